Context: an optimization exercise on an open-source flow, tuned for small area and a short achievable clock period. The choices shown serve that exercise and are no tape-out recipe. RTL that was checked went through simulation tests only; none was proved equivalent to the original. Order is by start time. A run may have started before the one above it ended, and the first run may already hold edits. Not every run is shown, and edits may drop behaviour that the tests do not exercise. For runs 2 to 6, only the layout was checked, not whether the RTL still works.

File: design/flow/design.v
module max_priority_queue_data_structure #(
    parameter DATA_WIDTH = 8,  
    parameter PQ_DEPTH = 8,  
    parameter INDEX_OUT_WIDTH = $clog2(PQ_DEPTH)  
)(
    input wire [DATA_WIDTH*PQ_DEPTH-1:0] data_in,  
    input wire [PQ_DEPTH-1:0] valid_vector_in,  
    output wire [DATA_WIDTH-1:0] pq_out,  
    output wire pq_valid_out,  
    output wire [INDEX_OUT_WIDTH-1:0] pq_index_out  
);
    generate  
        if(PQ_DEPTH == 2) begin  
            assign pq_out = (data_in[DATA_WIDTH*2-1:DATA_WIDTH] >= data_in[DATA_WIDTH-1:0]) ?  
                                (valid_vector_in[1] ? data_in[DATA_WIDTH*2-1:DATA_WIDTH] : data_in[DATA_WIDTH-1:0]) :  
                                (valid_vector_in[0] ? data_in[DATA_WIDTH-1:0] : data_in[DATA_WIDTH*2-1:DATA_WIDTH]);  
            assign pq_valid_out = |valid_vector_in;  
            assign pq_index_out = (data_in[DATA_WIDTH*2-1:DATA_WIDTH] >= data_in[DATA_WIDTH-1:0]) ?  
                                    (valid_vector_in[1] ? 1'b1 : 1'b0) :  
                                    (valid_vector_in[0] ? 1'b0 : 1'b1);  
        end
        else begin  
            localparam HALF = PQ_DEPTH/2;  
            localparam INDEX_OUT_WIDTH_HALF = $clog2(HALF);  
            wire [DATA_WIDTH-1:0] pq_out_left, pq_out_right;  
            wire pq_valid_out_left, pq_valid_out_right;  
            wire [INDEX_OUT_WIDTH_HALF-1:0] pq_index_out_left, pq_index_out_right;  
            max_priority_queue_data_structure #(
                .DATA_WIDTH(DATA_WIDTH),  
                .PQ_DEPTH(HALF),  
                .INDEX_OUT_WIDTH(INDEX_OUT_WIDTH_HALF)  
            ) pq_left (
                .data_in(data_in[DATA_WIDTH*PQ_DEPTH-1:DATA_WIDTH*HALF]),  
                .valid_vector_in(valid_vector_in[PQ_DEPTH-1:HALF]),  
                .pq_out(pq_out_left),  
                .pq_valid_out(pq_valid_out_left),  
                .pq_index_out(pq_index_out_left)  
            );
            max_priority_queue_data_structure #(
                .DATA_WIDTH(DATA_WIDTH),  
                .PQ_DEPTH(HALF),  
                .INDEX_OUT_WIDTH(INDEX_OUT_WIDTH_HALF)  
            ) pq_right (
                .data_in(data_in[DATA_WIDTH*HALF-1:0]),  
                .valid_vector_in(valid_vector_in[HALF-1:0]),  
                .pq_out(pq_out_right),  
                .pq_valid_out(pq_valid_out_right),  
                .pq_index_out(pq_index_out_right)  
            );
            assign pq_out = (pq_out_left >= pq_out_right) ?  
                                (pq_valid_out_left ? pq_out_left : pq_out_right) :  
                                (pq_valid_out_right ? pq_out_right : pq_out_left);  
            assign pq_valid_out = pq_valid_out_left | pq_valid_out_right;  
            assign pq_index_out = (pq_out_left >= pq_out_right) ?  
                                    (pq_valid_out_left ? {1'b1, pq_index_out_left} : {1'b0, pq_index_out_right}) :  
                                    (pq_valid_out_right ? {1'b0, pq_index_out_right} : {1'b1, pq_index_out_left});  
        end
    endgenerate  
endmodule  
module max_priority_queue #(
    parameter DATA_WIDTH = 16,  
    parameter PQ_DEPTH = 32  
)(
    input wire clk,  
    input wire reset,  
    input wire [DATA_WIDTH-1:0] data_in,  
    input wire valid_in,  
    input wire [1:0] op,  
    output wire ready_out,  
    output wire [DATA_WIDTH-1:0] pq_out,  
    output wire valid_out,  
    input wire ready_in  
);
    localparam PQ_FL_PTR_SIZE  = $clog2(PQ_DEPTH);  
    localparam OP_NOP  = 2'b00,  
               OP_PUSH = 2'b01,  
               OP_POP  = 2'b10,  
               OP_TOP  = 2'b11;  
    reg [PQ_DEPTH-1:0] pq_valid_vector;  
    reg [DATA_WIDTH*PQ_DEPTH-1:0] pq_data_vector;  
    reg [PQ_FL_PTR_SIZE-1:0] pq_free_list [0:PQ_DEPTH-1];  
    reg [PQ_FL_PTR_SIZE-1:0] pq_fl_rd_ptr, pq_fl_wr_ptr;  
    wire [PQ_FL_PTR_SIZE-1:0] pq_popped_index_out;  
    always@(posedge clk) begin  
        if(reset) begin  
            pq_valid_vector <= 'd0;  
            pq_data_vector <= 'd0;  
            pq_fl_rd_ptr <= 'd0;  
            pq_fl_wr_ptr <= 'd0;  
            for(integer i=0; i<PQ_DEPTH; i=i+1) begin  
                pq_free_list[i] <= i;  
            end
        end
        else begin  
            case(op)  
                OP_PUSH: begin  
                    if(valid_in && ready_out) begin  
                        pq_valid_vector[pq_free_list[pq_fl_rd_ptr]] <= 1'b1;  
                        pq_data_vector[DATA_WIDTH*pq_free_list[pq_fl_rd_ptr] +: DATA_WIDTH] <= data_in;  
                        pq_fl_rd_ptr <= pq_fl_rd_ptr + 1'b1;  
                    end
                end
                OP_POP: begin  
                    if(ready_in && valid_out) begin  
                        pq_valid_vector[pq_popped_index_out] <= 1'b0;  
                        pq_free_list[pq_fl_wr_ptr] <= pq_popped_index_out;  
                        pq_fl_wr_ptr <= pq_fl_wr_ptr + 1'b1;  
                    end
                end
                default : begin  
                end
            endcase  
        end
    end  
    max_priority_queue_data_structure #(
        .DATA_WIDTH(DATA_WIDTH),  
        .PQ_DEPTH(PQ_DEPTH),  
        .INDEX_OUT_WIDTH(PQ_FL_PTR_SIZE)  
    ) pq_data_structure (
        .data_in(pq_data_vector),  
        .valid_vector_in(pq_valid_vector),  
        .pq_out(pq_out),  
        .pq_valid_out(valid_out),  
        .pq_index_out(pq_popped_index_out)  
    );
    assign ready_out = ~&pq_valid_vector;  
endmodule  
File: design/flow/run.sh
#!/bin/bash
# synth_recipe.tcl (not shown) runs the flow's synth.tcl, then flattens the netlist and writes it again
# the make line also repeats each setting of config.mk as NAME=value (left out here)
make -C /OpenROAD-flow-scripts/flow DESIGN_CONFIG=/design/flow/config.mk WORK_HOME=/design/flow/orfs CLKGATE_MAP_FILE= SYNTH_SCRIPT=/design/flow/synth_recipe.tcl finish
File: design/flow/config.mk
export PLATFORM = sky130hd
export DESIGN_NAME = max_priority_queue
export DESIGN_NICKNAME = max_priority_queue
export VERILOG_FILES = /design/flow/design.v
export SDC_FILE = /design/flow/constraint.sdc
export NUM_CORES = 4
export LEC_CHECK = 0
export CAP_MARGIN = 20
export CORE_MARGIN = 2
export CORE_UTILIZATION = 45
export SLEW_MARGIN = 20
File: design/flow/constraint.sdc
create_clock -name core_clock -period 15.0 [get_ports {clk}]
set_input_delay 3.0000 -clock core_clock [delete_from_list [all_inputs] [get_ports {clk}]]
set_output_delay 3.0000 -clock core_clock [all_outputs]
set_load 0.01 [all_outputs]
==> results of run 1 <==
## cell type report
class                      count  area, sq um  area share
tap                         1368         1710      0.0321
inverter                     449         1690      0.0316
timing repair buffer         276         2510      0.0471
multi-input combinational   3602        28400       0.532
clock inverter                40          637      0.0120
clock buffer                 117         2380      0.0446
sequential                   719        16000       0.300
## per-stage QoR
step	worst slack [ns]	cell area [sq um]	utilization	instances	setup TNS, ns
6_report	0.269	53300	0.524	6571	0
5_1_grt	-0.107	53300	0.524	6571	-1.28
4_1_cts	0.00975	51900	0.511	6514	0
3_5_place_dp	-0.427	48500	0.477	6338	-0.427
3_3_place_gp	-0.429	48400	0.477	6337	-0.429
2_1_floorplan	0.0299	46100	-	5036	0
## cell families (layout without fill, tap and decap cells)
family          Yosys count  count (layout)  share of synthesized area
compound gates          744             744                      0.101
buf+inv                 719             882                     0.0623
mux                     896             900                      0.212
simple gates           1435            1435                      0.136
xor+xnor                 15              15                    0.00302
fa+ha+maj               508             508                      0.138
flops                   719             719                      0.347
## what timing repair did
item	in CTS	in global routing
buffers inserted	17	50
cloned	2	8
pin swaps	5	27
setup endpoints to repair	16	16
resized for setup	67	172
## tightest hold or removal path, delay by kind of cell (launching register included)
| kind | cells | cell delay [ns] |
|---|---|---|
| compound gates | 1 | 0.05 |
| simple gates | 1 | 0.05 |
| flops | 1 | 0.31 |
## worst paths after layout
check | endpoint | slack, ns | start | cells after the start
setup reg to reg | pq_valid_vector[27] | 2.12 | pq_data_vector[143] | 50
hold reg to reg | pq_data_vector[424] | 0.46 | pq_data_vector[424] | 2
setup / recovery | pq_out[13] | 0.27 | pq_data_vector[143] | 46
hold / removal | pq_data_vector[424] | 0.46 | pq_data_vector[424] | 2
## metal layers
layer,routed length [um],vias up,GRT usage
li1,-,17848,-
met1,62900,17680,0.353
met2,63400,870,0.425
met3,7740,250,0.0395
met4,4190,0,0.0743
met5,0,-,0
## cell usage in the layout, fill, tap and decap left out, types with 96 or more instances in the layout
| cell | n |
|---|---|
| o21ai_0 | 96 |
| a21oi_1 | 331 |
| mux2_2 | 145 |
| inv_1 | 448 |
| edfxtp_1 | 160 |
| ha_1 | 508 |
| mux2i_1 | 609 |
| buf_4 | 194 |
| dfxtp_1 | 555 |
| nand2_1 | 247 |
| nor2_1 | 828 |
==> qor.txt, run 1 <==
outcome - complete, no violations
Final period util - 0.982
fill cell count - 9,361
dominant cell type by area after synthesis - dfxtp_1
DRT Pass-1 Iters - 6
max_cap viols - 0
slowest stage delay, CP - 0.54 ns
IO Pins - 40
worst-path fanout max - 18
CP Launch Type - flip-flop
Hold WS - 0.458 ns
Critical Path AT - 11.73 ns
setup violators final - 0
first-pass GRT wire length - 210 mm
H-tree level count - 3
Hold Fails Final Rpt - 0
FF+latch count, synth - 719
normalized max-slew margin - 0.215
layout cells sized above 1 - 0.158
hold crit path type - reg2reg
Slowest cell on crit path - clkdlybuf4s50_1
vias in the first global route - 34,639
# diodes - 0
Root Buffer - clkbuf_16
CTS sink count - 719
crit-path leading delay family - compound AO/OA/AOI/OAI gates
Avg WL per Cell - 21.0 um
prevailing post-synth register cell - dfxtp_1
Die Height - 324 um
Netlist cell types - 81
row count - 117
core area - 102,000 sq um
Reg with most FFs - pq_data_vector
Initial DRC Count - 3,094
Gate Count Post-Synth - 5,036
final wirelength - 138 mm
Final Max Slew Viols - 0
Synth async-reset ratio - 0
DRC Markers - 0
CTS Buffer Depth - 3
post-route minimum period - 14.73 ns
chip width - 324 um
most numerous cell in the Yosys netlist - nor2_1
Synth area leaders - dfxtp_1 24%, mux2i_1 15%, ha_1 14%, edfxtp_1 10%, nor2_1 6.8%
Mapped Area - 46,100 sq um
Area growth, synth to finish - 15.7%
final worst clock skew - 0.0331 ns
CP endpoint kind - output port
Syn. warnings - 1
# nets final - 5,662
latest clock arrival within the worst-skew pair - 0.69 ns
hold buffers post-CTS - 0
GP Congestion - 0.942
fmax - 67.9 MHz
TritonCTS Buffers - 84
Vias - 36,648
DIE AREA - 105,000 sq um
measured slew at the worst slew-check pin - 1.18 ns
pin count of the biggest net entering global routing - 214
number of synthesized flops with an enable pin - 160
vias per cell - 5.58
Seq/Total Area, Yosys - 0.347
Synth top area share - 0.243
Initial Utilization - 0.453
number of flip-flops in the largest register - 512
initial antenna violation count - 2
Critical Path RT - 12.00 ns
DRT antenna net count - 0
worst path bufs/invs - 11
clock-pin slew on the worst setup and hold paths - 0.06 ns
GR Util All Layers - 0.259
I/O Buffers - 39
DPL Wire Length - 96.5 mm
CTS tree - built
GR Overflow Total - 0
CP most frequent cell - ha_1
Crit Path Class - reg2out
most frequent cells after synthesis - 830 x nor2_1, 698 x mux2i_1, 559 x dfxtp_1
Syn Area/Cell - 9.15 sq um
Power of run 1 is not shown: the default activity estimate is doubtful for this run.
==> inputs of run 2 (changes only) <==
==> design/flow/design.v (replaced) <==
module max_priority_queue #(
    parameter DATA_WIDTH = 16,
    parameter PQ_DEPTH = 32
)(
    input wire clk,
    input wire reset,
    input wire [DATA_WIDTH-1:0] data_in,
    input wire valid_in,
    input wire [1:0] op,
    output wire ready_out,
    output wire [DATA_WIDTH-1:0] pq_out,
    output wire valid_out,
    input wire ready_in
);
    localparam W = DATA_WIDTH;
    localparam N = PQ_DEPTH;
    reg [W*N-1:0] cv;  
    reg [N-1:0] v;
    wire push = (op == 2'b01) & valid_in & ~v[N-1];
    wire pop  = (op == 2'b10) & ready_in & v[0];
    wire [N:0] g;
    assign g[0] = 1'b1;
    genvar i;
    generate
        for (i = 0; i < N; i = i + 1) begin : cmp
            assign g[i+1] = v[i] & (cv[W*i +: W] >= data_in);
        end
    endgenerate
    generate
        for (i = 0; i < N; i = i + 1) begin : cells
            wire take_d    = push & ~g[i+1] & g[i];
            wire take_prev = push & ~g[i];
            wire take_next = pop;
            wire keep      = ~(take_d | take_prev | take_next);
            wire [W-1:0] prev_v = (i == 0)   ? {W{1'b0}} : cv[W*((i == 0) ? 0 : i-1) +: W];
            wire [W-1:0] next_v = (i == N-1) ? cv[W*i +: W] : cv[W*((i == N-1) ? i : i+1) +: W];
            always @(posedge clk) begin
                cv[W*i +: W] <= ({W{keep}} & cv[W*i +: W]) |
                           ({W{take_d}} & data_in) |
                           ({W{take_prev}} & prev_v) |
                           ({W{take_next}} & next_v);
            end
        end
    endgenerate
    always @(posedge clk) begin
        if (reset)
            v <= {N{1'b0}};
        else if (push)
            v <= {v[N-2:0], 1'b1};
        else if (pop)
            v <= {1'b0, v[N-1:1]};
    end
    assign pq_out = cv[W-1:0];
    assign valid_out = v[0];
    assign ready_out = ~v[N-1];
endmodule
==> qor.txt, run 2 <==
Vias - 30,516 (was 36,648)
IO Pins - 40 (unchanged)
H-tree level count - 3 (unchanged)
core area - 73,200 sq um (was 102,000 sq um)
reg2reg end - cv[471] (was pq_valid_vector[27])
Syn. warnings - 1 (unchanged)
GR Overflow Total - 0 (unchanged)
Setup crit end - cv[471] (was pq_out[13])
initial antenna violation count - 1 (was 2)
post-CTS repair timing setup buffer count - 0 (was 17)
Root Buffer - clkbuf_16 (unchanged)
Initial DRC Count - 3,395 (was 3,094)
Layout Cells excl Fill - 4,343 (was 6,571)
Crit Path Class - in2reg (was reg2out)
Slowest cell on crit path - a21oi_1 (was clkdlybuf4s50_1)
# diodes - 0 (unchanged)
prevailing post-synth register cell - dfxtp_1 (unchanged)
hold buffers post-CTS - 0 (unchanged)
vias per cell - 7.03 (was 5.58)
CP Launch Type - input pin (was flip-flop)
most numerous cell in the Yosys netlist - dfxtp_1 (was nor2_1)
Mapped Area - 33,400 sq um (was 46,100 sq um)
dominant cell type by area after synthesis - dfxtp_1 (unchanged)
FF+latch count, synth - 544 (was 719)
fmax - 141 MHz (was 67.9 MHz)
CP endpoint kind - flip-flop (was output port)
# nets final - 3,854 (was 5,662)
flop-to-flop setup slack - 10.89 ns (was 2.12 ns)
most common cell after layout, fill and taps aside - dfxtp_1 (was nor2_1)
reg-to-reg startpoint - v[31] (was pq_data_vector[143])
CTS tree - built (unchanged)
post-route minimum period - 7.10 ns (was 14.73 ns)
Synth area leaders - dfxtp_1 33%, ha_1 19%, a221o_1 13%, a22o_1 11%, nand2_1 2.9% (was dfxtp_1 24%, mux2i_1 15%, ha_1 14%, edfxtp_1 10%, nor2_1 6.8%)
DRT antenna net count - 0 (unchanged)
post_cts resized - 0 (was 67)
Initial Utilization - 0.456 (was 0.453)
Setup TNS Final - 0 ns (unchanged)
Synth top area share - 0.326 (was 0.243)
most frequent cells after synthesis - 544 x dfxtp_1, 496 x ha_1, 418 x a221o_1 (was 830 x nor2_1, 698 x mux2i_1, 559 x dfxtp_1)
worst r2r path cells - 7 (was 50)
Layout Utilization - 0.499 (was 0.524)
first-pass GRT wire length - 178 mm (was 210 mm)
Reg with most FFs - cv (was pq_data_vector)
row count - 99 (was 117)
Final Cell Area - 36,500 sq um (was 53,300 sq um)
normalized max-slew margin - 0.274 (was 0.215)
Die Height - 276 um (was 324 um)
number of synthesized flops with an enable pin - 0 (was 160)
Avg WL per Cell - 26.5 um (was 21.0 um)
Seq/Total Area, Yosys - 0.326 (was 0.347)
chip width - 276 um (was 324 um)
vias in the first global route - 29,430 (was 34,639)
Netlist cell types - 67 (was 81)
commonest non-fill, non-tap cells in the layout - 544 x dfxtp_1, 496 x ha_1, 418 x a221o_1 (was 828 x nor2_1, 609 x mux2i_1, 555 x dfxtp_1)
outcome - complete, no violations (unchanged)
GR Util All Layers - 0.292 (was 0.259)
Area growth, synth to finish - 9.49% (was 15.7%)
Critical Path RT - 15.57 ns (was 12.00 ns)
DRT Pass-1 Iters - 8 (was 6)
number of flip-flops in the largest register - 512 (unchanged)
latest clock arrival within the worst-skew pair - 0.62 ns (was 0.69 ns)
measured slew at the worst slew-check pin - 1.08 ns (was 1.18 ns)
worst-path fanout max - 31 (was 18)
final worst clock skew - 0.0247 ns (was 0.0331 ns)
hold crit path type - reg2reg (unchanged)
TritonCTS Buffers - 66 (was 84)
crit-path leading delay family - compound AO/OA/AOI/OAI gates (unchanged)
Hold Fails Final Rpt - 0 (unchanged)
DRC Markers - 0 (unchanged)
Critical Path AT - 7.66 ns (was 11.73 ns)
GP Congestion - 0.884 (was 0.942)
clock-pin slew on the worst setup and hold paths - 0.06 ns (about the same)
Area after DPL - 34,200 sq um (was 48,500 sq um)
layout cells sized above 1 - 0.0724 (was 0.158)
DIE AREA - 76,400 sq um (was 105,000 sq um)
DPL Wire Length - 79.0 mm (was 96.5 mm)
Gate Count Post-Synth - 3,441 (was 5,036)
Final period util - 0.473 (was 0.982)
slowest stage delay, CP - 0.77 ns (was 0.54 ns)
CTS sink count - 544 (was 719)
WP depth - 13 (was 46)
CP Launch Point - data_in[8] (was pq_data_vector[143])
I/O Buffers - 39 (unchanged)
Syn Area/Cell - 9.70 sq um (was 9.15 sq um)
RSZ-0062 raised after global routing - no
pin count of the biggest net entering global routing - 181 (was 214)
worst path cell trace - buf_2 > buf_4 > inv_2 > buf_4 > ha_1 > a21oi_1 > o211ai_1 > a21oi_1 > o21ai_1 > a21oi_1 > buf_4 > and3_1 > a221o_1
max_cap viols - 0 (unchanged)
Final Max Slew Viols - 0 (unchanged)
Synth async-reset ratio - 0 (unchanged)
CTS Buffer Depth - 3 (unchanged)
fill cell count - 6,651 (was 9,361)
final wirelength - 115 mm (was 138 mm)
worst path bufs/invs - 5 (was 11)
setup violators final - 0 (unchanged)
placed cell count - 4,226 (was 6,338)
-- run 2: cell type report --
| class | instances | area, sq um | area share |
|---|---|---|---|
| Multi-Input combinational cell | 2519 | 21000 | 0.575 |
| Sequential cell | 544 | 10900 | 0.298 |
| Clock buffer | 90 | 1910 | 0.0524 |
| Tap cell | 959 | 1200 | 0.0328 |
| Timing Repair Buffer | 86 | 688 | 0.0188 |
| Inverter | 119 | 447 | 0.0122 |
| Clock inverter | 26 | 377 | 0.0103 |
-- run 2: kinds of logic (layout without fill, tap and decap cells) --
family / Yosys count / after routing / share of synthesized area
AOI/OAI and AO/OA: 1388 / 1388 / 0.350
adders and majority gates: 496 / 496 / 0.186
buffers and inverters: 378 / 321 / 0.0463
DFF: 544 / 544 / 0.326
muxes: 1 / 1 / 0.000300
and+or+nand+nor: 634 / 634 / 0.0913
-- run 2: worst min-delay path by stage --
stage | start | end | slack (ns) | cells after the start
5_1_grt | cv[508] | cv[508] | 0.51 | 2
2_1_floorplan | cv[496] | cv[496] | 0.43 | 2
3_3_place_gp | cv[496] | cv[496] | 0.44 | 2
4_1_cts | cv[488] | cv[488] | 0.48 | 2
3_5_place_dp | cv[505] | cv[489] | 0.47 | 2
6_report | cv[488] | cv[488] | 0.48 | 2
-- run 2: per-layer routing --
metal / share of wire / track usage / vias up
li1: - / - / 13839
met1: 0.44 / 0.399 / 14999
met2: 0.45 / 0.469 / 1399
met3: 0.074 / 0.0400 / 279
met4: 0.037 / 0.107 / 0
met5: 0 / 0 / -
-- run 2: through the flow --
stage | hold slack (ns) | setup WS (ns)
CTS | 0.481 | 7.93
floorplan | 0.426 | 9.08
finish | 0.479 | 7.90
detailed placement | 0.469 | 7.29
global route | 0.511 | 7.66
global placement | 0.439 | 7.38
-- run 2: worst register-to-register path, delay by kind of cell (launching register included) --
kind / cells / cell delay, ns
and+or+nand+nor: 2 / 1.47
DFF: 1 / 0.32
AOI/OAI and AO/OA: 2 / 1.13
buffers and inverters: 3 / 1.14
Power of run 2 is not shown: the default activity estimate is doubtful for this run.
==> inputs of run 3 (changes only) <==
==> design/flow/design.v (replaced) <==
module max_priority_queue #(
    parameter DATA_WIDTH = 16,
    parameter PQ_DEPTH = 32
)(
    input wire clk,
    input wire reset,
    input wire [DATA_WIDTH-1:0] data_in,
    input wire valid_in,
    input wire [1:0] op,
    output wire ready_out,
    output wire [DATA_WIDTH-1:0] pq_out,
    output wire valid_out,
    input wire ready_in
);
    localparam W = DATA_WIDTH;
    localparam N = PQ_DEPTH;
    localparam CW = $clog2(PQ_DEPTH) + 1;
    reg [W*N-1:0] cv;        
    reg [W-1:0] d_reg;       
    reg pend_push, pend_pop, pend_clr;
    reg [W-1:0] top;         
    reg [CW-1:0] cnt;        
    reg not_full, not_empty;
    wire push_in = ~reset & (op == 2'b01) & valid_in & not_full;
    wire pop_in  = ~reset & (op == 2'b10) & ready_in & not_empty;
    wire [N:0] g;
    assign g[0] = 1'b1;
    genvar i;
    generate
        for (i = 0; i < N; i = i + 1) begin : cmp
            cmp_ge #(.W(W)) u_ge (.a(cv[W*i +: W]), .b(d_reg), .ge(g[i+1]));
        end
    endgenerate
    generate
        for (i = 0; i < N; i = i + 1) begin : cells
            wire take_d    = ~pend_clr & pend_push & ~g[i+1] & g[i];
            wire take_prev = ~pend_clr & pend_push & ~g[i];
            wire take_next = ~pend_clr & pend_pop;
            wire keep      = ~pend_clr & ~pend_push & ~pend_pop | pend_push & g[i+1];
            wire [W-1:0] prev_v = (i == 0)   ? {W{1'b0}} : cv[W*((i == 0) ? 0 : i-1) +: W];
            wire [W-1:0] next_v = (i == N-1) ? {W{1'b0}} : cv[W*((i == N-1) ? i : i+1) +: W];
            always @(posedge clk) begin
                cv[W*i +: W] <= ({W{keep}} & cv[W*i +: W]) |
                                ({W{take_d}} & d_reg) |
                                ({W{take_prev}} & prev_v) |
                                ({W{take_next}} & next_v);
            end
        end
    endgenerate
    always @(posedge clk) begin
        d_reg <= data_in;
        pend_push <= push_in;
        pend_pop <= pop_in;
        pend_clr <= reset;
    end
    wire [W-1:0] c0 = cv[0 +: W];
    wire [W-1:0] c1 = cv[W +: W];
    wire [W-1:0] c2 = cv[2*W +: W];
    reg [W-1:0] second;
    always @(*) begin
        if (pend_clr)
            second = {W{1'b0}};
        else if (pend_push)
            second = ~g[1] ? c0 : (g[2] ? c1 : d_reg);
        else if (pend_pop)
            second = c2;
        else
            second = c1;
    end
    wire top_ge_x;
    cmp_ge #(.W(W)) u_top (.a(top), .b(data_in), .ge(top_ge_x));
    always @(posedge clk) begin
        if (reset)
            top <= {W{1'b0}};
        else if (push_in & ~top_ge_x)
            top <= data_in;
        else if (pop_in)
            top <= second;
    end
    always @(posedge clk) begin
        if (reset) begin
            cnt <= {CW{1'b0}};
            not_full <= 1'b1;
            not_empty <= 1'b0;
        end else if (push_in) begin
            cnt <= cnt + 1'b1;
            not_full <= (cnt != N-1);
            not_empty <= 1'b1;
        end else if (pop_in) begin
            cnt <= cnt - 1'b1;
            not_full <= 1'b1;
            not_empty <= (cnt != 1);
        end
    end
    assign pq_out = top;
    assign valid_out = not_empty;
    assign ready_out = not_full;
endmodule
module cmp_ge #(parameter W = 16) (
    input wire [W-1:0] a,
    input wire [W-1:0] b,
    output wire ge
);
    wire [W:0] c;
    assign c[0] = 1'b1;
    genvar k;
    generate
        for (k = 0; k < W; k = k + 1) begin : r
            assign c[k+1] = (a[k] & ~b[k]) | (a[k] & c[k]) | (~b[k] & c[k]);
        end
    endgenerate
    assign ge = c[W];
endmodule
==> qor.txt, run 3 <==
most frequent cells after synthesis - 693 x nand2_1, 555 x dfxtp_1, 339 x a222oi_1 (was 544 x dfxtp_1, 496 x ha_1, 418 x a221o_1)
worst path cell trace - clkdlybuf4s50_1 > nor2b_1 > maj3_1 > maj3_1 > a2111oi_0 > a21oi_1 > a41oi_1 > or3_1 > a2111oi_0 > or3b_1 (was buf_2 > buf_4 > inv_2 > buf_4 > ha_1 > a21oi_1 > o211ai_1 > a21oi_1 > o21ai_1 > a21oi_1 > buf_4 > and3_1 > a221o_1)
Synth async-reset ratio - 0 (unchanged)
crit-path leading delay family - simple AND/OR/NAND/NOR gates (was compound AO/OA/AOI/OAI gates)
GR Util All Layers - 0.353 (was 0.292)
max_cap viols - 0 (unchanged)
Syn. warnings - 1 (unchanged)
measured slew at the worst slew-check pin - 1.12 ns (was 1.08 ns)
row count - 97 (was 99)
DPL Wire Length - 85.0 mm (was 79.0 mm)
worst path bufs/invs - 1 (was 5)
CTS tree - built (unchanged)
vias per cell - 7.27 (was 7.03)
Gate Count Post-Synth - 3,783 (was 3,441)
Critical Path AT - 6.47 ns (was 7.66 ns)
H-tree level count - 3 (unchanged)
Critical Path RT - 15.49 ns (was 15.57 ns)
Initial DRC Count - 5,582 (was 3,395)
Final Cell Area - 34,300 sq um (was 36,500 sq um)
worst hold path depth - 2 (unchanged)
most numerous cell in the Yosys netlist - nand2_1 (was dfxtp_1)
setup violators final - 0 (unchanged)
Synth top area share - 0.352 (was 0.326)
GR Overflow Total - 0 (unchanged)
IO Pins - 40 (unchanged)
post-CTS repair timing setup buffer count - 0 (unchanged)
TritonCTS Buffers - 68 (was 66)
hold buffers post-CTS - 0 (unchanged)
DRT Pass-1 Iters - 13 (was 8)
Final Max Slew Viols - 0 (unchanged)
CP Launch Type - input pin (unchanged)
final worst clock skew - 0.0215 ns (was 0.0247 ns)
commonest non-fill, non-tap cells in the layout - 693 x nand2_1, 539 x dfxtp_1, 339 x a222oi_1 (was 544 x dfxtp_1, 496 x ha_1, 418 x a221o_1)
DRC Markers - 0 (unchanged)
Seq/Total Area, Yosys - 0.352 (was 0.326)
CTS Buffer Depth - 3 (unchanged)
chip width - 269 um (was 276 um)
Die Height - 269 um (was 276 um)
Root Buffer - clkbuf_16 (unchanged)
hold crit path type - reg2reg (unchanged)
latest clock arrival within the worst-skew pair - 0.62 ns (about the same)
prevailing post-synth register cell - dfxtp_1 (unchanged)
CP endpoint kind - flip-flop (unchanged)
Avg WL per Cell - 28.6 um (was 26.5 um)
number of flip-flops in the largest register - 512 (unchanged)
Layout Cells excl Fill - 4,574 (was 4,343)
Setup TNS Final - 0 ns (unchanged)
Syn Area/Cell - 8.34 sq um (was 9.70 sq um)
slowest stage delay, CP - 0.65 ns (was 0.77 ns)
WP depth - 10 (was 13)
# diodes - 0 (unchanged)
most common cell after layout, fill and taps aside - nand2_1 (was dfxtp_1)
post_cts resized - 0 (unchanged)
Netlist cell types - 91 (was 67)
Hold Fails Final Rpt - 0 (unchanged)
clock-pin slew on the worst setup and hold paths - 0.06 ns (about the same)
fmax - 167 MHz (was 141 MHz)
post-route minimum period - 5.99 ns (was 7.10 ns)
pin count of the biggest net entering global routing - 210 (was 181)
core area - 69,700 sq um (was 73,200 sq um)
Area growth, synth to finish - 8.80% (was 9.49%)
Vias - 33,265 (was 30,516)
initial antenna violation count - 1 (unchanged)
GP Congestion - 1.03 (was 0.884)
outcome - complete, no violations (unchanged)
CTS sink count - 555 (was 544)
Final period util - 0.399 (was 0.473)
FF+latch count, synth - 555 (was 544)
vias in the first global route - 31,058 (was 29,430)
Mapped Area - 31,600 sq um (was 33,400 sq um)
final wirelength - 131 mm (was 115 mm)
Slowest cell on crit path - or3_1 (was a21oi_1)
dominant cell type by area after synthesis - dfxtp_1 (unchanged)
Crit Path Class - in2reg (unchanged)
placed cell count - 4,459 (was 4,226)
# nets final - 3,614 (was 3,854)
number of synthesized flops with an enable pin - 0 (unchanged)
worst r2r path cells - 11 (was 7)
normalized max-slew margin - 0.250 (was 0.274)
Initial Utilization - 0.453 (was 0.456)
worst-path fanout max - 22 (was 31)
Synth area leaders - dfxtp_1 35%, a222oi_1 11%, nand2_1 8.2%, a221o_1 3.8%, maj3_1 2.7% (was dfxtp_1 33%, ha_1 19%, a221o_1 13%, a22o_1 11%, nand2_1 2.9%)
layout cells sized above 1 - 0.0765 (was 0.0724)
I/O Buffers - 39 (unchanged)
Area after DPL - 32,100 sq um (was 34,200 sq um)
first-pass GRT wire length - 198 mm (was 178 mm)
DIE AREA - 72,200 sq um (was 76,400 sq um)
RSZ-0062 raised after global routing - no (unchanged)
DRT antenna net count - 0 (unchanged)
## run 3: cell count changes in the layout (fill, tap and decap cells not counted), sizes merged, moves of 112 or more
cell	before	now
ha	496	3
nand2	254	693
a22o	401	88
a221o	418	120
a222oi	78	339
nand2b	7	119
## run 3: through the flow
step / util / setup WS, ns / hold WS, ns
2_1_floorplan: - / 9.73 / 0.444
3_3_place_gp: 0.460 / 8.41 / 0.472
3_5_place_dp: 0.460 / 8.38 / 0.480
4_1_cts: 0.492 / 8.99 / 0.490
5_1_grt: 0.493 / 8.80 / 0.540
6_report: 0.493 / 9.01 / 0.489
## run 3: worst paths after layout
path / from / endpoint / slack [ns]
worst max-delay path: data_in[11] / top[14] / 9.01
worst max register to register: d_reg[3] / cv[123] / 9.61
worst min-delay path: cv[465] / cv[481] / 0.49
worst min register to register: cv[465] / cv[481] / 0.49
## run 3: cell type report
| cell class | instances | area [sq um] |
|---|---|---|
| fill | 6700 | 35300 |
| inverter | 152 | 574 |
| timing repair buffer | 109 | 932 |
| multi-input combinational | 2703 | 18300 |
| clock inverter | 11 | 163 |
| sequential | 555 | 11100 |
| tap | 940 | 1180 |
| clock buffer | 104 | 2060 |
## run 3: logic make-up after synthesis
logic type,Yosys count,share of synthesized area
AO/OA/AOI/OAI,1468,0.377
multiplexers,1,0.000317
AND/OR/NAND/NOR,1125,0.164
flip-flops,555,0.352
adder cells (fa/ha/maj),104,0.0338
XOR/XNOR,5,0.00139
buffers and inverters,525,0.0716
## run 3: worst register-to-register path, cell delays in order, from the launching register on
cell,delay [ns]
dfxtp_2,0.64
buf_4,0.54
inv_2,0.39
buf_4,0.43
a21oi_1,0.22
a2bb2oi_1,0.18
a2111oi_1,0.14
o31ai_2,0.39
maj3_2,0.54
and2_1,0.59
nor3b_2,0.97
a221o_1,0.29
## run 3: layer usage
layer / vias to the layer above / GRT usage / share of wire / routed length (um)
met1: 16223 / 0.452 / 0.39 / 51500
met2: 2024 / 0.547 / 0.44 / 57600
li1: 14564 / - / - / -
met5: - / 0 / 0 / 0
met3: 454 / 0.0658 / 0.098 / 12900
met4: 0 / 0.224 / 0.069 / 8990
Power of run 3 is not shown: the default activity estimate is doubtful for this run.
==> inputs of run 4 (changes only) <==
==> design/flow/flow/run.sh (new file) <==
#!/bin/bash
# Standard layout, with timing repair aimed well below the clock period.
set -euo pipefail
bash standard.sh SETUP_SLACK_MARGIN=11 finish > standard_flow.log 2>&1
==> design/flow/standard.sh (new file) <==
#!/bin/bash
# synth_recipe.tcl (not shown) runs the flow's synth.tcl, then flattens the netlist and writes it again
# the make line also repeats each setting of config.mk as NAME=value (left out here)
make -C /OpenROAD-flow-scripts/flow DESIGN_CONFIG=/design/flow/config.mk WORK_HOME=/design/flow/orfs CLKGATE_MAP_FILE= SYNTH_SCRIPT=/design/flow/synth_recipe.tcl "${@:-finish}"
removed: design/flow/run.sh
==> qor.txt, run 4 <==
outcome - complete, no violations (unchanged)
Avg WL per Cell - 26.8 um (was 28.6 um)
Hold Fails Final Rpt - 0 (unchanged)
# diodes - 0 (unchanged)
row count - 97 (unchanged)
Netlist cell types - 91 (unchanged)
Worst Hold End - not_empty (was cv[481])
CP Launch Type - input pin (unchanged)
setup violators final - 0 (unchanged)
final wirelength - 124 mm (was 131 mm)
hold crit path type - reg2reg (unchanged)
commonest non-fill, non-tap cells in the layout - 691 x nand2_1, 521 x dfxtp_1, 339 x a222oi_1 (was 693 x nand2_1, 539 x dfxtp_1, 339 x a222oi_1)
Syn Area/Cell - 8.34 sq um (unchanged)
first-pass GRT wire length - 189 mm (was 198 mm)
most common cell after layout, fill and taps aside - nand2_1 (unchanged)
layout cells sized above 1 - 0.126 (was 0.0765)
CTS Buffer Depth - 3 (unchanged)
chip width - 269 um (unchanged)
reg-to-reg startpoint - d_reg[11] (was d_reg[3])
reg2reg end - top[5] (was cv[123])
RSZ-0062 raised after global routing - yes (was no)
post-route minimum period - 4.57 ns (was 5.99 ns)
vias in the first global route - 31,544 (was 31,058)
CP most frequent cell - maj3_2
normalized max-slew margin - 0.214 (was 0.250)
Die Height - 269 um (unchanged)
DIE AREA - 72,200 sq um (unchanged)
number of flip-flops in the largest register - 512 (unchanged)
Slowest cell on crit path - maj3_2 (was or3_1)
worst-path fanout max - 4 (was 22)
FF+latch count, synth - 555 (unchanged)
Hold WS - 0.507 ns (was 0.489 ns)
Initial DRC Count - 5,487 (was 5,582)
number of synthesized flops with an enable pin - 0 (unchanged)
slowest stage delay, CP - 0.35 ns (was 0.65 ns)
Syn. warnings - 1 (unchanged)
DRT Pass-1 Iters - 13 (unchanged)
Final Max Slew Viols - 0 (unchanged)
Vias - 33,285 (was 33,265)
IO Pins - 40 (unchanged)
I/O Buffers - 39 (unchanged)
CP endpoint kind - flip-flop (unchanged)
Synth async-reset ratio - 0 (unchanged)
Crit Path Class - in2reg (unchanged)
Seq/Total Area, Yosys - 0.352 (unchanged)
DRC Markers - 0 (unchanged)
measured slew at the worst slew-check pin - 1.18 ns (was 1.12 ns)
core area - 69,700 sq um (unchanged)
GR Util All Layers - 0.330 (was 0.353)
Gate Count Post-Synth - 3,783 (unchanged)
fmax - 219 MHz (was 167 MHz)
GP Congestion - 0.923 (was 1.03)
flop-to-flop setup slack - 10.80 ns (was 9.61 ns)
initial antenna violation count - 2 (was 1)
Hold Crit Start - cnt[5] (was cv[465])
Mapped Area - 31,600 sq um (unchanged)
worst r2r path cells - 10 (was 11)
Final period util - 0.305 (was 0.399)
prevailing post-synth register cell - dfxtp_1 (unchanged)
vias per cell - 7.20 (was 7.27)
max_cap viols - 0 (unchanged)
latest clock arrival within the worst-skew pair - 0.62 ns (about the same)
most numerous cell in the Yosys netlist - nand2_1 (unchanged)
# nets final - 3,662 (was 3,614)
Root Buffer - clkbuf_16 (unchanged)
dominant cell type by area after synthesis - dfxtp_1 (unchanged)
Synth area leaders - dfxtp_1 35%, a222oi_1 11%, nand2_1 8.2%, a221o_1 3.8%, maj3_1 2.7% (unchanged)
Setup TNS Final - 0 ns (unchanged)
H-tree level count - 3 (unchanged)
TritonCTS Buffers - 67 (was 68)
GR Overflow Total - 0 (unchanged)
final worst clock skew - 0.0157 ns (was 0.0215 ns)
CTS sink count - 555 (unchanged)
DPL Wire Length - 80.2 mm (was 85.0 mm)
Initial Utilization - 0.453 (unchanged)
pin count of the biggest net entering global routing - 266 (was 210)
worst hold path depth - 2 (unchanged)
Critical Path AT - 5.07 ns (was 6.47 ns)
DRT antenna net count - 0 (unchanged)
worst path cell trace - buf_8 > nor2b_4 > maj3_2 > maj3_2 > a2111oi_4 > a21oi_4 > a41oi_4 > or3_4 > a311o_1 > or3b_1 (was clkdlybuf4s50_1 > nor2b_1 > maj3_1 > maj3_1 > a2111oi_0 > a21oi_1 > a41oi_1 > or3_1 > a2111oi_0 > or3b_1)
clock-pin slew on the worst setup and hold paths - 0.06 ns (about the same)
most frequent cells after synthesis - 693 x nand2_1, 555 x dfxtp_1, 339 x a222oi_1 (unchanged)
Area growth, synth to finish - 12.7% (was 8.80%)
Synth top area share - 0.352 (unchanged)
CTS tree - built (unchanged)
Critical Path RT - 15.50 ns (was 15.49 ns)
## run 4: cell counts after synthesis
No cell type changed its count.
## run 4: cells by family after synthesis
kind of cell,share of synthesized area
flops,0.352
xor+xnor,0.00139
compound gates,0.377
mux,0.000317
buf+inv,0.0716
fa+ha+maj,0.0338
simple gates,0.164
## run 4: routing by layer
layer  part of all wire  vias up  track usage
met4              0.057        2        0.190
met2               0.46     1985        0.531
li1                   -    14684            -
met1               0.40    16255        0.422
met5            0.00021        -            0
met3              0.090      359       0.0466
## run 4: how the worst max path moves through the flow
stage	depth (start not counted)	end	slack [ns]	startpoint
detailed placement	9	top[15]	8.79	reset
global route	10	top[14]	10.35	data_in[11]
finish	10	top[14]	10.43	data_in[11]
CTS	10	top[2]	10.38	data_in[11]
global placement	9	top[14]	8.86	reset
floorplan	9	top[14]	10.13	data_in[11]
## run 4: through the flow
stage                     std cells  setup slack (ns)  cell area [sq um]  utilization
after floorplan                3783             10.13              31700            -
after global placement         4445              8.86              32000        0.460
after detailed placement       4446              8.79              32000        0.460
after CTS                      4606             10.38              35100        0.504
after global routing           4624             10.35              35600        0.510
final                          4624             10.43              35600        0.510
## run 4: cell type report
class                           instances  area (sq um)
Clock buffer                          103          1980
Inverter                              152           623
Clock inverter                         13           133
Tap cell                              940          1180
Fill cell                            6591         34100
Multi-Input combinational cell       2706         18900
Sequential cell                       555         11200
Timing Repair Buffer                  155          1500
## run 4: repair_timing
action                     4_1_cts  5_1_grt
hold buffers                     0        0
cloned                           2        1
setup buffers                   42       16
gates resized for setup        268       81
pin swaps                       29       22
setup endpoints to repair      524      481
## run 4: worst max-delay path: cells and delay by family
family | cells | cell delay [ns]
simple gates | 3 | 0.58
fa+ha+maj | 2 | 0.66
compound gates | 4 | 0.74
buf+inv | 1 | 0.08
Power of run 4 is not shown: the default activity estimate is doubtful for this run.
==> inputs of run 5 (changes only) <==
--- a/design/flow/design.v
+++ b/design/flow/design.v
@@ -28,7 +28,11 @@
     genvar i;
     generate
         for (i = 0; i < N; i = i + 1) begin : cmp
-            cmp_ge #(.W(W)) u_ge (.a(cv[W*i +: W]), .b(d_reg), .ge(g[i+1]));
+            if (i < 2) begin : cf
+                cmp_ge_fast #(.W(W)) u_ge (.a(cv[W*i +: W]), .b(d_reg), .ge(g[i+1]));
+            end else begin : cs
+                cmp_ge #(.W(W)) u_ge (.a(cv[W*i +: W]), .b(d_reg), .ge(g[i+1]));
+            end
         end
     endgenerate
     generate
@@ -68,7 +72,7 @@
             second = c1;
     end
     wire top_ge_x;
-    cmp_ge #(.W(W)) u_top (.a(top), .b(data_in), .ge(top_ge_x));
+    cmp_ge_fast #(.W(W)) u_top (.a(top), .b(data_in), .ge(top_ge_x));
     always @(posedge clk) begin
         if (reset)
             top <= {W{1'b0}};
@@ -111,3 +115,32 @@
     endgenerate
     assign ge = c[W];
 endmodule
+module cmp_ge_fast #(parameter W = 16) (
+    input wire [W-1:0] a,
+    input wire [W-1:0] b,
+    output wire ge
+);
+    wire gt, lt;
+    cmp_tree #(.W(W)) t (.a(a), .b(b), .gt(gt), .lt(lt));
+    assign ge = ~lt;
+endmodule
+module cmp_tree #(parameter W = 16) (
+    input wire [W-1:0] a,
+    input wire [W-1:0] b,
+    output wire gt,
+    output wire lt
+);
+    generate
+        if (W == 1) begin : leaf
+            assign gt = a[0] & ~b[0];
+            assign lt = ~a[0] & b[0];
+        end else begin : node
+            localparam L = W / 2;
+            wire gt_h, lt_h, gt_l, lt_l;
+            cmp_tree #(.W(W-L)) h (.a(a[W-1:L]), .b(b[W-1:L]), .gt(gt_h), .lt(lt_h));
+            cmp_tree #(.W(L))   l (.a(a[L-1:0]), .b(b[L-1:0]), .gt(gt_l), .lt(lt_l));
+            assign gt = gt_h | (~lt_h & gt_l);
+            assign lt = lt_h | (~gt_h & lt_l);
+        end
+    endgenerate
+endmodule
--- a/design/flow/config.mk
+++ b/design/flow/config.mk
@@ -7,5 +7,8 @@
 export LEC_CHECK = 0
 export CAP_MARGIN = 20
 export CORE_MARGIN = 2
-export CORE_UTILIZATION = 45
+export CORE_UTILIZATION = 40
+export CTS_BUF_LIST = sky130_fd_sc_hd__clkbuf_8
+export CTS_CLUSTER_SIZE = 30
+export PLACE_DENSITY = 0.5
 export SLEW_MARGIN = 20
==> qor.txt, run 5 <==
Global Route met2 Usage - 0.511 (was 0.531)
Netlist cell types - 91 (unchanged)
core area - 83,400 sq um (was 69,700 sq um)
final worst clock skew - 0.0564 ns (was 0.0157 ns)
GR Util All Layers - 0.348 (was 0.330)
IO Pins - 40 (unchanged)
Initial Utilization - 0.403 (was 0.453)
Hold Fails Final Rpt - 0 (unchanged)
Synth area leaders - dfxtp_1 33%, a221o_1 6.8%, a22o_1 5.3%, nand2_1 4.6%, a22oi_1 4.0% (was dfxtp_1 35%, a222oi_1 11%, nand2_1 8.2%, a221o_1 3.8%, maj3_1 2.7%)
vias in the first global route - 32,505 (was 31,544)
grt met3 use - 0.0687 (was 0.0466)
CTS tree - built (unchanged)
CTS Buffer Depth - 3 (unchanged)
fill cell count - 8,344 (was 6,591)
FF+latch count, synth - 555 (unchanged)
GR Overflow Total - 0 (unchanged)
CP endpoint kind - flip-flop (unchanged)
# nets final - 3,940 (was 3,662)
outcome - complete, no violations (unchanged)
met1 Resource Use GR - 0.485 (was 0.422)
Critical Path RT - 15.66 ns (was 15.50 ns)
I/O Buffers - 39 (unchanged)
hold crit path type - reg2reg (unchanged)
pin count of the biggest net entering global routing - 207 (was 266)
Multi-input gate area - 20,300 sq um (was 18,900 sq um)
row count - 106 (was 97)
Area growth, synth to finish - 11.5% (was 12.7%)
Synth top area share - 0.330 (was 0.352)
max_cap viols - 0 (unchanged)
Seq/Total Area, Yosys - 0.330 (was 0.352)
initial antenna violation count - 3 (was 2)
vias per cell - 6.89 (was 7.20)
Initial DRC Count - 4,474 (was 5,487)
measured slew at the worst slew-check pin - 1.21 ns (was 1.18 ns)
CP Launch Type - input pin (unchanged)
chip width - 294 um (was 269 um)
Syn Area/Cell - 8.36 sq um (was 8.34 sq um)
CTS sink count - 555 (unchanged)
post-route minimum period - 5.03 ns (was 4.57 ns)
Die Height - 294 um (was 269 um)
sequential standard cell area - 11,200 sq um (about the same)
most common cell after layout, fill and taps aside - dfxtp_1 (was nand2_1)
hold buffers post-CTS - 0 (unchanged)
most frequent cells after synthesis - 555 x dfxtp_1, 415 x nand2_1, 229 x inv_1 (was 693 x nand2_1, 555 x dfxtp_1, 339 x a222oi_1)
latest clock arrival within the worst-skew pair - 0.80 ns (was 0.62 ns)
worst-path fanout max - 8 (was 4)
DRT antenna net count - 0 (unchanged)
H-tree level count - 3 (unchanged)
Root Buffer - clkbuf_8 (was clkbuf_16)
Gate Count Post-Synth - 4,023 (was 3,783)
DPL Wire Length - 102 mm (was 80.2 mm)
setup violators final - 0 (unchanged)
GP Congestion - 0.865 (was 0.923)
Final period util - 0.335 (was 0.305)
DIE AREA - 86,400 sq um (was 72,200 sq um)
normalized max-slew margin - 0.193 (was 0.214)
most numerous cell in the Yosys netlist - dfxtp_1 (was nand2_1)
clock-pin slew on the worst setup and hold paths - 0.07 ns (was 0.06 ns)
Syn. warnings - 1 (unchanged)
Crit Path Class - in2reg (unchanged)
first-pass GRT wire length - 226 mm (was 189 mm)
number of flip-flops in the largest register - 512 (unchanged)
Synth async-reset ratio - 0 (unchanged)
Mapped Area - 33,600 sq um (was 31,600 sq um)
Setup TNS Final - 0 ns (unchanged)
RSZ-0062 raised after global routing - yes (unchanged)
DRT Pass-1 Iters - 7 (was 13)
TritonCTS Buffers - 109 (was 67)
final wirelength - 155 mm (was 124 mm)
layout cells sized above 1 - 0.131 (was 0.126)
fmax - 199 MHz (was 219 MHz)
DRC Markers - 0 (unchanged)
number of synthesized flops with an enable pin - 0 (unchanged)
Critical Path AT - 5.68 ns (was 5.07 ns)
GR peak layer - met2 (unchanged)
prevailing post-synth register cell - dfxtp_1 (unchanged)
Final Max Slew Viols - 0 (unchanged)
Avg WL per Cell - 30.5 um (was 26.8 um)
Vias - 34,975 (was 33,285)
dominant cell type by area after synthesis - dfxtp_1 (unchanged)
commonest non-fill, non-tap cells in the layout - 520 x dfxtp_1, 411 x nand2_1, 247 x inv_1 (was 691 x nand2_1, 521 x dfxtp_1, 339 x a222oi_1)
run 5: per-stage QoR:
stage	setup WS, ns	instances	area (sq um)	util	hold slack, ns
final	9.97	5077	37500	0.449	0.489
after global routing	9.95	5077	37500	0.449	0.544
after global placement	8.44	4861	34600	0.415	0.486
after detailed placement	8.45	4862	34600	0.415	0.486
after floorplan	9.44	4023	33700	-	0.447
after CTS	9.95	5070	37300	0.447	0.489
run 5: area by class of cell:
class	instances	area share
Clock inverter	56	0.00998
Timing Repair Buffer	166	0.0410
Clock buffer	136	0.0499
Tap cell	1080	0.0360
Sequential cell	555	0.298
Multi-Input combinational cell	2845	0.540
Antenna cell	1	0.0000667
Inverter	238	0.0246
run 5: logic make-up after synthesis:
family | count (synthesis) | synth area share
mux | 63 | 0.0198
compound gates | 1627 | 0.385
xor+xnor | 5 | 0.00130
flops | 555 | 0.330
buf+inv | 623 | 0.0785
simple gates | 1015 | 0.144
fa+ha+maj | 135 | 0.0408
run 5: what timing repair did:
item                                    4_1_cts  5_1_grt
gates cloned                                  1        1
pin swaps                                     8       10
endpoints found under the setup margin      428      352
setup buffers                                15        5
resized for setup                           174       47
run 5: path summary, 6_finish.rpt:
check / startpoint / endpoint / slack (ns) / cells after the start
setup reg to reg: d_reg[8] / top[2] / 10.81 / 12
hold / removal: cv[496] / cv[480] / 0.49 / 2
setup / recovery: data_in[0] / top[4] / 9.97 / 11
hold reg to reg: cv[496] / cv[480] / 0.49 / 2
run 5: layer usage:
metal | up-vias | wire length [um] | part of all wire
li1 | 15499 | - | -
met1 | 17147 | 66800 | 0.43
met2 | 1937 | 65200 | 0.42
met3 | 390 | 14700 | 0.095
met4 | 2 | 8180 | 0.053
met5 | - | 13 | 0.000084
run 5: worst max-delay path, cell delays in order:
cell and delay (ns):
buf_6 0.09, nor2b_4 0.11, maj3_2 0.29, maj3_2 0.29
maj3_2 0.31, maj3_2 0.31, maj3_2 0.34, a21o_1 0.21
a21oi_4 0.22, buf_12 0.18, mux2_4 0.30
Power of run 5 is not shown: the default activity estimate is doubtful for this run.
==> inputs of run 6 (changes only) <==
==> design/flow/design.v (replaced) <==
module max_priority_queue #(
    parameter DATA_WIDTH = 16,
    parameter PQ_DEPTH = 32
)(
    input wire clk,
    input wire reset,
    input wire [DATA_WIDTH-1:0] data_in,
    input wire valid_in,
    input wire [1:0] op,
    output wire ready_out,
    output wire [DATA_WIDTH-1:0] pq_out,
    output wire valid_out,
    input wire ready_in
);
    localparam W = DATA_WIDTH;
    localparam N = PQ_DEPTH;
    localparam CW = $clog2(PQ_DEPTH) + 1;
    reg [W*N-1:0] cv;        
    reg [W-1:0] d_reg;       
    reg pend_push, pend_pop, pend_clr;
    reg [W-1:0] top;         
    reg [CW-1:0] cnt;        
    reg not_full, not_empty;
    function ge_small;
        input [W-1:0] a;
        input [W-1:0] b;
        integer k;
        reg c;
        begin
            c = 1'b1;
            for (k = 0; k < W; k = k + 1)
                c = (a[k] & ~b[k]) | (a[k] & c) | (~b[k] & c);
            ge_small = c;
        end
    endfunction
    function ge_fast;
        input [W-1:0] a;
        input [W-1:0] b;
        integer k, n;
        reg [W-1:0] gt, lt;
        begin
            gt = a & ~b;
            lt = ~a & b;
            for (n = 1; n < W; n = n * 2)
                for (k = 0; k + n < W; k = k + 2 * n) begin
                    gt[k] = gt[k + n] | (~lt[k + n] & gt[k]);
                    lt[k] = lt[k + n] | (~gt[k + n] & lt[k]);
                end
            ge_fast = ~lt[0];
        end
    endfunction
    wire push_in = ~reset & (op == 2'b01) & valid_in & not_full;
    wire pop_in  = ~reset & (op == 2'b10) & ready_in & not_empty;
    wire [N:0] g;
    assign g[0] = 1'b1;
    genvar i;
    generate
        for (i = 0; i < N; i = i + 1) begin : cmp
            if (i < 2) begin : cf
                assign g[i+1] = ge_fast(cv[W*i +: W], d_reg);
            end else begin : cs
                assign g[i+1] = ge_small(cv[W*i +: W], d_reg);
            end
        end
    endgenerate
    wire [W*(N+2)-1:0] ext = {{W{1'b0}}, cv, {W{1'b0}}};    
    generate
        for (i = 0; i < N; i = i + 1) begin : cells
            wire take_d    = ~pend_clr & pend_push & ~g[i+1] & g[i];
            wire take_prev = ~pend_clr & pend_push & ~g[i];
            wire take_next = ~pend_clr & pend_pop;
            wire keep      = ~pend_clr & ~pend_push & ~pend_pop | pend_push & g[i+1];
            wire [W-1:0] q;
            pq_cell #(.W(W)) u_cell (
                .clk(clk), .keep(keep), .take_d(take_d), .take_prev(take_prev), .take_next(take_next),
                .d(d_reg), .prev_v(ext[W*i +: W]), .next_v(ext[W*(i+2) +: W]), .q(q)
            );
            always @(*) cv[W*i +: W] = q;
        end
    endgenerate
    always @(posedge clk) begin
        d_reg <= data_in;
        pend_push <= push_in;
        pend_pop <= pop_in;
        pend_clr <= reset;
    end
    wire [W-1:0] c0 = cv[0 +: W];
    wire [W-1:0] c1 = cv[W +: W];
    wire [W-1:0] c2 = cv[2*W +: W];
    reg [W-1:0] second;
    always @(*) begin
        if (pend_clr)
            second = {W{1'b0}};
        else if (pend_push)
            second = ~g[1] ? c0 : (g[2] ? c1 : d_reg);
        else if (pend_pop)
            second = c2;
        else
            second = c1;
    end
    wire top_ge_x = ge_fast(top, data_in);
    always @(posedge clk) begin
        if (reset)
            top <= {W{1'b0}};
        else if (push_in & ~top_ge_x)
            top <= data_in;
        else if (pop_in)
            top <= second;
    end
    always @(posedge clk) begin
        if (reset) begin
            cnt <= {CW{1'b0}};
            not_full <= 1'b1;
            not_empty <= 1'b0;
        end else if (push_in) begin
            cnt <= cnt + 1'b1;
            not_full <= (cnt != N-1);
            not_empty <= 1'b1;
        end else if (pop_in) begin
            cnt <= cnt - 1'b1;
            not_full <= 1'b1;
            not_empty <= (cnt != 1);
        end
    end
    assign pq_out = top;
    assign valid_out = not_empty;
    assign ready_out = not_full;
endmodule
module pq_cell #(parameter W = 16) (
    input wire clk,
    input wire keep,
    input wire take_d,
    input wire take_prev,
    input wire take_next,
    input wire [W-1:0] d,
    input wire [W-1:0] prev_v,
    input wire [W-1:0] next_v,
    output reg [W-1:0] q
);
    always @(posedge clk)
        q <= ({W{keep}} & q) | ({W{take_d}} & d) | ({W{take_prev}} & prev_v) | ({W{take_next}} & next_v);
endmodule
==> design/flow/flow/run.sh (replaced) <==
#!/bin/bash
# Standard layout, with the synthesis buffers removed before placement and
# timing repair aimed well below the clock period.
set -euo pipefail
bash standard.sh SETUP_SLACK_MARGIN=11 REMOVE_ABC_BUFFERS=1 finish > standard_flow.log 2>&1
--- a/design/flow/config.mk
+++ b/design/flow/config.mk
@@ -8,7 +8,8 @@
 export CAP_MARGIN = 20
 export CORE_MARGIN = 2
 export CORE_UTILIZATION = 40
-export CTS_BUF_LIST = sky130_fd_sc_hd__clkbuf_8
+export CTS_BUF_LIST = sky130_fd_sc_hd__clkbuf_16
+export CTS_CLUSTER_DIAMETER = 100
 export CTS_CLUSTER_SIZE = 30
 export PLACE_DENSITY = 0.5
 export SLEW_MARGIN = 20
==> qor.txt, run 6 <==
layout cells sized above 1 - 0.125 (was 0.131)
post-synthesis xor/xnor area fraction - 0.00137 (was 0.00130)
Synth area leaders - dfxtp_1 35%, a222oi_1 11%, nand2_1 6.7%, a221o_1 4.4%, maj3_1 3.2% (was dfxtp_1 33%, a221o_1 6.8%, a22o_1 5.3%, nand2_1 4.6%, a22oi_1 4.0%)
Mapped Area - 32,100 sq um (was 33,600 sq um)
Initial DRC Count - 5,951 (was 4,474)
most common cell after layout, fill and taps aside - nand2_1 (was dfxtp_1)
Area after DPL - 32,800 sq um (was 34,600 sq um)
post-route minimum period - 4.39 ns (was 5.03 ns)
Critical Path AT - 4.94 ns (was 5.68 ns)
number of synthesized flops with an enable pin - 0 (unchanged)
GP Congestion - 0.892 (was 0.865)
setup violators final - 0 (unchanged)
H-tree level count - 1 (was 3)
most frequent cells after synthesis - 571 x nand2_1, 555 x dfxtp_1, 340 x a222oi_1 (was 555 x dfxtp_1, 415 x nand2_1, 229 x inv_1)
DIE AREA - 82,500 sq um (was 86,400 sq um)
Hold WS - 0.475 ns (was 0.489 ns)
final worst clock skew - 0.0260 ns (was 0.0564 ns)
DPL Wire Length - 91.3 mm (was 102 mm)
FF+latch count, synth - 555 (unchanged)
vias per cell - 7.01 (was 6.89)
clock-pin slew on the worst setup and hold paths - 0.12 ns (was 0.07 ns)
Netlist cell types - 100 (was 91)
IO Pins - 40 (unchanged)
Layout Utilization - 0.444 (was 0.449)
pin count of the biggest net entering global routing - 232 (was 207)
outcome - complete, no violations (unchanged)
Gate Count Post-Synth - 3,806 (was 4,023)
simple-gate share of the synthesized area - 0.159 (was 0.144)
Vias - 33,057 (was 34,975)
Seq/Total Area, Yosys - 0.346 (was 0.330)
Area growth, synth to finish - 9.52% (was 11.5%)
Critical Path RT - 15.55 ns (was 15.66 ns)
initial antenna violation count - 1 (was 3)
# diodes - 0 (was 1)
final wirelength - 138 mm (was 155 mm)
Syn. warnings - 2 (was 1)
DRT Pass-1 Iters - 13 (was 7)
vias in the first global route - 30,393 (was 32,505)
# nets final - 3,671 (was 3,940)
latest clock arrival within the worst-skew pair - 0.67 ns (was 0.80 ns)
measured slew at the worst slew-check pin - 1.12 ns (was 1.21 ns)
max_cap viols - 0 (unchanged)
number of flip-flops in the largest register - 512 (unchanged)
row count - 103 (was 106)
Synth Area in Compound Gates - 0.368 (was 0.385)
Final period util - 0.293 (was 0.335)
worst-path fanout max - 13 (was 8)
Final Max Slew Viols - 0 (unchanged)
DRT antenna net count - 0 (unchanged)
fmax - 228 MHz (was 199 MHz)
post-synthesis mux area share - 0.0103 (was 0.0198)
Die Height - 287 um (was 294 um)
normalized max-slew margin - 0.253 (was 0.193)
prevailing post-synth register cell - dfxtp_1 (unchanged)
first-pass GRT wire length - 202 mm (was 226 mm)
Synth top area share - 0.346 (was 0.330)
Root Buffer - clkbuf_16 (was clkbuf_8)
I/O Buffers - 39 (unchanged)
CP endpoint kind - flip-flop (unchanged)
CTS Buffer Depth - 3 (unchanged)
Avg WL per Cell - 29.2 um (was 30.5 um)
CTS sink count - 555 (unchanged)
CP Launch Type - input pin (unchanged)
RSZ-0062 raised after global routing - yes (unchanged)
GR Overflow Total - 0 (unchanged)
DRC Markers - 0 (unchanged)
Crit Path Class - in2reg (unchanged)
Layout Cells excl Fill - 4,719 (was 5,077)
core area - 79,100 sq um (was 83,400 sq um)
Syn Area/Cell - 8.43 sq um (was 8.36 sq um)
Initial Utilization - 0.405 (was 0.403)
Synth async-reset ratio - 0 (unchanged)
placed cell count - 4,620 (was 4,862)
Final Cell Area - 35,100 sq um (was 37,500 sq um)
chip width - 287 um (was 294 um)
most numerous cell in the Yosys netlist - nand2_1 (was dfxtp_1)
Synth Area in Adders - 0.0400 (was 0.0408)
hold crit path type - reg2reg (unchanged)
CTS tree - built (unchanged)
dominant cell type by area after synthesis - dfxtp_1 (unchanged)
Hold Fails Final Rpt - 0 (unchanged)
combinational family with the most area after synthesis - compound AO/OA/AOI/OAI gates (unchanged)
TritonCTS Buffers - 30 (was 109)
commonest non-fill, non-tap cells in the layout - 565 x nand2_1, 519 x dfxtp_1, 340 x a222oi_1 (was 520 x dfxtp_1, 411 x nand2_1, 247 x inv_1)
GR Util All Layers - 0.318 (was 0.348)
## run 6: cell types whose count changed after synthesis, sizes merged, moves of 25 or more
cell / change
o21ai: +45
nand2: +159
a222oi: +250
o211ai: -50
mux2: -25
clkbuf: -29
nand3: -66
a221oi: -44
a22o: -101
a221o: -88
a211o: -34
o2111ai: -32
inv: -36
a22oi: -95
## run 6: cell families after synthesis
| group | Yosys count |
|---|---|
| xor gates and xnor gates | 5 |
| muxes | 33 |
| buffers and inverters | 548 |
| DFF | 555 |
| adders and majority gates | 125 |
| AOI/OAI and AO/OA | 1446 |
| and+or+nand+nor | 1094 |
## run 6: repair_timing
action / 4_1_cts / 5_1_grt
pin swaps: 31 / 29
endpoints found under the setup margin: 394 / 475
setup buffers: 29 / 11
gates cloned: 2 / 1
gates resized for setup: 240 / 90
hold buffers: 0 / 0
## run 6: worst paths after layout
path | cells after the start | end | start | slack [ns]
min reg2reg | 2 | cells[24].u_cell.q[13] | cells[25].u_cell.q[13] | 0.47
min | 2 | cells[24].u_cell.q[13] | cells[25].u_cell.q[13] | 0.47
max reg2reg | 13 | top[8] | d_reg[0] | 10.87
max | 12 | top[11] | data_in[0] | 10.61
## run 6: cell type report
class,count,area (sq um)
clock buffer,31,776
clock inverter,24,283
timing repair inverter,1,7.51
timing repair buffer,152,1440
inverter,202,773
sequential,555,11200
tap,1050,1310
fill,7788,44000
multi-input combinational,2704,19300
## run 6: stage by stage
stage | TNS (ns) | worst slack, ns
finish | 0 | 10.61
global route | 0 | 10.53
CTS | 0 | 10.68
detailed placement | 0 | 8.84
global placement | 0 | 8.97
floorplan | -1681.75 | -4.01
## run 6: layer usage
metal	GRT usage	wire length, um
met1	0.475	61000
met2	0.464	57300
met3	0.0525	15100
met4	0.0964	4440
met5	0	0
## run 6: critical path, cell delays in order
cell and delay, ns:
buf_8 0.08, nand2b_4 0.04, maj3_2 0.36, a221oi_4 0.35, nor3_4 0.08, o2bb2ai_4 0.20, a211oi_4 0.10, nor3_2 0.29
buf_4 0.18, buf_12 0.13, nand2_1 0.07, o41ai_2 0.05
Power of run 6 is not shown: the default activity estimate is doubtful for this run.
==> inputs of run 7 (changes only) <==
==> design/flow/design.v (replaced) <==
module max_priority_queue #(
    parameter DATA_WIDTH = 16,
    parameter PQ_DEPTH = 32
)(
    input wire clk,
    input wire reset,
    input wire [DATA_WIDTH-1:0] data_in,
    input wire valid_in,
    input wire [1:0] op,
    output wire ready_out,
    output wire [DATA_WIDTH-1:0] pq_out,
    output wire valid_out,
    input wire ready_in
);
    localparam W = DATA_WIDTH;
    localparam N = PQ_DEPTH;
    localparam CW = $clog2(PQ_DEPTH) + 1;
    reg [W*N-1:0] cv;        
    reg [W-1:0] d_reg;       
    reg pend_push, pend_pop, pend_clr;
    reg [W-1:0] top;         
    reg [CW-1:0] cnt;        
    reg not_full, not_empty;
    function ge_small;
        input [W-1:0] a;
        input [W-1:0] b;
        integer k;
        reg c;
        begin
            c = 1'b1;
            for (k = 0; k < W; k = k + 1)
                c = (a[k] & ~b[k]) | (a[k] & c) | (~b[k] & c);
            ge_small = c;
        end
    endfunction
    wire push_in = ~reset & (op == 2'b01) & valid_in & not_full;
    wire pop_in  = ~reset & (op == 2'b10) & ready_in & not_empty;
    wire [N:0] g;
    assign g[0] = 1'b1;
    genvar i;
    generate
        for (i = 0; i < N; i = i + 1) begin : cmp
            if (i < 2) begin : cf
                pq_ge_fast #(.W(W)) u_ge (.a(cv[W*i +: W]), .b(d_reg), .ge(g[i+1]));
            end else begin : cs
                assign g[i+1] = ge_small(cv[W*i +: W], d_reg);
            end
        end
    endgenerate
    generate
        for (i = 0; i < N; i = i + 1) begin : cells
            wire take_d    = ~pend_clr & pend_push & ~g[i+1] & g[i];
            wire take_prev = ~pend_clr & pend_push & ~g[i];
            wire take_next = ~pend_clr & pend_pop;
            wire keep      = ~pend_clr & ~pend_push & ~pend_pop | pend_push & g[i+1];
            wire [W-1:0] prev_v = (i == 0)   ? {W{1'b0}} : cv[W*((i == 0) ? 0 : i-1) +: W];
            wire [W-1:0] next_v = (i == N-1) ? {W{1'b0}} : cv[W*((i == N-1) ? i : i+1) +: W];
            always @(posedge clk) begin
                cv[W*i +: W] <= ({W{keep}} & cv[W*i +: W]) |
                                ({W{take_d}} & d_reg) |
                                ({W{take_prev}} & prev_v) |
                                ({W{take_next}} & next_v);
            end
        end
    endgenerate
    always @(posedge clk) begin
        d_reg <= data_in;
        pend_push <= push_in;
        pend_pop <= pop_in;
        pend_clr <= reset;
    end
    wire [W-1:0] c0 = cv[0 +: W];
    wire [W-1:0] c1 = cv[W +: W];
    wire [W-1:0] c2 = cv[2*W +: W];
    reg [W-1:0] second;
    always @(*) begin
        if (pend_clr)
            second = {W{1'b0}};
        else if (pend_push)
            second = ~g[1] ? c0 : (g[2] ? c1 : d_reg);
        else if (pend_pop)
            second = c2;
        else
            second = c1;
    end
    wire [W-1:0] top_next;
    pq_top_next #(.W(W)) u_top_next (
        .reset(reset), .push_in(push_in), .pop_in(pop_in),
        .data_in(data_in), .top(top), .second(second), .top_next(top_next)
    );
    always @(posedge clk)
        top <= top_next;
    always @(posedge clk) begin
        if (reset) begin
            cnt <= {CW{1'b0}};
            not_full <= 1'b1;
            not_empty <= 1'b0;
        end else if (push_in) begin
            cnt <= cnt + 1'b1;
            not_full <= (cnt != N-1);
            not_empty <= 1'b1;
        end else if (pop_in) begin
            cnt <= cnt - 1'b1;
            not_full <= 1'b1;
            not_empty <= (cnt != 1);
        end
    end
    assign pq_out = top;
    assign valid_out = not_empty;
    assign ready_out = not_full;
endmodule
module pq_top_next #(parameter W = 16) (
    input wire reset,
    input wire push_in,
    input wire pop_in,
    input wire [W-1:0] data_in,
    input wire [W-1:0] top,
    input wire [W-1:0] second,
    output wire [W-1:0] top_next
);
    wire top_ge_x;
    pq_ge_fast #(.W(W)) u_ge (.a(top), .b(data_in), .ge(top_ge_x));
    assign top_next = reset ? {W{1'b0}} :
                      (push_in & ~top_ge_x) ? data_in :
                      pop_in ? second : top;
endmodule
module pq_ge_fast #(parameter W = 16) (
    input wire [W-1:0] a,
    input wire [W-1:0] b,
    output wire ge
);
    function ge_tree;
        input [W-1:0] a;
        input [W-1:0] b;
        integer k, n;
        reg [W-1:0] gt, lt;
        begin
            gt = a & ~b;
            lt = ~a & b;
            for (n = 1; n < W; n = n * 2)
                for (k = 0; k + n < W; k = k + 2 * n) begin
                    gt[k] = gt[k + n] | (~lt[k + n] & gt[k]);
                    lt[k] = lt[k + n] | (~gt[k + n] & lt[k]);
                end
            ge_tree = ~lt[0];
        end
    endfunction
    assign ge = ge_tree(a, b);
endmodule
--- a/design/flow/config.mk
+++ b/design/flow/config.mk
@@ -8,8 +8,6 @@
 export CAP_MARGIN = 20
 export CORE_MARGIN = 2
 export CORE_UTILIZATION = 40
-export CTS_BUF_LIST = sky130_fd_sc_hd__clkbuf_16
-export CTS_CLUSTER_DIAMETER = 100
-export CTS_CLUSTER_SIZE = 30
 export PLACE_DENSITY = 0.5
 export SLEW_MARGIN = 20
+export SYNTH_HIERARCHICAL = 1
==> qor.txt, run 7 <==
worst-path fanout max - 8 (was 13)
row count - 104 (was 103)
RSZ-0062 raised after global routing - yes (unchanged)
Final Max Slew Viols - 0 (unchanged)
Synth async-reset ratio - 0 (unchanged)
post-route minimum period - 4.14 ns (was 4.39 ns)
GR Util All Layers - 0.369 (was 0.318)
hold crit path type - reg2reg (unchanged)
most common cell after layout, fill and taps aside - dfxtp_1 (was nand2_1)
DRC Markers - 0 (unchanged)
vias in the first global route - 32,724 (was 30,393)
H-tree level count - 3 (was 1)
DIE AREA - 83,500 sq um (was 82,500 sq um)
Avg WL per Cell - 33.5 um (was 29.2 um)
first-pass GRT wire length - 230 mm (was 202 mm)
GP Congestion - 0.927 (was 0.892)
Layout Cells excl Fill - 4,744 (was 4,719)
DRT Pass-1 Iters - 10 (was 13)
setup violators final - 0 (unchanged)
Gate Count Post-Synth - 3,735 (was 3,806)
number of synthesized flops with an enable pin - 0 (unchanged)
Die Height - 289 um (was 287 um)
final worst clock skew - 0.0262 ns (was 0.0260 ns)
clock-pin slew on the worst setup and hold paths - 0.06 ns (was 0.12 ns)
FF+latch count, synth - 555 (unchanged)
Netlist cell types - 90 (was 100)
Mapped Area - 32,500 sq um (was 32,100 sq um)
crit-path leading delay family - adder cells (was compound AO/OA/AOI/OAI gates)
Initial DRC Count - 4,621 (was 5,951)
CTS sink count - 555 (unchanged)
worst path cell trace - buf_8 > nand2b_4 > maj3_2 > maj3_2 > o221ai_4 > o31ai_4 > buf_6 > nand2b_4 > a211oi_2 (was buf_8 > nand2b_4 > maj3_2 > a221oi_4 > nor3_4 > o2bb2ai_4 > a211oi_4 > nor3_2 > buf_4 > buf_12 > nand2_1 > o41ai_2)
Hold Fails Final Rpt - 0 (unchanged)
outcome - complete, no violations (unchanged)
fmax - 242 MHz (was 228 MHz)
latest clock arrival within the worst-skew pair - 0.63 ns (was 0.67 ns)
final wirelength - 159 mm (was 138 mm)
CTS Buffer Depth - 3 (unchanged)
Seq/Total Area, Yosys - 0.342 (was 0.346)
CTS tree - built (unchanged)
Slowest cell on crit path - maj3_2 (unchanged)
commonest non-fill, non-tap cells in the layout - 520 x dfxtp_1, 310 x nand2_1, 274 x a221o_1 (was 565 x nand2_1, 519 x dfxtp_1, 340 x a222oi_1)
worst path bufs/invs - 2 (was 3)
TritonCTS Buffers - 69 (was 30)
Crit Path Class - in2reg (unchanged)
Syn. warnings - 8 (was 2)
Initial Utilization - 0.404 (was 0.405)
initial antenna violation count - 6 (was 1)
Area growth, synth to finish - 13.4% (was 9.52%)
CP endpoint kind - flip-flop (unchanged)
number of flip-flops in the largest register - 512 (unchanged)
most numerous cell in the Yosys netlist - dfxtp_1 (was nand2_1)
dominant cell type by area after synthesis - dfxtp_1 (unchanged)
core area - 80,400 sq um (was 79,100 sq um)
most frequent cells after synthesis - 555 x dfxtp_1, 318 x nand2_1, 275 x a221o_1 (was 571 x nand2_1, 555 x dfxtp_1, 340 x a222oi_1)
pin count of the biggest net entering global routing - 96 (was 232)
GR Overflow Total - 0 (unchanged)
layout cells sized above 1 - 0.130 (was 0.125)
Vias - 34,324 (was 33,057)
normalized max-slew margin - 0.153 (was 0.253)
# nets final - 3,652 (was 3,671)
chip width - 289 um (was 287 um)
slowest stage delay, CP - 0.34 ns (was 0.36 ns)
vias per cell - 7.24 (was 7.01)
IO Pins - 40 (unchanged)
Root Buffer - clkbuf_16 (unchanged)
Synth top area share - 0.342 (was 0.346)
Critical Path RT - 15.53 ns (was 15.55 ns)
CP Launch Type - input pin (unchanged)
Syn Area/Cell - 8.70 sq um (was 8.43 sq um)
hold buffers post-CTS - 0 (unchanged)
DRT antenna net count - 0 (unchanged)
I/O Buffers - 39 (unchanged)
placed cell count - 4,576 (was 4,620)
prevailing post-synth register cell - dfxtp_1 (unchanged)
Critical Path AT - 4.67 ns (was 4.94 ns)
Synth area leaders - dfxtp_1 34%, a221o_1 8.5%, a22o_1 5.7%, a22oi_1 4.7%, maj3_1 3.7% (was dfxtp_1 35%, a222oi_1 11%, nand2_1 6.7%, a221o_1 4.4%, maj3_1 3.2%)
DPL Wire Length - 104 mm (was 91.3 mm)
max_cap viols - 0 (unchanged)
Final period util - 0.276 (was 0.293)
measured slew at the worst slew-check pin - 1.27 ns (was 1.12 ns)
-- run 7: cell count changes in the layout (fill, tap and decap cells not counted), moves of 34 or more --
cell / delta
a221o_1: +134
a222oi_1: -225
a22o_1: +109
a22oi_1: +121
clkbuf_16: +41
inv_1: +41
nand2_1: -255
nor2_1: -34
o211ai_1: +76
o21ai_0: -60
o221ai_1: +46
-- run 7: worst paths after layout --
path | from | slack [ns] | depth (start not counted) | endpoint
max | data_in[12] | 10.86 | 9 | top[6]
min reg2reg | cv[1] | 0.49 | 2 | cv[1]
max reg2reg | d_reg[4] | 11.02 | 13 | top[6]
min | cv[1] | 0.49 | 2 | cv[1]
-- run 7: layout make-up --
class | count | area, sq um
antenna | 5 | 12.5
clock buffer | 94 | 1970
clock inverter | 29 | 333
fill | 7766 | 43600
inverter | 243 | 917
multi-input combinational | 2591 | 19500
sequential | 555 | 11200
tap | 1060 | 1330
timing repair buffer | 167 | 1650
-- run 7: worst min-delay path: cells and delay by family, from the launching register on --
family | cells | cell delay [ns]
compound gates | 1 | 0.07
buf+inv | 1 | 0.05
flops | 1 | 0.35
-- run 7: timing repair --
action                                  in CTS  in global routing
resized for setup                          234                 69
pin swaps                                   15                 16
cloned                                       5                  0
endpoints found under the setup margin     413                360
buffers inserted                            19                 14
hold endpoints to repair                     0                  0
-- run 7: per-stage QoR --
| stage | setup WS (ns) | hold slack [ns] | util | area, sq um | setup TNS, ns |
|---|---|---|---|---|---|
| after global placement | 9.59 | 0.479 | 0.415 | 33400 | 0 |
| final | 10.86 | 0.495 | 0.458 | 36900 | 0 |
| after CTS | 10.86 | 0.494 | 0.453 | 36400 | 0 |
| after detailed placement | 9.55 | 0.478 | 0.417 | 33500 | 0 |
| after floorplan | -3.46 | 0.448 | - | 30900 | -1124.87 |
| after global routing | 10.81 | 0.523 | 0.458 | 36800 | 0 |
-- run 7: logic make-up after synthesis --
| kind of cell | after synthesis | share of synthesized area |
|---|---|---|
| AO/OA/AOI/OAI | 1591 | 0.401 |
| AND/OR/NAND/NOR | 838 | 0.130 |
| buffers and inverters | 591 | 0.0765 |
| flip-flops | 555 | 0.342 |
| adder cells (fa/ha/maj) | 137 | 0.0430 |
| multiplexers | 18 | 0.00554 |
| XOR/XNOR | 5 | 0.00135 |
-- run 7: per-layer routing --
layer  vias to the layer above  part of all wire  GRT usage
met5                         -           0.00032          0
met4                         8             0.075      0.246
met3                       531              0.10     0.0869
met2                      2194              0.43      0.550
met1                     17020              0.39      0.476
li1                      14571                 -          -
Power of run 7 is not shown: the default activity estimate is doubtful for this run.
==> inputs of run 8 (changes only) <==
--- a/design/flow/config.mk
+++ b/design/flow/config.mk
@@ -8,6 +8,9 @@
 export CAP_MARGIN = 20
 export CORE_MARGIN = 2
 export CORE_UTILIZATION = 40
+export CTS_BUF_LIST = sky130_fd_sc_hd__clkbuf_16
+export CTS_CLUSTER_DIAMETER = 70
+export CTS_CLUSTER_SIZE = 24
 export PLACE_DENSITY = 0.5
 export SLEW_MARGIN = 20
 export SYNTH_HIERARCHICAL = 1
==> qor.txt, run 8 <==
CP endpoint kind - flip-flop (unchanged)
Syn. warnings - 8 (unchanged)
Avg WL per Cell - 33.7 um (was 33.5 um)
post-route minimum period - 4.19 ns (was 4.14 ns)
vias in the first global route - 32,412 (was 32,724)
Synth area leaders - dfxtp_1 34%, a221o_1 8.5%, a22o_1 5.7%, a22oi_1 4.7%, maj3_1 3.7% (unchanged)
Area growth, synth to finish - 11.1% (was 13.4%)
Slowest cell on crit path - maj3_2 (unchanged)
core area - 80,400 sq um (unchanged)
setup violators final - 0 (unchanged)
Layout Utilization - 0.449 (was 0.458)
Hold WS - 0.503 ns (was 0.495 ns)
CP Launch Point - data_in[12] (unchanged)
GR Overflow Total - 0 (unchanged)
Crit Path Class - in2reg (unchanged)
clock-pin slew on the worst setup and hold paths - 0.08 ns (was 0.06 ns)
CTS tree - built (unchanged)
I/O Buffers - 39 (unchanged)
Final Max Slew Viols - 0 (unchanged)
Initial Utilization - 0.404 (unchanged)
Initial DRC Count - 4,588 (was 4,621)
GP Congestion - 0.927 (unchanged)
pin count of the biggest net entering global routing - 96 (unchanged)
worst r2r path cells - 10 (was 13)
Root Buffer - clkbuf_16 (unchanged)
WP depth - 9 (unchanged)
first-pass GRT wire length - 229 mm (was 230 mm)
dominant cell type by area after synthesis - dfxtp_1 (unchanged)
hold crit path type - reg2reg (unchanged)
Critical Path RT - 15.53 ns (about the same)
DPL Wire Length - 104 mm (unchanged)
Mapped Area - 32,500 sq um (unchanged)
measured slew at the worst slew-check pin - 1.28 ns (was 1.27 ns)
slowest stage delay, CP - 0.33 ns (was 0.34 ns)
Syn Area/Cell - 8.70 sq um (unchanged)
pre-CTS WS - 9.55 ns (unchanged)
DRT Pass-1 Iters - 9 (was 10)
most frequent cells after synthesis - 555 x dfxtp_1, 318 x nand2_1, 275 x a221o_1 (unchanged)
initial antenna violation count - 4 (was 6)
Seq/Total Area, Yosys - 0.342 (unchanged)
worst path bufs/invs - 2 (unchanged)
reg2reg end - cv[497] (was top[6])
GR Util All Layers - 0.368 (was 0.369)
Gate Count Post-Synth - 3,735 (unchanged)
final wirelength - 158 mm (was 159 mm)
prevailing post-synth register cell - dfxtp_1 (unchanged)
chip width - 289 um (unchanged)
CTS sink count - 555 (unchanged)
number of synthesized flops with an enable pin - 0 (unchanged)
H-tree level count - 2 (was 3)
Setup TNS Final - 0 ns (unchanged)
latest clock arrival within the worst-skew pair - 0.64 ns (was 0.63 ns)
# nets final - 3,631 (was 3,652)
CP Launch Type - input pin (unchanged)
worst path cell trace - buf_8 > nand2b_4 > maj3_2 > maj3_2 > o221ai_4 > o31ai_4 > buf_6 > nand2b_4 > a211oi_2 (unchanged)
Hold Crit Start - cv[1] (unchanged)
Setup crit end - top[3] (was top[6])
Critical Path AT - 4.72 ns (was 4.67 ns)
most numerous cell in the Yosys netlist - dfxtp_1 (unchanged)
worst-path fanout max - 8 (unchanged)
Die Height - 289 um (unchanged)
number of flip-flops in the largest register - 512 (unchanged)
commonest non-fill, non-tap cells in the layout - 520 x dfxtp_1, 308 x nand2_1, 274 x a221o_1 (was 520 x dfxtp_1, 310 x nand2_1, 274 x a221o_1)
vias per cell - 7.24 (about the same)
Hold Fails Final Rpt - 0 (unchanged)
layout cells sized above 1 - 0.122 (was 0.130)
Synth async-reset ratio - 0 (unchanged)
RSZ-0062 raised after global routing - yes (unchanged)
normalized max-slew margin - 0.147 (was 0.153)
Final period util - 0.280 (was 0.276)
flop-to-flop setup slack - 11.06 ns (was 11.02 ns)
max_cap viols - 0 (unchanged)
final worst clock skew - 0.0308 ns (was 0.0262 ns)
DRT antenna net count - 0 (unchanged)
Vias - 34,067 (was 34,324)
most common cell after layout, fill and taps aside - dfxtp_1 (unchanged)
fmax - 238 MHz (was 242 MHz)
IO Pins - 40 (unchanged)
Netlist cell types - 90 (unchanged)
DRC Markers - 0 (unchanged)
Synth top area share - 0.342 (unchanged)
TritonCTS Buffers - 47 (was 69)
FF+latch count, synth - 555 (unchanged)
reg-to-reg startpoint - d_reg[11] (was d_reg[4])
fin worst setup slack - 10.81 ns (was 10.86 ns)
hold buffers post-CTS - 0 (unchanged)
DIE AREA - 83,500 sq um (unchanged)
outcome - complete, no violations (unchanged)
row count - 104 (unchanged)
crit-path leading delay family - adder cells (unchanged)
CTS Buffer Depth - 3 (unchanged)
-- run 8: repair_timing --
action / in CTS / in global routing
pin swaps: 15 / 18
buffers inserted: 20 / 11
resized for setup: 231 / 57
gates cloned: 6 / 0
setup endpoints to repair: 417 / 346
-- run 8: per-stage QoR --
step | cells | area, sq um
floorplan | 3387 | 30900
global placement | 4570 | 33400
detailed placement | 4576 | 33500
CTS | 4687 | 35700
global route | 4702 | 36100
finish | 4706 | 36100
-- run 8: how the worst min path moves through the flow --
stage,cells past startpoint,slack (ns),to
6_report,2,0.50,cv[1]
3_5_place_dp,2,0.48,cv[1]
2_1_floorplan,2,0.45,cv[417]
4_1_cts,2,0.50,cv[426]
3_3_place_gp,2,0.48,cv[427]
5_1_grt,2,0.53,cv[426]
-- run 8: kinds of logic (layout without fill, tap and decap cells) --
logic type,after synthesis,in the layout,share of synthesized area
compound gates,1591,1591,0.401
simple gates,838,840,0.130
buf+inv,591,496,0.0765
flops,555,555,0.342
fa+ha+maj,137,137,0.0430
mux,18,18,0.00554
xor+xnor,5,5,0.00135
other cells,0,4,0
-- run 8: final cells by class --
type | count | area [sq um]
Antenna cell | 4 | 10.0
Clock buffer | 49 | 1230
Clock inverter | 36 | 343
Fill cell | 7774 | 44300
Inverter | 243 | 921
Multi-Input combinational cell | 2591 | 19400
Sequential cell | 555 | 11200
Tap cell | 1060 | 1330
Timing Repair Buffer | 168 | 1650
-- run 8: worst register-to-register path, stage by stage (launching register included) --
cell and delay, ns:
dfxtp_2 0.64, buf_8 0.46, inv_2 0.23, buf_6 0.29, a221o_1 0.45, a2111oi_4 0.21
o221ai_2 0.19, a21o_1 0.20, maj3_2 0.32, a21o_1 0.41, a221o_1 0.45
-- run 8: metal layers --
metal  GRT usage  wire [um]
met5           0         13
met2       0.549      67100
met4       0.240      12200
met1       0.477      62800
met3      0.0812      16200
Power of run 8 is not shown: the default activity estimate is doubtful for this run.
==> inputs of run 9 (changes only) <==
==> design/flow/flow/run.sh (replaced) <==
#!/bin/bash
# Standard layout, with the synthesis buffers removed before placement and
# timing repair aimed below the clock period.
set -euo pipefail
bash standard.sh SETUP_SLACK_MARGIN=10.9 REMOVE_ABC_BUFFERS=1 finish > standard_flow.log 2>&1
--- a/design/flow/config.mk
+++ b/design/flow/config.mk
@@ -7,10 +7,10 @@
 export LEC_CHECK = 0
 export CAP_MARGIN = 20
 export CORE_MARGIN = 2
-export CORE_UTILIZATION = 40
+export CORE_UTILIZATION = 50
 export CTS_BUF_LIST = sky130_fd_sc_hd__clkbuf_16
 export CTS_CLUSTER_DIAMETER = 70
-export CTS_CLUSTER_SIZE = 24
-export PLACE_DENSITY = 0.5
+export CTS_CLUSTER_SIZE = 30
+export PLACE_DENSITY = 0.6
 export SLEW_MARGIN = 20
 export SYNTH_HIERARCHICAL = 1
==> qor.txt, run 9 <==
Gate Count Post-Synth - 3,735 (unchanged)
Setup TNS Final - 0 ns (unchanged)
row count - 93 (was 104)
DPL Wire Length - 90.7 mm (was 104 mm)
Crit Path Class - in2reg (unchanged)
number of flip-flops in the largest register - 512 (unchanged)
Final period util - 0.275 (was 0.280)
Hold Fails Final Rpt - 0 (unchanged)
pin count of the biggest net entering global routing - 249 (was 96)
Area growth, synth to finish - 8.97% (was 11.1%)
I/O Buffers - 39 (unchanged)
DRT Pass-1 Iters - 9 (unchanged)
FF+latch count, synth - 555 (unchanged)
Initial Utilization - 0.505 (was 0.404)
GR Util All Layers - 0.394 (was 0.368)
hold crit path type - reg2reg (unchanged)
worst r2r path cells - 11 (was 10)
Syn. warnings - 8 (unchanged)
Critical Path RT - 15.53 ns (about the same)
Mapped Area - 32,500 sq um (unchanged)
Initial DRC Count - 5,143 (was 4,588)
vias in the first global route - 31,561 (was 32,412)
CTS tree - built (unchanged)
Vias - 33,421 (was 34,067)
# nets final - 3,601 (was 3,631)
Root Buffer - clkbuf_16 (unchanged)
CP endpoint kind - flip-flop (unchanged)
outcome - complete, no violations (unchanged)
hold buffers post-CTS - 0 (unchanged)
layout cells sized above 1 - 0.112 (was 0.122)
worst hold path depth - 1 (was 2)
most numerous cell in the Yosys netlist - dfxtp_1 (unchanged)
Syn Area/Cell - 8.70 sq um (unchanged)
TritonCTS Buffers - 44 (was 47)
H-tree level count - 2 (unchanged)
max_cap viols - 0 (unchanged)
final worst clock skew - 0.0298 ns (was 0.0308 ns)
Final Cell Area - 35,400 sq um (was 36,100 sq um)
most frequent cells after synthesis - 555 x dfxtp_1, 318 x nand2_1, 275 x a221o_1 (unchanged)
Synth area leaders - dfxtp_1 34%, a221o_1 8.5%, a22o_1 5.7%, a22oi_1 4.7%, maj3_1 3.7% (unchanged)
GR Overflow Total - 0 (unchanged)
GP Congestion - 0.931 (was 0.927)
Synth async-reset ratio - 0 (unchanged)
post-route minimum period - 4.12 ns (was 4.19 ns)
first-pass GRT wire length - 204 mm (was 229 mm)
CP Launch Type - input pin (unchanged)
DIE AREA - 67,000 sq um (was 83,500 sq um)
Multi-input gate area - 19,400 sq um (about the same)
clock-pin slew on the worst setup and hold paths - 0.08 ns (about the same)
Die Height - 259 um (was 289 um)
Seq/Total Area, Yosys - 0.342 (unchanged)
number of synthesized flops with an enable pin - 0 (unchanged)
Area after DPL - 33,000 sq um (was 33,500 sq um)
setup violators final - 0 (unchanged)
worst-path fanout max - 8 (unchanged)
CTS sink count - 555 (unchanged)
sequential standard cell area - 11,200 sq um (about the same)
Avg WL per Cell - 30.7 um (was 33.7 um)
Critical Path AT - 4.66 ns (was 4.72 ns)
commonest non-fill, non-tap cells in the layout - 520 x dfxtp_1, 318 x nand2_1, 275 x a221o_1 (was 520 x dfxtp_1, 308 x nand2_1, 274 x a221o_1)
core area - 64,300 sq um (was 80,400 sq um)
DRC Markers - 0 (unchanged)
final wirelength - 137 mm (was 158 mm)
Final Max Slew Viols - 0 (unchanged)
DRT antenna net count - 0 (unchanged)
measured slew at the worst slew-check pin - 1.29 ns (was 1.28 ns)
Synth top area share - 0.342 (unchanged)
Netlist cell types - 90 (unchanged)
fill cell count - 5,901 (was 7,774)
initial antenna violation count - 3 (was 4)
chip width - 259 um (was 289 um)
fmax - 243 MHz (was 238 MHz)
dominant cell type by area after synthesis - dfxtp_1 (unchanged)
vias per cell - 7.48 (was 7.24)
most common cell after layout, fill and taps aside - dfxtp_1 (unchanged)
prevailing post-synth register cell - dfxtp_1 (unchanged)
IO Pins - 40 (unchanged)
CTS Buffer Depth - 3 (unchanged)
latest clock arrival within the worst-skew pair - 0.63 ns (was 0.64 ns)
normalized max-slew margin - 0.139 (was 0.147)
RSZ-0062 raised after global routing - yes (unchanged)
run 9: cell counts after synthesis:
Identical to the previous run, type by type.
run 9: kinds of logic after synthesis:
| kind of cell | count (synthesis) | synth area share |
|---|---|---|
| buf+inv | 591 | 0.0765 |
| mux | 18 | 0.00554 |
| flops | 555 | 0.342 |
| xor+xnor | 5 | 0.00135 |
| fa+ha+maj | 137 | 0.0430 |
| compound gates | 1591 | 0.401 |
| simple gates | 838 | 0.130 |
run 9: stage by stage:
stage | hold WS (ns) | worst slack (ns) | instances | utilization
after CTS | 0.494 | 10.87 | 4452 | 0.544
after global placement | 0.475 | 9.67 | 4354 | 0.513
after floorplan | 0.448 | -3.46 | 3387 | -
after detailed placement | 0.479 | 9.74 | 4354 | 0.513
final | 0.493 | 10.88 | 4466 | 0.550
after global routing | 0.507 | 10.85 | 4463 | 0.550
run 9: layout make-up:
type / instances / share of cell area
Inverter: 243 / 0.0259
Timing Repair Buffer: 141 / 0.0369
Clock inverter: 33 / 0.0115
Multi-Input combinational cell: 2591 / 0.548
Antenna cell: 3 / 0.000212
Sequential cell: 555 / 0.316
Tap cell: 855 / 0.0302
Clock buffer: 45 / 0.0318
run 9: routing by layer:
layer  wire length, um  up-vias  part of all wire  track usage
met4              9320        2             0.068        0.250
met5                13        -          0.000095            0
met1             54100    16441              0.39        0.513
met2             59400     2123              0.43        0.599
met3             14300      426              0.10       0.0752
li1                  -    14429                 -            -
run 9: path summary, 6_finish.rpt:
| kind | startpoint | endpoint | slack [ns] |
|---|---|---|---|
| hold reg to reg | not_empty | not_empty | 0.49 |
| setup reg to reg | d_reg[11] | cv[504] | 10.94 |
| setup / recovery | data_in[12] | top[10] | 10.88 |
| hold / removal | not_empty | not_empty | 0.49 |
run 9: worst max-delay path, cell delays in order:
cell and delay (ns):
buf_8 0.09, nand2b_4 0.05, maj3_2 0.30, maj3_2 0.33
o221ai_2 0.24, o31ai_4 0.14, nand2b_4 0.25, a211oi_2 0.26
run 9: timing repair:
item,4_1_cts,5_1_grt
endpoints found under the setup margin,436,287
pin swaps,15,28
setup buffers,16,8
gates cloned,4,0
resized for setup,226,58
hold endpoints to repair,0,0
Power of run 9 is not shown: the default activity estimate is doubtful for this run.
==> inputs of run 10 (changes only) <==
--- a/design/flow/config.mk
+++ b/design/flow/config.mk
@@ -7,10 +7,10 @@
 export LEC_CHECK = 0
 export CAP_MARGIN = 20
 export CORE_MARGIN = 2
-export CORE_UTILIZATION = 50
+export CORE_UTILIZATION = 40
 export CTS_BUF_LIST = sky130_fd_sc_hd__clkbuf_16
 export CTS_CLUSTER_DIAMETER = 70
 export CTS_CLUSTER_SIZE = 30
-export PLACE_DENSITY = 0.6
+export PLACE_DENSITY = 0.5
 export SLEW_MARGIN = 20
 export SYNTH_HIERARCHICAL = 1
==> qor.txt, run 10 <==
CP Launch Type - input pin (unchanged)
Critical Path RT - 15.53 ns (about the same)
normalized max-slew margin - 0.122 (was 0.139)
fmax - 239 MHz (was 243 MHz)
pin count of the biggest net entering global routing - 96 (was 249)
Hold Fails Final Rpt - 0 (unchanged)
chip width - 289 um (was 259 um)
Critical Path AT - 4.71 ns (was 4.66 ns)
clock-pin slew on the worst setup and hold paths - 0.08 ns (about the same)
slowest stage delay, CP - 0.34 ns (was 0.33 ns)
dominant cell type by area after synthesis - dfxtp_1 (unchanged)
Die Height - 289 um (was 259 um)
Syn. warnings - 8 (unchanged)
DRT Pass-1 Iters - 10 (was 9)
H-tree level count - 2 (unchanged)
TritonCTS Buffers - 47 (was 44)
reg-to-reg startpoint - d_reg[13] (was d_reg[11])
hold crit path type - reg2reg (unchanged)
Synth area leaders - dfxtp_1 34%, a221o_1 8.5%, a22o_1 5.7%, a22oi_1 4.7%, maj3_1 3.7% (unchanged)
GP Congestion - 0.927 (was 0.931)
worst path bufs/invs - 2 (was 1)
Initial DRC Count - 4,779 (was 5,143)
outcome - complete, no violations (unchanged)
final wirelength - 158 mm (was 137 mm)
CTS Buffer Depth - 3 (unchanged)
core area - 80,400 sq um (was 64,300 sq um)
post-route minimum period - 4.18 ns (was 4.12 ns)
vias in the first global route - 32,425 (was 31,561)
Final Max Slew Viols - 0 (unchanged)
most frequent cells after synthesis - 555 x dfxtp_1, 318 x nand2_1, 275 x a221o_1 (unchanged)
flop-to-flop setup slack - 10.87 ns (was 10.94 ns)
row count - 104 (was 93)
Multi-input gate area - 19,300 sq um (was 19,400 sq um)
first-pass GRT wire length - 229 mm (was 204 mm)
number of synthesized flops with an enable pin - 0 (unchanged)
setup violators final - 0 (unchanged)
RSZ-0062 raised after global routing - yes (unchanged)
WP depth - 9 (was 8)
Synth async-reset ratio - 0 (unchanged)
worst r2r path cells - 9 (was 11)
Vias - 34,010 (was 33,421)
Avg WL per Cell - 33.7 um (was 30.7 um)
sequential standard cell area - 11,200 sq um (unchanged)
FF+latch count, synth - 555 (unchanged)
DIE AREA - 83,500 sq um (was 67,000 sq um)
CTS sink count - 555 (unchanged)
latest clock arrival within the worst-skew pair - 0.64 ns (was 0.63 ns)
initial antenna violation count - 9 (was 3)
CP Launch Point - data_in[12] (unchanged)
max_cap viols - 0 (unchanged)
Initial Utilization - 0.404 (was 0.505)
hold buffers post-CTS - 0 (unchanged)
Area after DPL - 33,500 sq um (was 33,000 sq um)
Final Cell Area - 35,800 sq um (was 35,400 sq um)
CTS tree - built (unchanged)
crit-path leading delay family - adder cells (was compound AO/OA/AOI/OAI gates)
Mapped Area - 32,500 sq um (unchanged)
Root Buffer - clkbuf_16 (unchanged)
most common cell after layout, fill and taps aside - dfxtp_1 (unchanged)
fill cell count - 7,820 (was 5,901)
vias per cell - 7.24 (was 7.48)
Crit Path Class - in2reg (unchanged)
Area growth, synth to finish - 10.2% (was 8.97%)
I/O Buffers - 39 (unchanged)
GR Util All Layers - 0.367 (was 0.394)
Setup crit end - top[3] (was top[10])
commonest non-fill, non-tap cells in the layout - 520 x dfxtp_1, 310 x nand2_1, 275 x a221o_1 (was 520 x dfxtp_1, 318 x nand2_1, 275 x a221o_1)
Slowest cell on crit path - maj3_2 (unchanged)
Synth top area share - 0.342 (unchanged)
prevailing post-synth register cell - dfxtp_1 (unchanged)
DRC Markers - 0 (unchanged)
final worst clock skew - 0.0304 ns (was 0.0298 ns)
DPL Wire Length - 104 mm (was 90.7 mm)
Netlist cell types - 90 (unchanged)
Syn Area/Cell - 8.70 sq um (unchanged)
most numerous cell in the Yosys netlist - dfxtp_1 (unchanged)
layout cells sized above 1 - 0.116 (was 0.112)
Final period util - 0.279 (was 0.275)
Gate Count Post-Synth - 3,735 (unchanged)
Seq/Total Area, Yosys - 0.342 (unchanged)
# nets final - 3,621 (was 3,601)
Layout Utilization - 0.445 (was 0.550)
reg2reg end - cv[68] (was cv[504])
CP endpoint kind - flip-flop (unchanged)
number of flip-flops in the largest register - 512 (unchanged)
worst-path fanout max - 8 (unchanged)
GR Overflow Total - 0 (unchanged)
measured slew at the worst slew-check pin - 1.31 ns (was 1.29 ns)
IO Pins - 40 (unchanged)
worst path cell trace - buf_8 > nand2b_4 > maj3_2 > maj3_2 > o221ai_4 > o31ai_4 > buf_6 > nand2b_4 > a211oi_2 (was buf_8 > nand2b_4 > maj3_2 > maj3_2 > o221ai_2 > o31ai_4 > nand2b_4 > a211oi_2)
Hold WS - 0.503 ns (was 0.493 ns)
DRT antenna net count - 0 (unchanged)
-- run 10: cell count changes in the layout (fill, tap and decap cells not counted), moves of 8 or more --
cell	previous run	this run
nand2_1	318	310
buf_4	85	105
inv_6	6	16
nor3b_2	10	1
nor3b_1	11	26
nand2_2	0	8
-- run 10: area by class of cell --
type                    instances  area share
multi-input cells            2591       0.540
flip-flops and latches        555       0.312
repair buffers                158      0.0412
well taps                    1060      0.0370
clock buffers                  49      0.0342
inverters                     243      0.0257
clock inverters                36     0.00957
diodes                          5    0.000349
-- run 10: tightest hold or removal path, stage by stage, from the launching register on --
cell and delay, ns:
dfxtp_1 0.36, a222oi_1 0.07, inv_1 0.05
-- run 10: worst min-delay path by stage --
| stage | start | depth (start not counted) | endpoint |
|---|---|---|---|
| after floorplan | cv[417] | 2 | cv[417] |
| after global placement | cv[427] | 2 | cv[427] |
| after detailed placement | cv[1] | 2 | cv[1] |
| after CTS | cv[426] | 2 | cv[426] |
| after global routing | cv[426] | 2 | cv[426] |
| final | cv[1] | 2 | cv[1] |
-- run 10: stage by stage --
stage,TNS [ns],instances,worst slack (ns)
3_3_place_gp,0,4570,9.59
3_5_place_dp,0,4576,9.55
5_1_grt,0,4692,10.79
2_1_floorplan,-1124.87,3387,-3.46
4_1_cts,0,4684,10.82
6_report,0,4697,10.82
-- run 10: kinds of logic (layout without fill, tap and decap cells) --
family                   Yosys count  count (layout)  synth area share
multiplexers                      18              18           0.00554
other                              0               5                 0
AO/OA/AOI/OAI                   1591            1591             0.401
buffers and inverters            591             486            0.0765
AND/OR/NAND/NOR                  838             840             0.130
adder cells (fa/ha/maj)          137             137            0.0430
XOR/XNOR                           5               5           0.00135
flip-flops                       555             555             0.342
-- run 10: metal layers --
metal	vias to the layer above	part of all wire	track usage
met4	16	0.077	0.242
met2	2185	0.42	0.547
li1	14481	-	-
met1	16794	0.40	0.474
met3	534	0.10	0.0861
met5	-	0.00075	0
-- run 10: what timing repair did --
item | 4_1_cts | 5_1_grt
buffers inserted | 17 | 5
resized for setup | 206 | 54
pin swaps | 14 | 15
endpoints found under the setup margin | 331 | 292
cloned | 6 | 0
Power of run 10 is not shown: the default activity estimate is doubtful for this run.
==> inputs of run 11 (changes only) <==
==> design/flow/flow/run.sh (replaced) <==
#!/bin/bash
# Standard layout, with the synthesis buffers removed before placement,
# timing repair aimed below the clock period, and a clock tree without
# dummy loads.
set -euo pipefail
bash standard.sh SETUP_SLACK_MARGIN=10.9 REMOVE_ABC_BUFFERS=1 \
  "CTS_ARGS=-sink_clustering_enable -repair_clock_nets -dont_use_dummy_load -sink_clustering_size 30 -sink_clustering_max_diameter 70 -buf_list sky130_fd_sc_hd__clkbuf_16" \
  finish > standard_flow.log 2>&1
--- a/design/flow/config.mk
+++ b/design/flow/config.mk
@@ -8,9 +8,6 @@
 export CAP_MARGIN = 20
 export CORE_MARGIN = 2
 export CORE_UTILIZATION = 40
-export CTS_BUF_LIST = sky130_fd_sc_hd__clkbuf_16
-export CTS_CLUSTER_DIAMETER = 70
-export CTS_CLUSTER_SIZE = 30
 export PLACE_DENSITY = 0.5
 export SLEW_MARGIN = 20
 export SYNTH_HIERARCHICAL = 1
==> qor.txt, run 11 <==
DRC Markers - 0 (unchanged)
Synth async-reset ratio - 0 (unchanged)
first-pass GRT wire length - 229 mm (about the same)
Syn. warnings - 8 (unchanged)
core area - 80,400 sq um (unchanged)
commonest non-fill, non-tap cells in the layout - 520 x dfxtp_1, 310 x nand2_1, 275 x a221o_1 (unchanged)
CP Launch Type - input pin (unchanged)
DPL Wire Length - 104 mm (unchanged)
Crit Path Class - in2reg (unchanged)
Critical Path AT - 4.70 ns (was 4.71 ns)
fmax - 238 MHz (was 239 MHz)
CP endpoint kind - flip-flop (unchanged)
pin count of the biggest net entering global routing - 96 (unchanged)
Mapped Area - 32,500 sq um (unchanged)
H-tree level count - 2 (unchanged)
vias per cell - 7.31 (was 7.24)
prevailing post-synth register cell - dfxtp_1 (unchanged)
# nets final - 3,620 (was 3,621)
DRT Pass-1 Iters - 10 (unchanged)
layout cells sized above 1 - 0.109 (was 0.116)
fill cell count - 7,852 (was 7,820)
post-route minimum period - 4.20 ns (was 4.18 ns)
Multi-input gate area - 19,400 sq um (was 19,300 sq um)
final wirelength - 158 mm (about the same)
most numerous cell in the Yosys netlist - dfxtp_1 (unchanged)
outcome - complete, no violations (unchanged)
setup violators final - 0 (unchanged)
GR Util All Layers - 0.367 (about the same)
initial antenna violation count - 6 (was 9)
GR Overflow Total - 0 (unchanged)
latest clock arrival within the worst-skew pair - 0.63 ns (was 0.64 ns)
most common cell after layout, fill and taps aside - dfxtp_1 (unchanged)
RSZ-0062 raised after global routing - yes (unchanged)
CTS tree - built (unchanged)
final worst clock skew - 0.0441 ns (was 0.0304 ns)
number of synthesized flops with an enable pin - 0 (unchanged)
hold crit path type - reg2reg (unchanged)
chip width - 289 um (unchanged)
CTS sink count - 555 (unchanged)
I/O Buffers - 39 (unchanged)
Hold WS - 0.488 ns (was 0.503 ns)
Gate Count Post-Synth - 3,735 (unchanged)
vias in the first global route - 32,378 (was 32,425)
Area growth, synth to finish - 9.19% (was 10.2%)
CTS Buffer Depth - 3 (unchanged)
max_cap viols - 0 (unchanged)
Final period util - 0.280 (was 0.279)
Syn Area/Cell - 8.70 sq um (unchanged)
Synth top area share - 0.342 (unchanged)
Seq/Total Area, Yosys - 0.342 (unchanged)
measured slew at the worst slew-check pin - 1.30 ns (was 1.31 ns)
Die Height - 289 um (unchanged)
Avg WL per Cell - 33.9 um (was 33.7 um)
Final Max Slew Viols - 0 (unchanged)
DIE AREA - 83,500 sq um (unchanged)
Initial Utilization - 0.404 (unchanged)
most frequent cells after synthesis - 555 x dfxtp_1, 318 x nand2_1, 275 x a221o_1 (unchanged)
IO Pins - 40 (unchanged)
Synth area leaders - dfxtp_1 34%, a221o_1 8.5%, a22o_1 5.7%, a22oi_1 4.7%, maj3_1 3.7% (unchanged)
sequential standard cell area - 11,200 sq um (about the same)
GP Congestion - 0.927 (unchanged)
dominant cell type by area after synthesis - dfxtp_1 (unchanged)
Root Buffer - clkbuf_16 (unchanged)
FF+latch count, synth - 555 (unchanged)
normalized max-slew margin - 0.131 (was 0.122)
clock-pin slew on the worst setup and hold paths - 0.06 ns (was 0.08 ns)
number of flip-flops in the largest register - 512 (unchanged)
Initial DRC Count - 4,753 (was 4,779)
Critical Path RT - 15.51 ns (was 15.53 ns)
Netlist cell types - 90 (unchanged)
worst-path fanout max - 8 (unchanged)
TritonCTS Buffers - 47 (unchanged)
DRT antenna net count - 0 (unchanged)
Vias - 34,102 (was 34,010)
row count - 104 (unchanged)
Hold Fails Final Rpt - 0 (unchanged)
-- run 11: area by class of cell --
type | instances | share of cell area
clock buffers | 47 | 0.0331
well taps | 1060 | 0.0374
flip-flops and latches | 555 | 0.315
repair buffers | 157 | 0.0420
inverters | 243 | 0.0260
multi-input cells | 2591 | 0.546
diodes | 10 | 0.000705
-- run 11: per-layer routing --
layer	share of wire	global-route usage
met5	0.00026	0
met4	0.073	0.236
met3	0.10	0.0815
met2	0.43	0.551
met1	0.40	0.475
-- run 11: path summary, 6_finish.rpt --
path | start | end | slack [ns] | cells after the start
max reg2reg | d_reg[13] | cv[68] | 10.85 | 9
min reg2reg | not_full | not_full | 0.49 | 2
min | not_full | not_full | 0.49 | 2
max | data_in[12] | top[12] | 10.80 | 9
-- run 11: cell families after synthesis --
| kind of cell | count (synthesis) | share of synthesized area |
|---|---|---|
| XOR/XNOR | 5 | 0.00135 |
| AND/OR/NAND/NOR | 838 | 0.130 |
| adder cells (fa/ha/maj) | 137 | 0.0430 |
| buffers and inverters | 591 | 0.0765 |
| AO/OA/AOI/OAI | 1591 | 0.401 |
| flip-flops | 555 | 0.342 |
| multiplexers | 18 | 0.00554 |
-- run 11: critical path, stage by stage --
cell and delay (ns):
buf_8 0.08, nand2b_4 0.05, maj3_2 0.30, maj3_2 0.34, o221ai_4 0.22, o31ai_4 0.11, buf_6 0.15, nand2b_4 0.21
a211oi_2 0.23
-- run 11: metrics by stage --
stage	util	setup TNS, ns	instances	setup WS (ns)	area [sq um]
floorplan	-	-1124.87	3387	-3.46	30900
global placement	0.415	0	4570	9.59	33400
detailed placement	0.417	0	4576	9.55	33500
CTS	0.437	0	4644	10.78	35100
global route	0.441	0	4653	10.74	35500
finish	0.441	0	4663	10.80	35500
-- run 11: timing repair --
item	4_1_cts	5_1_grt
hold buffers	0	0
gates cloned	6	0
resized for setup	206	52
hold endpoints to repair	0	0
setup buffers	15	5
setup endpoints to repair	322	213
pin swaps	15	12
Power of run 11 is not shown: the default activity estimate is doubtful for this run.
==> inputs of run 12 (changes only) <==
--- a/design/flow/config.mk
+++ b/design/flow/config.mk
@@ -7,7 +7,7 @@
 export LEC_CHECK = 0
 export CAP_MARGIN = 20
 export CORE_MARGIN = 2
-export CORE_UTILIZATION = 40
-export PLACE_DENSITY = 0.5
+export CORE_UTILIZATION = 50
+export PLACE_DENSITY = 0.6
 export SLEW_MARGIN = 20
 export SYNTH_HIERARCHICAL = 1
==> qor.txt, run 12 <==
final wirelength - 137 mm (was 158 mm)
Initial Utilization - 0.505 (was 0.404)
core area - 64,300 sq um (was 80,400 sq um)
outcome - complete, no violations (unchanged)
normalized max-slew margin - 0.129 (was 0.131)
RSZ-0062 raised after global routing - yes (unchanged)
Hold Crit Start - cv[9] (was not_full)
Synth async-reset ratio - 0 (unchanged)
Gate Count Post-Synth - 3,735 (unchanged)
CP Launch Point - data_in[8] (was data_in[12])
hold crit path type - reg2reg (unchanged)
DRT Pass-1 Iters - 13 (was 10)
Die Height - 259 um (was 289 um)
fmax - 243 MHz (was 238 MHz)
Vias - 33,206 (was 34,102)
layout cells sized above 1 - 0.100 (was 0.109)
first-pass GRT wire length - 204 mm (was 229 mm)
Hold WS - 0.494 ns (was 0.488 ns)
final worst clock skew - 0.0504 ns (was 0.0441 ns)
dominant cell type by area after synthesis - dfxtp_1 (unchanged)
Seq/Total Area, Yosys - 0.342 (unchanged)
Netlist cell types - 90 (unchanged)
hold buffers post-CTS - 0 (unchanged)
pin count of the biggest net entering global routing - 249 (was 96)
initial antenna violation count - 5 (was 6)
# nets final - 3,591 (was 3,620)
CTS tree - built (unchanged)
Syn. warnings - 8 (unchanged)
prevailing post-synth register cell - dfxtp_1 (unchanged)
commonest non-fill, non-tap cells in the layout - 520 x dfxtp_1, 318 x nand2_1, 275 x a221o_1 (was 520 x dfxtp_1, 310 x nand2_1, 275 x a221o_1)
CTS sink count - 555 (unchanged)
most frequent cells after synthesis - 555 x dfxtp_1, 318 x nand2_1, 275 x a221o_1 (unchanged)
latest clock arrival within the worst-skew pair - 0.63 ns (about the same)
Synth area leaders - dfxtp_1 34%, a221o_1 8.5%, a22o_1 5.7%, a22oi_1 4.7%, maj3_1 3.7% (unchanged)
Critical Path RT - 15.50 ns (was 15.51 ns)
Syn Area/Cell - 8.70 sq um (unchanged)
GR Overflow Total - 0 (unchanged)
H-tree level count - 2 (unchanged)
row count - 93 (was 104)
Critical Path AT - 4.61 ns (was 4.70 ns)
measured slew at the worst slew-check pin - 1.30 ns (about the same)
DRT antenna net count - 0 (unchanged)
CP Launch Type - input pin (unchanged)
Final period util - 0.274 (was 0.280)
GP Congestion - 0.931 (was 0.927)
vias per cell - 7.51 (was 7.31)
max_cap viols - 0 (unchanged)
CP endpoint kind - flip-flop (unchanged)
reg-to-reg startpoint - d_reg[6] (was d_reg[13])
Initial DRC Count - 5,277 (was 4,753)
DRC Markers - 0 (unchanged)
Area growth, synth to finish - 7.10% (was 9.19%)
vias in the first global route - 31,480 (was 32,378)
clock-pin slew on the worst setup and hold paths - 0.06 ns (about the same)
IO Pins - 40 (unchanged)
Crit Path Class - in2reg (unchanged)
Synth top area share - 0.342 (unchanged)
Mapped Area - 32,500 sq um (unchanged)
GR Util All Layers - 0.393 (was 0.367)
most numerous cell in the Yosys netlist - dfxtp_1 (unchanged)
worst-path fanout max - 8 (unchanged)
Final Max Slew Viols - 0 (unchanged)
I/O Buffers - 39 (unchanged)
number of flip-flops in the largest register - 512 (unchanged)
Layout Utilization - 0.541 (was 0.441)
DPL Wire Length - 90.7 mm (was 104 mm)
FF+latch count, synth - 555 (unchanged)
flop-to-flop setup slack - 10.92 ns (was 10.85 ns)
Root Buffer - clkbuf_16 (unchanged)
chip width - 259 um (was 289 um)
setup violators final - 0 (unchanged)
Hold Fails Final Rpt - 0 (unchanged)
most common cell after layout, fill and taps aside - dfxtp_1 (unchanged)
number of synthesized flops with an enable pin - 0 (unchanged)
Avg WL per Cell - 30.9 um (was 33.9 um)
TritonCTS Buffers - 44 (was 47)
DIE AREA - 67,000 sq um (was 83,500 sq um)
CTS Buffer Depth - 3 (unchanged)
post-route minimum period - 4.11 ns (was 4.20 ns)
run 12: cell counts after synthesis:
Identical to the previous run, type by type.
run 12: logic make-up after synthesis:
family | synth area share
compound gates | 0.401
simple gates | 0.130
buf+inv | 0.0765
flops | 0.342
fa+ha+maj | 0.0430
mux | 0.00554
xor+xnor | 0.00135
run 12: worst paths after layout:
kind | end | cells past startpoint
max | top[11] | 9
min | cv[9] | 2
max reg2reg | cv[75] | 10
min reg2reg | cv[9] | 2
run 12: area by class of cell:
| cell class | count | area (sq um) |
|---|---|---|
| antenna | 3 | 7.51 |
| tap | 855 | 1070 |
| timing repair buffer | 131 | 1150 |
| sequential | 555 | 11200 |
| multi-input combinational | 2591 | 19400 |
| fill | 5952 | 29500 |
| inverter | 243 | 918 |
| clock buffer | 44 | 1100 |
run 12: critical path, cell delays in order:
cell,delay [ns]
buf_8,0.10
nor2b_4,0.11
maj3_2,0.32
a21oi_4,0.18
o31ai_4,0.10
o31ai_4,0.32
buf_6,0.24
nor3b_2,0.07
a211oi_2,0.18
run 12: what timing repair did:
item,in CTS,in global routing
cloned,4,0
resized for setup,216,61
pin swaps,18,23
buffers inserted,11,5
setup endpoints to repair,437,268
run 12: routing by layer:
metal  up-vias  wire (um)  GRT usage
li1      14361          -          -
met1     16288      53300      0.513
met2      2114      59200      0.599
met3       437      14500     0.0734
met4         6       9450      0.247
met5         -         42          0
run 12: through the flow:
stage | TNS [ns] | cell area [sq um] | instances | worst slack, ns
floorplan | -1124.87 | 30900 | 3387 | -3.46
global placement | 0 | 33000 | 4354 | 9.67
detailed placement | 0 | 33000 | 4354 | 9.74
CTS | 0 | 34500 | 4413 | 10.89
global route | 0 | 34800 | 4419 | 10.82
finish | 0 | 34800 | 4422 | 10.89
Power of run 12 is not shown: the default activity estimate is doubtful for this run.
==> inputs of run 13 (changes only) <==
--- a/design/flow/config.mk
+++ b/design/flow/config.mk
@@ -7,7 +7,7 @@
 export LEC_CHECK = 0
 export CAP_MARGIN = 20
 export CORE_MARGIN = 2
-export CORE_UTILIZATION = 50
-export PLACE_DENSITY = 0.6
+export CORE_UTILIZATION = 60
+export PLACE_DENSITY = 0.7
 export SLEW_MARGIN = 20
 export SYNTH_HIERARCHICAL = 1
==> qor.txt, run 13 <==
outcome - complete, no violations (unchanged)
CP Launch Type - input pin (unchanged)
dominant cell type by area after synthesis - dfxtp_1 (unchanged)
Multi-input gate area - 19,300 sq um (was 19,400 sq um)
final wirelength - 132 mm (was 137 mm)
Vias - 33,730 (was 33,206)
layout cells sized above 1 - 0.0966 (was 0.100)
Syn. warnings - 8 (unchanged)
post-route minimum period - 4.15 ns (was 4.11 ns)
slowest stage delay, CP - 0.34 ns (was 0.32 ns)
Netlist cell types - 90 (unchanged)
I/O Buffers - 39 (unchanged)
number of synthesized flops with an enable pin - 0 (unchanged)
measured slew at the worst slew-check pin - 1.26 ns (was 1.30 ns)
Hold Fails Final Rpt - 0 (unchanged)
row count - 85 (was 93)
Avg WL per Cell - 30.9 um (about the same)
worst-path fanout max - 7 (was 8)
sequential standard cell area - 11,200 sq um (about the same)
Initial DRC Count - 5,594 (was 5,277)
normalized max-slew margin - 0.156 (was 0.129)
GR Overflow Total - 0 (unchanged)
chip width - 237 um (was 259 um)
Critical Path RT - 15.49 ns (was 15.50 ns)
core area - 53,700 sq um (was 64,300 sq um)
vias per cell - 7.92 (was 7.51)
DPL Wire Length - 87.1 mm (was 90.7 mm)
DRT Pass-1 Iters - 14 (was 13)
fill cell count - 4,559 (was 5,952)
final worst clock skew - 0.0603 ns (was 0.0504 ns)
most frequent cells after synthesis - 555 x dfxtp_1, 318 x nand2_1, 275 x a221o_1 (unchanged)
commonest non-fill, non-tap cells in the layout - 520 x dfxtp_1, 317 x nand2_1, 275 x a221o_1 (was 520 x dfxtp_1, 318 x nand2_1, 275 x a221o_1)
CTS Buffer Depth - 3 (unchanged)
vias in the first global route - 31,693 (was 31,480)
initial antenna violation count - 5 (unchanged)
Final period util - 0.277 (was 0.274)
Initial Utilization - 0.605 (was 0.505)
Synth area leaders - dfxtp_1 34%, a221o_1 8.5%, a22o_1 5.7%, a22oi_1 4.7%, maj3_1 3.7% (unchanged)
clock-pin slew on the worst setup and hold paths - 0.07 ns (was 0.06 ns)
number of flip-flops in the largest register - 512 (unchanged)
Syn Area/Cell - 8.70 sq um (unchanged)
hold buffers post-CTS - 0 (unchanged)
prevailing post-synth register cell - dfxtp_1 (unchanged)
flop-to-flop setup slack - 10.92 ns (about the same)
DRC Markers - 0 (unchanged)
most common cell after layout, fill and taps aside - dfxtp_1 (unchanged)
pin count of the biggest net entering global routing - 109 (was 249)
# nets final - 3,589 (was 3,591)
CTS sink count - 555 (unchanged)
Area growth, synth to finish - 6.00% (was 7.10%)
TritonCTS Buffers - 37 (was 44)
Seq/Total Area, Yosys - 0.342 (unchanged)
GR Util All Layers - 0.448 (was 0.393)
Area after DPL - 32,800 sq um (was 33,000 sq um)
setup violators final - 0 (unchanged)
RSZ-0062 raised after global routing - yes (unchanged)
Critical Path AT - 4.64 ns (was 4.61 ns)
Gate Count Post-Synth - 3,735 (unchanged)
Final Cell Area - 34,400 sq um (was 34,800 sq um)
most numerous cell in the Yosys netlist - dfxtp_1 (unchanged)
GP Congestion - 1.00 (was 0.931)
Crit Path Class - in2reg (unchanged)
Mapped Area - 32,500 sq um (unchanged)
CTS tree - built (unchanged)
latest clock arrival within the worst-skew pair - 0.63 ns (about the same)
Synth async-reset ratio - 0 (unchanged)
worst path cell trace - buf_8 > nand2b_4 > maj3_2 > maj3_2 > o221ai_4 > o31ai_4 > nand2b_4 > buf_12 > a211oi_2 (was buf_8 > nor2b_4 > maj3_2 > a21oi_4 > o31ai_4 > o31ai_4 > buf_6 > nor3b_2 > a211oi_2)
CP endpoint kind - flip-flop (unchanged)
max_cap viols - 0 (unchanged)
Root Buffer - clkbuf_16 (unchanged)
fmax - 241 MHz (was 243 MHz)
hold crit path type - reg2reg (unchanged)
DIE AREA - 56,000 sq um (was 67,000 sq um)
Die Height - 237 um (was 259 um)
IO Pins - 40 (unchanged)
first-pass GRT wire length - 196 mm (was 204 mm)
Final Max Slew Viols - 0 (unchanged)
FF+latch count, synth - 555 (unchanged)
Synth top area share - 0.342 (unchanged)
DRT antenna net count - 0 (unchanged)
Slowest cell on crit path - maj3_2 (unchanged)
H-tree level count - 2 (unchanged)
## run 13: cell count changes in the layout (fill, tap and decap cells not counted), moves of 5 or more
cell / delta
buf_4: +6
nor3b_2: -5
nor2_2: -9
nor3b_1: +10
nor3b_4: -5
nor2_1: +8
buf_6: -5
clkbuf_16: -7
## run 13: final cells by class
| class | instances | share of cell area |
|---|---|---|
| tap | 696 | 0.0253 |
| sequential | 555 | 0.325 |
| inverter | 243 | 0.0269 |
| antenna | 3 | 0.000218 |
| clock buffer | 37 | 0.0269 |
| timing repair buffer | 138 | 0.0354 |
| multi-input combinational | 2589 | 0.561 |
## run 13: cells by family after synthesis
logic type               synth area share
adder cells (fa/ha/maj)            0.0430
AO/OA/AOI/OAI                       0.401
flip-flops                          0.342
AND/OR/NAND/NOR                     0.130
XOR/XNOR                          0.00135
multiplexers                      0.00554
buffers and inverters              0.0765
## run 13: critical path, delay by kind of cell
kind	cells	cell delay, ns
fa+ha+maj	2	0.64
compound gates	3	0.53
buf+inv	2	0.23
simple gates	2	0.24
## run 13: per-stage QoR
stage	cells	utilization	setup TNS, ns	hold WS (ns)	worst slack (ns)
floorplan	3387	-	-1124.87	0.448	-3.46
global placement	4192	0.610	0	0.473	9.71
detailed placement	4193	0.610	0	0.481	9.71
CTS	4248	0.635	0	0.497	10.90
global route	4258	0.641	0	0.511	10.81
finish	4261	0.641	0	0.491	10.85
## run 13: final timing paths
path             end  cells past startpoint        start
min reg2reg    cv[9]                      2        cv[9]
max reg2reg  cv[382]                     10    d_reg[12]
max           top[4]                      9  data_in[12]
min            cv[9]                      2        cv[9]
## run 13: what timing repair did
item / 4_1_cts / 5_1_grt
cloned: 2 / 0
endpoints found under the setup margin: 402 / 329
buffers inserted: 16 / 7
resized for setup: 213 / 62
endpoints found under the hold margin: 0 / 0
pin swaps: 15 / 19
## run 13: per-layer routing
metal	vias up	global-route usage	wire length, um	share of wire
met4	8	0.310	10400	0.079
met2	2600	0.652	54400	0.41
met3	602	0.133	18500	0.14
met5	-	0	55	0.00042
met1	16161	0.569	48100	0.37
li1	14359	-	-	-
Power of run 13 is not shown: the default activity estimate is doubtful for this run.
==> inputs of run 14 (changes only) <==
--- a/design/flow/config.mk
+++ b/design/flow/config.mk
@@ -7,7 +7,7 @@
 export LEC_CHECK = 0
 export CAP_MARGIN = 20
 export CORE_MARGIN = 2
-export CORE_UTILIZATION = 60
-export PLACE_DENSITY = 0.7
+export CORE_UTILIZATION = 65
+export PLACE_DENSITY = 0.75
 export SLEW_MARGIN = 20
 export SYNTH_HIERARCHICAL = 1
==> qor.txt, run 14 <==
CTS sink count - 555 (unchanged)
Final Max Slew Viols - 0 (unchanged)
DPL Wire Length - 88.4 mm (was 87.1 mm)
DRT Pass-1 Iters - 14 (unchanged)
hold crit path type - reg2reg (unchanged)
fmax - 237 MHz (was 241 MHz)
first-pass GRT wire length - 205 mm (was 196 mm)
Seq/Total Area, Yosys - 0.342 (unchanged)
CP endpoint kind - flip-flop (unchanged)
row count - 81 (was 85)
DIE AREA - 51,800 sq um (was 56,000 sq um)
Synth Area in Adders - 0.0430 (unchanged)
Slowest cell on crit path - o22ai_2 (was maj3_2)
max_cap viols - 0 (unchanged)
Initial Utilization - 0.661 (was 0.605)
Synth async-reset ratio - 0 (unchanged)
Gate Count Post-Synth - 3,735 (unchanged)
# nets final - 3,592 (was 3,589)
chip width - 228 um (was 237 um)
GR Util All Layers - 0.527 (was 0.448)
vias in the first global route - 32,574 (was 31,693)
GP Congestion - 1.05 (was 1.00)
fin worst setup slack - 10.78 ns (was 10.85 ns)
Area after DPL - 32,700 sq um (was 32,800 sq um)
CTS Buffer Depth - 3 (unchanged)
pre-CTS WS - 9.26 ns (was 9.71 ns)
slowest stage delay, CP - 0.84 ns (was 0.34 ns)
worst-path fanout max - 35 (was 7)
prevailing post-synth register cell - dfxtp_1 (unchanged)
final worst clock skew - 0.0410 ns (was 0.0603 ns)
pin count of the biggest net entering global routing - 243 (was 109)
final wirelength - 139 mm (was 132 mm)
simple-gate share of the synthesized area - 0.130 (unchanged)
placed cell count - 4,151 (was 4,193)
H-tree level count - 2 (unchanged)
Syn. warnings - 8 (unchanged)
Synth Area in Compound Gates - 0.401 (unchanged)
Crit Path Class - reg2reg (was in2reg)
commonest non-fill, non-tap cells in the layout - 520 x dfxtp_1, 312 x nand2_1, 275 x a221o_1 (was 520 x dfxtp_1, 317 x nand2_1, 275 x a221o_1)
Initial DRC Count - 7,536 (was 5,594)
DRT antenna net count - 0 (unchanged)
RSZ-0062 raised after global routing - yes (unchanged)
dominant cell type by area after synthesis - dfxtp_1 (unchanged)
CP Launch Point - pend_push (was data_in[12])
normalized max-slew margin - 0.125 (was 0.156)
worst path cell trace - inv_1 > nor2_4 > buf_4 > nand2_1 > o22ai_2 > a221o_1 (was buf_8 > nand2b_4 > maj3_2 > maj3_2 > o221ai_4 > o31ai_4 > nand2b_4 > buf_12 > a211oi_2)
I/O Buffers - 39 (unchanged)
hold buffers post-CTS - 0 (unchanged)
Netlist cell types - 90 (unchanged)
setup violators final - 0 (unchanged)
number of flip-flops in the largest register - 512 (unchanged)
reg-to-reg startpoint - pend_push (was d_reg[12])
outcome - complete, no violations (unchanged)
TritonCTS Buffers - 37 (unchanged)
Synth top area share - 0.342 (unchanged)
Vias - 34,754 (was 33,730)
combinational family with the most area after synthesis - compound AO/OA/AOI/OAI gates (unchanged)
vias per cell - 8.21 (was 7.92)
Root Buffer - clkbuf_16 (unchanged)
post-route minimum period - 4.22 ns (was 4.15 ns)
latest clock arrival within the worst-skew pair - 0.63 ns (about the same)
GR Overflow Total - 0 (unchanged)
most common cell after layout, fill and taps aside - dfxtp_1 (unchanged)
Layout Cells excl Fill - 4,231 (was 4,261)
Critical Path AT - 4.77 ns (was 4.64 ns)
DRC Markers - 0 (unchanged)
layout cells sized above 1 - 0.105 (was 0.0966)
Syn Area/Cell - 8.70 sq um (unchanged)
most numerous cell in the Yosys netlist - dfxtp_1 (unchanged)
worst r2r path cells - 6 (was 10)
Setup crit end - cv[478] (was top[4])
clock-pin slew on the worst setup and hold paths - 0.11 ns (was 0.07 ns)
reg2reg end - cv[478] (was cv[382])
Synth area leaders - dfxtp_1 34%, a221o_1 8.5%, a22o_1 5.7%, a22oi_1 4.7%, maj3_1 3.7% (unchanged)
Area growth, synth to finish - 6.33% (was 6.00%)
CP Launch Type - flip-flop (was input pin)
worst path bufs/invs - 2 (unchanged)
post-synthesis mux area share - 0.00554 (unchanged)
WP depth - 6 (was 9)
Mapped Area - 32,500 sq um (unchanged)
measured slew at the worst slew-check pin - 1.31 ns (was 1.26 ns)
number of synthesized flops with an enable pin - 0 (unchanged)
post-synthesis xor/xnor area fraction - 0.00135 (unchanged)
flop-to-flop setup slack - 10.78 ns (was 10.92 ns)
Final period util - 0.281 (was 0.277)
initial antenna violation count - 8 (was 5)
CTS tree - built (unchanged)
Die Height - 228 um (was 237 um)
crit-path leading delay family - simple AND/OR/NAND/NOR gates (was adder cells)
IO Pins - 40 (unchanged)
Final Cell Area - 34,600 sq um (was 34,400 sq um)
Hold Fails Final Rpt - 0 (unchanged)
FF+latch count, synth - 555 (unchanged)
Avg WL per Cell - 32.9 um (was 30.9 um)
Critical Path RT - 15.55 ns (was 15.49 ns)
most frequent cells after synthesis - 555 x dfxtp_1, 318 x nand2_1, 275 x a221o_1 (unchanged)
core area - 49,200 sq um (was 53,700 sq um)
## run 14: cell counts after synthesis
No cell type changed its count.
## run 14: worst min path at each step
stage                     endpoint     from  cells past startpoint
after floorplan            cv[417]  cv[417]                      2
after global placement     cv[417]  cv[417]                      2
after detailed placement   cv[417]  cv[417]                      2
after CTS                  cv[417]  cv[417]                      2
after global routing       cv[417]  cv[417]                      2
final                      cv[417]  cv[417]                      2
## run 14: area by class of cell
cell class                      instances  area, sq um
Antenna cell                            2         5.00
Clock buffer                           37          926
Fill cell                            3925        14600
Inverter                              243          921
Multi-Input combinational cell       2592        19400
Sequential cell                       555        11200
Tap cell                              664          831
Timing Repair Buffer                  138         1250
## run 14: kinds of logic (layout without fill, tap and decap cells)
logic type      count (synthesis)  count (layout)
simple gates                  838             841
other cells                     0               2
xor+xnor                        5               5
flops                         555             555
compound gates               1591            1591
fa+ha+maj                     137             137
mux                            18              18
buf+inv                       591             418
## run 14: stage by stage
stage / hold WS, ns / setup TNS, ns / utilization
2_1_floorplan: 0.448 / -1124.87 / -
3_3_place_gp: 0.470 / 0 / 0.665
3_5_place_dp: 0.470 / 0 / 0.665
4_1_cts: 0.486 / 0 / 0.696
5_1_grt: 0.507 / 0 / 0.703
6_report: 0.494 / 0 / 0.703
## run 14: worst min-delay path, stage by stage, from the launching register on
cell,delay (ns)
dfxtp_1,0.35
nand2_1,0.06
nand2_1,0.05
## run 14: timing repair
item	in CTS	in global routing
endpoints found under the setup margin	381	349
cloned	4	0
pin swaps	19	20
gates resized for setup	215	65
buffers inserted	30	6
## run 14: layer usage
layer | vias to the layer above | track usage | wire length [um]
li1 | 14382 | - | -
met1 | 16112 | 0.642 | 46800
met2 | 3334 | 0.715 | 53500
met3 | 914 | 0.242 | 25300
met4 | 12 | 0.407 | 13500
met5 | - | 0.00854 | 154
Power of run 14 is not shown: the default activity estimate is doubtful for this run.

-- port drivers added, routing unchanged --
The results above use ideal ports. As a check the final layouts listed here were re-extracted and re-timed, cells and wires unchanged.
Step 1 sets driving cells, clkbuf_16 on the clock port and buf_2 on the other inputs (assumed; they add their load-dependent delay and slew).
Step 2 times the ports against the registers' clock, not the clock port: input delays grow and output delays shrink by t, the midpoint of the rising clock arrivals with the driver on.
Three values: no drivers, after step 1, after step 2; two values: the first two.
run | t (ns) | setup WS [ns] | worst data-port slew with drivers (ns)
run 1 | 0.738 | 0.269 / 0.201 / 0.939 | 0.05
run 2 | 0.686 | 7.904 / 7.955 / 7.268 | 0.05
run 3 | 0.679 | 9.015 / 9.066 / 8.386 | 0.04
run 4 | 0.677 | 10.432 / 10.444 / 9.767 | 0.06
run 5 | 0.836 | 9.975 / 10.011 / 9.175 | 0.06
run 6 | 0.724 | 10.610 / 10.633 / 9.908 | 0.05
run 7 | 0.690 | 10.861 / 10.814 / 10.185 | 0.06
run 8 | 0.699 | 10.805 / 10.803 / 10.122 | 0.06
run 9 | 0.688 | 10.876 / 10.809 / 10.206 | 0.05
run 10 | 0.699 | 10.817 / 10.801 / 10.135 | 0.06
run 11 | 0.679 | 10.804 / 10.816 / 10.137 | 0.06
run 12 | 0.667 | 10.890 / 10.835 / 10.239 | 0.07
run 13 | 0.663 | 10.846 / 10.849 / 10.193 | 0.05
run 14 | 0.674 | 10.783 / 10.783 / 10.150 | 0.05
After both steps setup and hold are still met in every run listed. For run 5, which loses most, drivers alone change the setup slack by +0.036 ns; drivers and shift together by -0.800 ns.
